Context: an optimization exercise on an open-source flow, tuned for small area. The choices shown serve that exercise and are no tape-out recipe.
At most, simulation tests tie the RTL to the original design; equivalence was not proved.
The runs stand in the order in which they began. Some may have run side by side, so a run need not build on the results above it, and the first need not be the original design.
Not every run is shown, and edits may drop behaviour that the tests do not exercise.
The RTL of run 1 was laid out without a check of its function.
No driver is modelled on the clock port, so clocking that relies on it looks cheaper here than on a real chip.
Power is estimated from default activity; no workload was simulated.

===== flow/config.mk =====
export PLATFORM = sky130hd
export DESIGN_NAME = msrv32_integer_file
export DESIGN_NICKNAME = msrv32_integer_file
export VERILOG_FILES = /design/flow/design.v
export SDC_FILE = /design/flow/constraint.sdc
export NUM_CORES = 4
export LEC_CHECK = 0
export CAP_MARGIN = 20
export CORE_MARGIN = 2
export CORE_UTILIZATION = 40
export SLEW_MARGIN = 20

===== flow/constraint.sdc =====
create_clock -name core_clock -period 8.0 [get_ports {ms_riscv32_mp_clk_in}]
set_input_delay 1.6000 -clock core_clock [delete_from_list [all_inputs] [get_ports {ms_riscv32_mp_clk_in}]]
set_output_delay 1.6000 -clock core_clock [all_outputs]
set_load 0.01 [all_outputs]

===== flow/design.v =====
module msrv32_integer_file (
    input ms_riscv32_mp_clk_in,
    input ms_riscv32_mp_rst_in,
    input [4:0] rs1_addr_in,
    input [4:0] rs2_addr_in,
    input [4:0] rd_addr_in,
    input wr_en_in,
    input [31:0] rd_in,
    output reg [31:0] rs1_out,
    output reg [31:0] rs2_out
);
    reg [31:0] register_file [31:0];
    always @(posedge ms_riscv32_mp_clk_in or posedge ms_riscv32_mp_rst_in) begin
        if (ms_riscv32_mp_rst_in) begin
            for (integer i = 0; i < 32; i = i + 1) begin
                register_file[i] <= 32'b0;
            end
        end else if (wr_en_in && rd_addr_in != 5'b00000) begin
            register_file[rd_addr_in] <= rd_in;
        end
    end
    always @(*) begin
        if (wr_en_in && rd_addr_in != 5'b00000 && rs1_addr_in == rd_addr_in) 
            rs1_out = rd_in;
        else
            rs1_out = register_file[rs1_addr_in];
        if (wr_en_in && rd_addr_in != 5'b00000 && rs2_addr_in == rd_addr_in) 
            rs2_out = rd_in;
        else
            rs2_out = register_file[rs2_addr_in];
    end
endmodule

===== flow/run.sh =====
#!/bin/bash
# synth_recipe.tcl (not shown) runs the flow's synth.tcl, then flattens the netlist and writes it again
# the make line also repeats each setting of config.mk as NAME=value (left out here)
make -C /OpenROAD-flow-scripts/flow DESIGN_CONFIG=/design/flow/config.mk WORK_HOME=/design/flow/orfs CLKGATE_MAP_FILE= SYNTH_SCRIPT=/design/flow/synth_recipe.tcl finish

==> impl_metrics.toml, run 1 <==
[run_status]
status = "no timing/DRC/antenna violations"

[pwr]
p_leak_nw = 26.7
p_seq_frac = 0.476
power_switching_share = 0.300
clkPwrFrac = 0.376
p_int_mw = 10.7
netSwitchingPower_mw = 4.56
p_comb_frac = 0.147
p_per_area_nw_per_um2 = 252
ir_drop_uv = 168

[logic_synthesis]
synthDistinctLibCells = 77
ys_ff_latch = 1024
syn_area_um2 = 52500
synthFlopType = "dfrtp_1"
async_flop_share = 1.00
syn_nets = 4594
yosys_warnings = 2
avgSynthCellArea_um2 = 11.5
synth-edff-count = 0
ys_seq_area_frac = 0.488
syn_inst = 4544

[global_route]
grt_pass1_wl_mm = 384
grt_max_degree = 159
track_usage = 0.411
grt_pass1_vias = 45700
grt_overflow = 0
antenna_found_initial = 39

[routing]
firstDrtPassIters = 11
vias = 48900
wirelength_mm = 286
drc = 0
final_antenna_net_count = 0
wire_per_inst_um = 44.8
via_per_inst = 7.65
drt_iter0_drc = 10600

[sta]
fin_crit_sh = 0.913
max_freq_ghz = 0.137
slew_headroom = 0.0918
finalWorstSetupSlack_ns = 0.699
final.setup_skew_ns = 0
hold_viol = 0
fin_tns_setup_ns = 0
finalSetupViolCount = 0
slew_viol_final = 0
rsz0062_at_grt = "false"
worst_pin_slew_ns = 1.36
finalCriticalPeriod_ns = 7.30

[floorplan]
fp.dieW_um = 366
rows = 132
ios = 114
core_um2 = 130000
die_area_um2 = 134000
initial_core_util = 0.404
dieHeight_um = 366

[clock_tree]
clk_pin_slew_worst_paths_ns = 0.06
post_cts_resized = 0
htreeDepth = 3
clk_root_buffer_cell = "clkbuf_16"
cts_setup_buffers = 0
clock_latency_ns = 0.76
clkSinkCount = 1024
cts_buffers = 112
ctsHoldBuffers = 0
cts_tree = "done"
cts_buffer_depth = 3

[setup_path]
reg2reg_from = "register_file[9][4]"
path_max_fanout = 32
crit_slowest_cell = "nor2_4"
ff2ff_path_depth = 1
crit_path_start = "rs1_addr_in[0]"
r2r_slack_ns = 7.04
endpoint_kind = "output pin"
arrival_ns = 5.70
slowest_delay_ns = 1.09
worstPathRequired_ns = 6.40
r2r-end = "register_file[9][4]"
crit_chain = "buf_2 -> or3b_1 -> nor2_4 -> buf_4 -> a22oi_1 -> nand3_1 -> nor4_1 -> a21oi_1 -> clkdlybuf4s50_1"
criticalPathCategory = "input pin to output pin"
startpoint_type = "input pin"

[placement]
dpl.hpwl_mm = 172
place_ws_ns = 0.995
gp_congestion = 1.02
numPortBuffers = 113
dp.cells = 6165

[worst_hold_path]
min-delay-start = "register_file[0][26]"
whs_endpoint = "register_file[0][26]"
hp-class = "register to register"
holdPathStages = 0

[layout]
layoutNonFillerInstCount = 6397
drive_gt1_frac = 0.344
regMostFlops = "register_file"
syn2layout_area_growth_pct = 15.2
largestRegisters = "register_file (1024)"
nNetsFinal = 4590
largest_reg_flops = 1024

[job]
cap_violations = 0
## how the worst max path moves through the flow
stage	endpoint	slack, ns	cells past startpoint
after floorplan	register_file[0][0]	-7.71	1
after detailed placement	rs2_out[31]	0.99	10
final	rs1_out[7]	0.70	9
after global placement	rs2_out[31]	1.03	10
after global routing	rs1_out[13]	0.81	8
after CTS	rs2_out[31]	0.98	10
## critical path, delay by kind of cell
kind            cells  cell delay, ns
simple gates        4            1.97
buf+inv             3            1.60
compound gates      2            0.46
## per-layer routing
layer,up-vias,global-route usage,routed length (um)
li1,17500,-,-
met1,24400,0.524,103000
met2,5235,0.545,110000
met3,1740,0.203,47900
met4,35,0.264,24900
met5,-,0.00142,302
## stage by stage
step                      hold slack (ns)  utilization  power [mW]  instance area (um2)
after floorplan                     0.440            -        8.23                52500
after global placement              0.381        0.433        9.34                56200
after detailed placement            0.386        0.434        9.40                56300
after CTS                           0.401        0.465        15.1                60300
after global routing                0.407        0.465        15.5                60400
final                               0.398        0.465        15.2                60400
## layout by cell type (no fill, tap or decap), types with 50 or more instances in the layout
master,synthesis,final
a21oi_1,51,50
and3_1,279,278
a2111oi_0,83,82
nor2_4,8,79
nand3_1,127,123
buf_4,21,229
dfrtp_1,1024,1024
clkbuf_16,0,113
clkdlybuf4s50_1,0,95
nand2_1,171,158
nand4_1,103,103
a22oi_1,676,676
mux2_2,982,982
## power groups by stage
stage          clock network, mW  registers [mW]  logic [mW]
6_report                    5.73            7.25        2.24
3_5_place_dp                   0            7.23        2.17
4_1_cts                     5.73            7.15        2.17
5_1_grt                     5.94            7.27        2.33
3_3_place_gp                   0            7.23        2.11
2_1_floorplan                  0            6.79        1.45
## kinds of logic after synthesis
logic type / Yosys count / synth area share
AOI/OAI and AO/OA: 1038 / 0.148
DFF: 1024 / 0.488
muxes: 994 / 0.213
and+or+nand+nor: 984 / 0.106
buffers and inverters: 494 / 0.0427
xor gates and xnor gates: 10 / 0.00167
## area by class of cell
class | instances | area, um2
fillers | 12100 | 69400
diodes | 22 | 55.1
well taps | 1742 | 2180
flip-flops and latches | 1024 | 25600
clock inverters | 45 | 714
clock buffers | 162 | 3310
repair buffers | 365 | 3250
multi-input cells | 3026 | 25300
inverters | 11 | 45.0
## Yosys cell counts, types with 10 or more instances
cell type | instances | area [um2]
a2111oi_0 | 83 | 727
a21oi_1 | 51 | 255
a221oi_1 | 28 | 245
a22o_1 | 24 | 210
a22oi_1 | 676 | 5070
a31oi_1 | 11 | 68.8
and3_1 | 279 | 1750
and4_1 | 13 | 114
buf_1 | 26 | 97.6
buf_2 | 185 | 926
buf_4 | 21 | 158
buf_6 | 10 | 113
clkbuf_1 | 240 | 901
dfrtp_1 | 1024 | 25600
inv_1 | 11 | 41.3
mux2_2 | 982 | 11100
mux2i_1 | 12 | 120
nand2_1 | 171 | 642
nand3_1 | 127 | 636
nand4_1 | 103 | 644
nor2_1 | 82 | 308
nor2_2 | 24 | 150
nor2b_1 | 11 | 68.8
nor3_1 | 48 | 240
nor4_1 | 47 | 294
o21ai_0 | 45 | 225
o21ai_1 | 10 | 50.1
o22ai_1 | 41 | 257
o31ai_1 | 19 | 143
==> run 2, diff against run 1 <==
==> flow/design.v (replaced) <==
module msrv32_integer_file (
    input ms_riscv32_mp_clk_in,
    input ms_riscv32_mp_rst_in,
    input [4:0] rs1_addr_in,
    input [4:0] rs2_addr_in,
    input [4:0] rd_addr_in,
    input wr_en_in,
    input [31:0] rd_in,
    output [31:0] rs1_out,
    output [31:0] rs2_out
);
    wire clk = ms_riscv32_mp_clk_in;
    wire rst = ms_riscv32_mp_rst_in;
    wire wr_act = wr_en_in & (rd_addr_in != 5'd0);
    wire byp1 = wr_act & (rs1_addr_in == rd_addr_in);
    wire byp2 = wr_act & (rs2_addr_in == rd_addr_in);
    reg  [31:1] valid;
    reg  [31:0] q  [1:31];
    wire [31:0] nx [1:31];
    wire [31:0] s1, s2;
    wire [31:0] t  [0:31];
    assign s1[0] = byp1;
    assign s2[0] = byp2;
    assign t[0]  = rd_in;
    genvar i;
    generate
        for (i = 1; i < 32; i = i + 1) begin : g_reg
            wire hit = wr_en_in & (rd_addr_in == i);
            rf_wr u_wr (.we(hit & ~rst), .hold(~hit), .d(rd_in), .q(q[i]), .nx(nx[i]));
            always @(posedge clk)
                q[i] <= nx[i];
            always @(posedge clk or posedge rst)
                if (rst)
                    valid[i] <= 1'b0;
                else if (hit)
                    valid[i] <= 1'b1;
            assign s1[i] = valid[i] & (rs1_addr_in == i) & ~byp1;
            assign s2[i] = valid[i] & (rs2_addr_in == i) & ~byp2;
            assign t[i]  = q[i];
        end
    endgenerate
    rf_rd u_rd1 (.s(s1), .t0(t[0]), .t1(t[1]), .t2(t[2]), .t3(t[3]), .t4(t[4]), .t5(t[5]), .t6(t[6]), .t7(t[7]),
                 .t8(t[8]), .t9(t[9]), .t10(t[10]), .t11(t[11]), .t12(t[12]), .t13(t[13]), .t14(t[14]), .t15(t[15]),
                 .t16(t[16]), .t17(t[17]), .t18(t[18]), .t19(t[19]), .t20(t[20]), .t21(t[21]), .t22(t[22]), .t23(t[23]),
                 .t24(t[24]), .t25(t[25]), .t26(t[26]), .t27(t[27]), .t28(t[28]), .t29(t[29]), .t30(t[30]), .t31(t[31]),
                 .y(rs1_out));
    rf_rd u_rd2 (.s(s2), .t0(t[0]), .t1(t[1]), .t2(t[2]), .t3(t[3]), .t4(t[4]), .t5(t[5]), .t6(t[6]), .t7(t[7]),
                 .t8(t[8]), .t9(t[9]), .t10(t[10]), .t11(t[11]), .t12(t[12]), .t13(t[13]), .t14(t[14]), .t15(t[15]),
                 .t16(t[16]), .t17(t[17]), .t18(t[18]), .t19(t[19]), .t20(t[20]), .t21(t[21]), .t22(t[22]), .t23(t[23]),
                 .t24(t[24]), .t25(t[25]), .t26(t[26]), .t27(t[27]), .t28(t[28]), .t29(t[29]), .t30(t[30]), .t31(t[31]),
                 .y(rs2_out));
endmodule
module rf_wr (
    input we,
    input hold,
    input [31:0] d,
    input [31:0] q,
    output [31:0] nx
);
    assign nx = ({32{we}} & d) | ({32{hold}} & q);
endmodule
module rf_rd (
    input [31:0] s,
    input [31:0] t0, t1, t2, t3, t4, t5, t6, t7, t8, t9, t10, t11, t12, t13, t14, t15,
    input [31:0] t16, t17, t18, t19, t20, t21, t22, t23, t24, t25, t26, t27, t28, t29, t30, t31,
    output [31:0] y
);
    wire [31:0] n [0:10];
    rf_aoi3 a0 (.s0(s[0]),  .s1(s[1]),  .s2(s[2]),  .a(t0),  .b(t1),  .c(t2),  .y(n[0]));
    rf_aoi3 a1 (.s0(s[3]),  .s1(s[4]),  .s2(s[5]),  .a(t3),  .b(t4),  .c(t5),  .y(n[1]));
    rf_aoi3 a2 (.s0(s[6]),  .s1(s[7]),  .s2(s[8]),  .a(t6),  .b(t7),  .c(t8),  .y(n[2]));
    rf_aoi3 a3 (.s0(s[9]),  .s1(s[10]), .s2(s[11]), .a(t9),  .b(t10), .c(t11), .y(n[3]));
    rf_aoi3 a4 (.s0(s[12]), .s1(s[13]), .s2(s[14]), .a(t12), .b(t13), .c(t14), .y(n[4]));
    rf_aoi3 a5 (.s0(s[15]), .s1(s[16]), .s2(s[17]), .a(t15), .b(t16), .c(t17), .y(n[5]));
    rf_aoi3 a6 (.s0(s[18]), .s1(s[19]), .s2(s[20]), .a(t18), .b(t19), .c(t20), .y(n[6]));
    rf_aoi3 a7 (.s0(s[21]), .s1(s[22]), .s2(s[23]), .a(t21), .b(t22), .c(t23), .y(n[7]));
    rf_aoi3 a8 (.s0(s[24]), .s1(s[25]), .s2(s[26]), .a(t24), .b(t25), .c(t26), .y(n[8]));
    rf_aoi3 a9 (.s0(s[27]), .s1(s[28]), .s2(s[29]), .a(t27), .b(t28), .c(t29), .y(n[9]));
    rf_aoi2 a10 (.s0(s[30]), .s1(s[31]), .a(t30), .b(t31), .y(n[10]));
    rf_nand11 u_or (.n0(n[0]), .n1(n[1]), .n2(n[2]), .n3(n[3]), .n4(n[4]), .n5(n[5]), .n6(n[6]), .n7(n[7]),
                    .n8(n[8]), .n9(n[9]), .n10(n[10]), .y(y));
endmodule
module rf_aoi3 (
    input s0, s1, s2,
    input [31:0] a, b, c,
    output [31:0] y
);
    assign y = ~(({32{s0}} & a) | ({32{s1}} & b) | ({32{s2}} & c));
endmodule
module rf_aoi2 (
    input s0, s1,
    input [31:0] a, b,
    output [31:0] y
);
    assign y = ~(({32{s0}} & a) | ({32{s1}} & b));
endmodule
module rf_nand11 (
    input [31:0] n0, n1, n2, n3, n4, n5, n6, n7, n8, n9, n10,
    output [31:0] y
);
    assign y = ~(n0 & n1 & n2 & n3 & n4 & n5 & n6 & n7 & n8 & n9 & n10);
endmodule
--- a/flow/config.mk
+++ b/flow/config.mk
@@ -11 +11,2 @@
 export SLEW_MARGIN = 20
+export SYNTH_HIERARCHICAL = 1
==> run 2 against run 1 <==
  * Still clean on timing, DRC and antenna
  * Non-clock buffer count down 42
  * Global-route usage down 6.2 points
  * Sequential power is 13% lower
  * Via count decreased by 17%
  * Die area decreased by 17%
  * Sequential cell count fell by 1
  * Setup slack worse by 0.28 ns
  * Design area is 20% lower
  * Clock power down 6.8%
  * Maximum frequency is 3.7% lower
  * Combinational power down 46%
  * Routed wire length down 29%
  * Critical path type unchanged
  * Critical endpoint is now rs1_out[31]
==> impl_metrics.toml, run 2 <==
[global_route]
grt_overflow = 0
grt_max_degree = 35
grt_pass1_vias = 38700
track_usage = 0.348
antenna_found_initial = 6
grt_pass1_wl_mm = 285

[routing]
wire_per_inst_um = 39.4
drt-met1-wl_mm = 74.1
drc = 0
via_per_inst = 7.88
drt_iter0_drc = 11400
firstDrtPassIters = 14
routed.top_layer = "met5"
vias = 40800
final_antenna_net_count = 0
wl_met3_mm = 29.9
detailroute.wirelength.met2_mm = 84.4
wirelength_mm = 204

[sta]
worst_pin_slew_ns = 1.31
rsz0062_at_grt = "false"
finalCriticalPeriod_ns = 7.58
slew_headroom = 0.121
finalSetupViolCount = 0
fin_crit_sh = 0.948
whs_ns = 0.490
slew_viol_final = 0
fin_tns_setup_ns = 0
max_freq_ghz = 0.132
hold_viol = 0
final.setup_skew_ns = 0

[floorplan]
initial_core_util = 0.404
rows = 120
dieHeight_um = 333
fp.dieW_um = 333
core_um2 = 107000
ios = 114
die_area_um2 = 111000

[layout]
mostFrequentLayoutCells = "dfxtp_1, a22o_1, a222oi_1"
drive_gt1_frac = 0.154
final_common_cell = "dfxtp_1"
nNetsFinal = 3730
syn2layout_area_growth_pct = 12.0
final_cell_area_um2 = 48600
largestRegisters = "q (992), valid (31)"
largest_reg_flops = 992
regMostFlops = "q"

[logic_synthesis]
yosysTopAreaCellShare = 0.458
syn_nets = 3706
yosysTopAreaCell = "dfxtp_1"
syn_area_um2 = 43400
synthDistinctLibCells = 33
synthTopCellsByCount = "dfxtp_1, a22o_1, a222oi_1, buf_6, nand4_1"
avgSynthCellArea_um2 = 11.9
synth_area_leaders = "dfxtp_1, a22o_1, a222oi_1"
async_flop_share = 0.0303
yosysMostFrequentCell = "dfxtp_1"
yosys_warnings = 10
synth-edff-count = 0
syn_inst = 3656
ys_seq_area_frac = 0.475
ys_ff_latch = 1023
synthFlopType = "dfxtp_1"

[setup_path]
criticalPathCategory = "input pin to output pin"
endpoint_kind = "output pin"
slowest_delay_ns = 1.08
crit_slowest_cell = "nor4_4"
path_max_fanout = 20
critPathTopFamily = "simple AND/OR/NAND/NOR gates"
critPathBufInv = 3
crit_chain = "clkdlybuf4s50_1 -> or4_4 -> o21ai_4 -> nor4_4 -> nor4_4 -> buf_4 -> a222oi_1 -> nand3_1 -> or3_1 -> clkdlybuf4s50_1"
arrival_ns = 5.98
worstPathRequired_ns = 6.40
startpoint_type = "input pin"

[pwr]
ir_drop_uv = 177
p_int_mw = 9.51
p_per_area_nw_per_um2 = 265
clkPwrFrac = 0.415
p_seq_frac = 0.491
p_comb_frac = 0.094
netSwitchingPower_mw = 3.35
power_switching_share = 0.260
p_leak_nw = 18.4

[clock_tree]
clk_root_buffer_cell = "clkbuf_16"
cts_setup_buffers = 0
clkSinkCount = 1023
post_cts_resized = 0
clk_pin_slew_worst_paths_ns = 0.06
cts_buffers = 108
cts_buffer_depth = 3
clock_latency_ns = 0.69
htreeDepth = 3
cts_tree = "done"
ctsHoldBuffers = 0

[worst_hold_path]
hp-class = "register to register"

[placement]
numPortBuffers = 113
dpl_cell_area_um2 = 44900
dpl.hpwl_mm = 113
gp_congestion = 0.909

[job]
cap_violations = 0

[run_status]
status = "no timing/DRC/antenna violations"
[run 2: changes by cell type in the layout (fill, tap and decap cells not counted), moves of 116 or more]
cell	before	now
a222oi_1	9	640
a22o_1	24	930
a22oi_1	676	64
and3_1	278	1
dfrtp_1	1024	31
dfxtp_1	0	992
mux2_2	982	0
nand2_1	158	42
[run 2: layout make-up]
class	instances	area, um2
sequential	1023	20600
antenna	2	5.00
clock inverter	40	551
fill	9770	58800
multi-input combinational	2223	19600
inverter	1	3.75
tap	1403	1760
timing repair buffer	323	2910
clock buffer	155	3170
[run 2: worst paths after layout]
path,to,cells after the start,startpoint,slack (ns)
worst max-delay path,rs1_out[31],10,rd_addr_in[0],0.42
worst min-delay path,valid[16],1,valid[16],0.49
worst max register to register,valid[3],1,valid[3],7.27
worst min register to register,valid[16],1,valid[16],0.49
max in group asynchronous,valid[9],3,ms_riscv32_mp_rst_in,6.23
min in group asynchronous,valid[21],3,ms_riscv32_mp_rst_in,1.42
[run 2: logic make-up (layout without fill, tap and decap cells)]
family | after synthesis | after routing | share of synthesized area
other | 0 | 2 | 0
flip-flops | 1023 | 1023 | 0.475
XOR/XNOR | 10 | 10 | 0.00202
AO/OA/AOI/OAI | 1697 | 1697 | 0.361
buffers and inverters | 410 | 519 | 0.0920
AND/OR/NAND/NOR | 516 | 516 | 0.0695
[run 2: per-layer routing]
layer / vias to the layer above / GRT usage
met3: 960 / 0.114
met5: - / 0
li1: 16000 / -
met2: 4048 / 0.506
met1: 19700 / 0.438
met4: 8 / 0.233
[run 2: Yosys stat by module (local to each module, per instance), a selection]
module,area [um2],copies in the design
rf_nand11,761,2
msrv32_integer_file,22400,1
rf_aoi2,289,2
rf_aoi3,403,20
rf_wr,350,31
[run 2: power groups by stage]
stage / Combinational [mW] / Clock (mW) / Sequential [mW]
after detailed placement: 1.17 / 0 / 6.37
after CTS: 1.17 / 5.34 / 6.28
after global routing: 1.27 / 5.54 / 6.38
after global placement: 1.14 / 0 / 6.37
after floorplan: 0.733 / 0 / 6.24
final: 1.20 / 5.34 / 6.32
[run 2: per-stage QoR]
step | power [mW] | std cells | worst slack, ns | utilization
after floorplan | 6.97 | 3656 | 2.48 | -
after global placement | 7.51 | 4970 | 0.562 | 0.417
after detailed placement | 7.54 | 4973 | 0.634 | 0.418
after CTS | 12.8 | 5168 | 0.611 | 0.453
after global routing | 13.2 | 5168 | 0.367 | 0.453
final | 12.9 | 5170 | 0.417 | 0.453
==> run 3, diff against run 2 <==
--- a/flow/design.v
+++ b/flow/design.v
@@ -16,2 +16,17 @@
     wire byp2 = wr_act & (rs2_addr_in == rd_addr_in);
+    wire [3:0] wlo, r1lo, r2lo;
+    wire [7:0] whi, r1hi, r2hi;
+    genvar k;
+    generate
+        for (k = 0; k < 4; k = k + 1) begin : g_lo
+            assign wlo[k]  = wr_en_in & (rd_addr_in[1:0] == k);
+            assign r1lo[k] = ~byp1 & (rs1_addr_in[1:0] == k);
+            assign r2lo[k] = ~byp2 & (rs2_addr_in[1:0] == k);
+        end
+        for (k = 0; k < 8; k = k + 1) begin : g_hi
+            assign whi[k]  = (rd_addr_in[4:2] == k);
+            assign r1hi[k] = (rs1_addr_in[4:2] == k);
+            assign r2hi[k] = (rs2_addr_in[4:2] == k);
+        end
+    endgenerate
     reg  [31:1] valid;
@@ -27,3 +42,3 @@
         for (i = 1; i < 32; i = i + 1) begin : g_reg
-            wire hit = wr_en_in & (rd_addr_in == i);
+            wire hit = wlo[i % 4] & whi[i / 4];
             rf_wr u_wr (.we(hit & ~rst), .hold(~hit), .d(rd_in), .q(q[i]), .nx(nx[i]));
@@ -36,4 +51,4 @@
                     valid[i] <= 1'b1;
-            assign s1[i] = valid[i] & (rs1_addr_in == i) & ~byp1;
-            assign s2[i] = valid[i] & (rs2_addr_in == i) & ~byp2;
+            assign s1[i] = valid[i] & r1lo[i % 4] & r1hi[i / 4];
+            assign s2[i] = valid[i] & r2lo[i % 4] & r2hi[i / 4];
             assign t[i]  = q[i];
==> flow/flow/run.sh (new file) <==
#!/bin/bash
# The standard ORFS layout (standard.sh, unchanged synthesis), with changes that only make it
# smaller: plain buf_1 cells as the port buffers, and a clock tree of clkbuf_8 cells without
# dummy loads, whose slowest leaf buffers clkfix.tcl upsizes.
set -euo pipefail
bash standard.sh \
  "BUFFER_PORTS_ARGS=-buffer_cell sky130_fd_sc_hd__buf_1" \
  "CTS_ARGS=-sink_clustering_enable -repair_clock_nets -dont_use_dummy_load -buf_list sky130_fd_sc_hd__clkbuf_8 -sink_clustering_size 16 -sink_clustering_max_diameter 60" \
  "POST_CTS_TCL=$(pwd)/flow/clkfix.tcl" \
  finish > standard_flow.log 2>&1
==> flow/flow/clkfix.tcl (new file) <==
# Upsize clock-tree buffers whose sinks see a slow clock edge.
proc clkfix_pass { thr } {
  estimate_parasitics -placement
  set n 0
  foreach inst [[ord::get_db_block] getInsts] {
    set mname [[$inst getMaster] getName]
    if {![regexp {^sky130_fd_sc_hd__clkbuf_(\d+)$} $mname -> sz]} { continue }
    set onet ""
    foreach it [$inst getITerms] {
      if {[$it isOutputSignal]} { set onet [$it getNet] }
    }
    if {$onet eq "" || [$onet getSigType] ne "CLOCK"} { continue }
    set worst 0
    foreach it [$onet getITerms] {
      if {[$it isInputSignal]} {
        set p [get_pins [[$it getInst] getName]/[[$it getMTerm] getName]]
        set s [get_property $p slew_max]
        if {$s > $worst} { set worst $s }
      }
    }
    if {$worst > $thr} {
      set next [dict get {1 2 2 4 4 8 8 16 16 16} $sz]
      if {$next != $sz} {
        replace_cell [$inst getName] sky130_fd_sc_hd__clkbuf_$next
        incr n
      }
    }
  }
  return $n
}
set thr [expr {[info exists ::env(CLKFIX_SLEW)] ? $::env(CLKFIX_SLEW) : 0.105}]
for {set i 0} {$i < 4} {incr i} {
  set n [clkfix_pass $thr]
  puts "clkfix: pass $i upsized $n clock buffers"
  if {$n == 0} { break }
}
detailed_placement
check_placement -verbose
estimate_parasitics -placement
==> flow/standard.sh (new file) <==
#!/bin/bash
# synth_recipe.tcl (not shown) runs the flow's synth.tcl, then flattens the netlist and writes it again
# the make line also repeats each setting of config.mk as NAME=value (left out here)
make -C /OpenROAD-flow-scripts/flow DESIGN_CONFIG=/design/flow/config.mk WORK_HOME=/design/flow/orfs CLKGATE_MAP_FILE= SYNTH_SCRIPT=/design/flow/synth_recipe.tcl "${@:-finish}"
--- a/flow/config.mk
+++ b/flow/config.mk
@@ -9,3 +9,3 @@
 export CORE_MARGIN = 2
-export CORE_UTILIZATION = 40
+export CORE_UTILIZATION = 60
 export SLEW_MARGIN = 20
removed: flow/run.sh
==> run 3 against run 2 <==
  * Sequential share of layout area up 4.4 points
  * Routed wire length is 10% lower
  * Combinational power is 6% lower
  * Critical path type unchanged
  * Synthesized cell count barely moved
  * Critical endpoint is now rs2_out[6]
  * Die area shrank 33%
==> impl_metrics.toml, run 3 <==
[job]
cap_violations = 0

[setup_path]
endpoint_kind = "output pin"
ff2ff_path_depth = 1
crit_chain = "buf_1 -> xnor2_1 -> nand3_1 -> nor4_4 -> buf_12 -> nor2_4 -> buf_4 -> a222oi_1 -> nand4_1 -> or3_1 -> buf_1"
critPathBufInv = 4
path_max_fanout = 36
cp_num_cells = 11
critPathTopFamily = "simple AND/OR/NAND/NOR gates"
reg2reg_from = "valid[3]"
r2r-end = "valid[3]"
r2r_slack_ns = 7.25
crit_slowest_cell = "or3_1"
startpoint_type = "input pin"
worstPathRequired_ns = 6.40
arrival_ns = 5.39
criticalPathCategory = "input pin to output pin"
cp_common_cell = "buf_1"
slowest_delay_ns = 0.58

[sta]
hold_viol = 0
final.setup_skew_ns = 0
slew_viol_final = 0
fin_crit_sh = 0.874
fin_tns_setup_ns = 0
rsz0062_at_grt = "false"
worst_pin_slew_ns = 1.30
finalSetupViolCount = 0
finalCriticalPeriod_ns = 6.99
max_freq_ghz = 0.143
slew_headroom = 0.133
whs_ns = 0.504

[logic_synthesis]
synthTopCellsByCount = "dfxtp_1, a22o_1, a222oi_1, buf_6, nand4_1"
async_flop_share = 0.0303
yosysMostFrequentCell = "dfxtp_1"
synthFlopType = "dfxtp_1"
yosysTopAreaCell = "dfxtp_1"
synth-edff-count = 0
yosysTopAreaCellShare = 0.460
syn_nets = 3705
syn_area_um2 = 43200
synth_area_leaders = "dfxtp_1, a22o_1, a222oi_1"
synthDistinctLibCells = 33
syn_inst = 3655
ys_seq_area_frac = 0.478
avgSynthCellArea_um2 = 11.8
ys_ff_latch = 1023
yosys_warnings = 10

[routing]
vias = 40000
wire_per_inst_um = 40.1
final_antenna_net_count = 0
firstDrtPassIters = 15
wirelength_mm = 182
drc = 0
via_per_inst = 8.80
drt_iter0_drc = 11400

[floorplan]
rows = 98
dieHeight_um = 272
initial_core_util = 0.605
fp.dieW_um = 272
ios = 114
core_um2 = 71400
die_area_um2 = 74200

[global_route]
grt_overflow = 0
grt_max_degree = 42
grt_pass1_wl_mm = 260
antenna_found_initial = 3
track_usage = 0.469
grt_pass1_vias = 38200

[layout]
largestRegisters = "q (992), valid (31)"
largest_reg_flops = 992
n_fill_cell = 5776
mostFrequentLayoutCells = "dfxtp_1, a22o_1, a222oi_1"
regMostFlops = "q"
final_common_cell = "dfxtp_1"
fin_util = 0.617
nNetsFinal = 3644
syn2layout_area_growth_pct = 1.98
drive_gt1_frac = 0.119

[pwr]
p_leak_nw = 16.6
p_per_area_nw_per_um2 = 231
ir_drop_uv = 160

[worst_hold_path]
hp-class = "register to register"
holdPathStages = 1
whs_endpoint = "q[13][26]"
min-delay-start = "q[13][26]"

[clock_tree]
clkSinkCount = 1023
clk_pin_slew_worst_paths_ns = 0.07
clock_latency_ns = 0.62
cts_tree = "done"

[placement]
gp_congestion = 0.996
numPortBuffers = 113
dpl.hpwl_mm = 106

[run_status]
status = "no timing/DRC/antenna violations"
[run 3: changes by cell type after synthesis, moves of 8 or more]
cell      delta
clkbuf_1     -9
nor4_1       -8
nand2_1     +13
nor3_1      +26
nand3_1     -10
nor4_2      -21
[run 3: how the worst max path moves through the flow]
stage,start,end,slack [ns]
2_1_floorplan,rs2_addr_in[2],rs2_out[10],2.52
6_report,rs2_addr_in[2],rs2_out[6],1.01
3_5_place_dp,rd_addr_in[1],rs2_out[14],0.94
3_3_place_gp,rd_addr_in[1],rs2_out[14],1.11
5_1_grt,rd_addr_in[1],rs1_out[9],1.0
[run 3: per-module statistics from Yosys, one instance, submodules excluded, a selection]
module               flops+latches  cells inside  copies in the design  area (um2)
rf_aoi3                          0            41                    20         403
rf_nand11                        0           128                     2         761
msrv32_integer_file           1023          1325                     1       22200
rf_wr                            0            38                    31         350
rf_aoi2                          0            38                     2         289
[run 3: where the power goes]
group / switching, mW / internal (mW) / leakage, nW / total, mW
registers: 0.555 / 5.76 / 8.51 / 6.32
clock network: 1.70 / 1.02 / 0.627 / 2.72
logic: 0.593 / 0.537 / 7.47 / 1.13
[run 3: area by class of cell]
| cell class | instances | area, um2 | area share |
|---|---|---|---|
| Antenna cell | 3 | 7.51 | 0.000170 |
| Clock buffer | 80 | 1210 | 0.0276 |
| Inverter | 1 | 3.75 | 0.0000852 |
| Multi-Input combinational cell | 2226 | 19300 | 0.438 |
| Sequential cell | 1023 | 20600 | 0.468 |
| Tap cell | 950 | 1190 | 0.0270 |
| Timing Repair Buffer | 262 | 1720 | 0.0391 |
[run 3: per-layer routing]
| metal | part of all wire | track usage | up-vias |
|---|---|---|---|
| li1 | - | - | 15700 |
| met1 | 0.35 | 0.599 | 19300 |
| met2 | 0.41 | 0.658 | 4131 |
| met3 | 0.15 | 0.142 | 831 |
| met4 | 0.090 | 0.365 | 6 |
| met5 | 0.00082 | 0.00770 | - |
[run 3: cells by family after synthesis]
group,count (synthesis),synth area share
compound gates,1697,0.363
xor+xnor,10,0.00203
buf+inv,406,0.0918
flops,1023,0.478
simple gates,519,0.0658
[run 3: through the flow]
stage                     setup WS [ns]  total power, mW  area [um2]  instances
after global routing              0.998             10.4       44000       4542
final                              1.01             10.2       44000       4545
after floorplan                    2.52             6.97       43200       3655
after detailed placement          0.942             7.46       42600       4454
after global placement             1.11             7.38       42600       4453
==> run 4, diff against run 3 <==
==> flow/run.sh (new file) <==
#!/bin/bash
# synth_recipe.tcl (not shown) runs the flow's synth.tcl, then flattens the netlist and writes it again
# the make line also repeats each setting of config.mk as NAME=value (left out here)
make -C /OpenROAD-flow-scripts/flow DESIGN_CONFIG=/design/flow/config.mk WORK_HOME=/design/flow/orfs CLKGATE_MAP_FILE= SYNTH_SCRIPT=/design/flow/synth_recipe.tcl finish
--- a/flow/config.mk
+++ b/flow/config.mk
@@ -10,2 +10,5 @@
 export CORE_UTILIZATION = 60
+export CTS_BUF_LIST = sky130_fd_sc_hd__clkbuf_8
+export CTS_CLUSTER_DIAMETER = 60
+export CTS_CLUSTER_SIZE = 16
 export SLEW_MARGIN = 20
removed: flow/flow/run.sh
removed: flow/flow/clkfix.tcl
removed: flow/standard.sh
==> run 4 against run 3 <==
  * Non-clock buffer count up 64
  * Clock-buffer cell count grew 8
  * Total power up 4.0%
  * Sequential cell count unchanged
  * Register-to-register slack better by 0.02 ns
  * First-iteration DRC count rose by 14%
  * Clock skew stayed put
  * Utilization up 2.3 points
  * Still clean on timing, DRC and antenna
  * Critical endpoint is now rs1_out[4]
  * Critical path depth up 1
  * Final cell count is 2.2% higher
  * Synthesized cell count unchanged
  * Area after synthesis did not move
==> impl_metrics.toml, run 4 <==
[layout]
layoutNonFillerInstCount = 4646
nNetsFinal = 3707
final_cell_area_um2 = 45700
largestRegisters = "q (992), valid (31)"
largest_reg_flops = 992
final_common_cell = "dfxtp_1"
drive_gt1_frac = 0.136
syn2layout_area_growth_pct = 5.81
regMostFlops = "q"
mostFrequentLayoutCells = "dfxtp_1, a22o_1, a222oi_1"

[setup_path]
arrival_ns = 6.28
worstPathRequired_ns = 6.40
startpoint_type = "input pin"
path_max_fanout = 14
criticalPathCategory = "input pin to output pin"
endpoint_kind = "output pin"

[global_route]
grt_pass1_vias = 39400
met3_usage = 0.181
grt.busiest_layer = "met2"
track_usage = 0.512
grt_pass1_wl_mm = 279
grt_use_met2 = 0.718
met1_usage = 0.627
antenna_found_initial = 7
grt_overflow = 0
grt_max_degree = 35

[logic_synthesis]
synth_area_leaders = "dfxtp_1, a22o_1, a222oi_1"
synthDistinctLibCells = 33
synthFlopType = "dfxtp_1"
synthTopCellsByCount = "dfxtp_1, a22o_1, a222oi_1, buf_6, nand4_1"
yosys_warnings = 10
syn_nets = 3705
yosysTopAreaCellShare = 0.460
avgSynthCellArea_um2 = 11.8
ys_ff_latch = 1023
yosysMostFrequentCell = "dfxtp_1"
async_flop_share = 0.0303
synth-edff-count = 0
yosysTopAreaCell = "dfxtp_1"
syn_inst = 3655
syn_area_um2 = 43200
ys_seq_area_frac = 0.478

[clock_tree]
cts_buffers = 79
cts_tree = "done"
clock_latency_ns = 0.80
clkSinkCount = 1023
clk_root_buffer_cell = "clkbuf_8"
htreeDepth = 3
cts_setup_buffers = 0
clk_pin_slew_worst_paths_ns = 0.12
post_cts_resized = 0
ctsHoldBuffers = 0
cts_buffer_depth = 3

[routing]
vias = 41900
wire_per_inst_um = 42.6
drt_iter0_drc = 13000
via_per_inst = 9.02
drc = 0
wirelength_mm = 198
firstDrtPassIters = 20
final_antenna_net_count = 0

[pwr]
netSwitchingPower_mw = 3.03
p_int_mw = 7.54
power_switching_share = 0.286
clkPwrFrac = 0.284
p_seq_frac = 0.600
p_comb_frac = 0.116
p_per_area_nw_per_um2 = 231
ir_drop_uv = 163
p_leak_nw = 17.4

[sta]
whs_ns = 0.507
finalSetupViolCount = 0
finalCriticalPeriod_ns = 7.88
max_freq_ghz = 0.127
fin_tns_setup_ns = 0
slew_viol_final = 0
final.setup_skew_ns = 0
rsz0062_at_grt = "false"
fin_crit_sh = 0.984
worst_pin_slew_ns = 1.35
hold_viol = 0
slew_headroom = 0.0952

[floorplan]
die_area_um2 = 74200
core_um2 = 71400
ios = 114
dieHeight_um = 272
fp.dieW_um = 272
initial_core_util = 0.605
rows = 98

[job]
cap_violations = 0

[placement]
numPortBuffers = 113
dpl_cell_area_um2 = 44000
gp_congestion = 0.985
dp.cells = 4518
dpl.hpwl_mm = 116

[run_status]
status = "no timing/DRC/antenna violations"

[worst_hold_path]
hp-class = "register to register"
-- run 4: cell counts after synthesis --
No cell type changed its count.
-- run 4: per-module statistics from Yosys (local to each module, per instance), a selection --
module               flops+latches  cells inside
msrv32_integer_file           1023          1325
rf_aoi2                          0            38
rf_aoi3                          0            41
rf_nand11                        0           128
rf_wr                            0            38
-- run 4: area by class of cell --
| class | instances | area (um2) |
|---|---|---|
| Antenna cell | 7 | 17.5 |
| Multi-Input combinational cell | 2226 | 19300 |
| Clock inverter | 25 | 285 |
| Sequential cell | 1023 | 20600 |
| Fill cell | 5619 | 25700 |
| Inverter | 1 | 3.75 |
| Tap cell | 950 | 1190 |
| Clock buffer | 88 | 1210 |
| Timing Repair Buffer | 326 | 3060 |
-- run 4: cell families (layout without fill, tap and decap cells) --
family | after synthesis | count (layout) | share of synthesized area
simple gates | 519 | 519 | 0.0658
buf+inv | 406 | 440 | 0.0918
compound gates | 1697 | 1697 | 0.363
other cells | 0 | 7 | 0
xor+xnor | 10 | 10 | 0.00203
flops | 1023 | 1023 | 0.478
-- run 4: worst max-delay path, cell delays in order --
cell and delay, ns:
clkdlybuf4s50_1 0.53, or4_1 0.59, o21ai_2 0.26, nor4_4 0.18, buf_4 0.22, buf_4 0.17
nor4_4 1.09, buf_4 0.42, a222oi_1 0.11, nand4_1 0.22, or3_1 0.26, clkdlybuf4s50_1 0.60
-- run 4: path summary, 6_finish.rpt --
| kind | start | end | slack, ns | cells past startpoint |
|---|---|---|---|---|
| max | rd_addr_in[1] | rs1_out[4] | 0.12 | 12 |
| min | valid[16] | valid[16] | 0.51 | 1 |
| max reg2reg | q[16][25] | q[16][25] | 7.27 | 1 |
| min reg2reg | valid[16] | valid[16] | 0.51 | 1 |
| max in group asynchronous | ms_riscv32_mp_rst_in | valid[29] | 6.10 | 4 |
| min in group asynchronous | ms_riscv32_mp_rst_in | valid[7] | 1.54 | 4 |
-- run 4: power by group through the flow --
stage | logic, mW | registers [mW] | clock network, mW
after floorplan | 0.725 | 6.24 | 0
after global placement | 1.12 | 6.37 | 0
after detailed placement | 1.16 | 6.40 | 0
after CTS | 1.17 | 6.30 | 2.95
after global routing | 1.27 | 6.40 | 3.16
final | 1.22 | 6.35 | 3.01
-- run 4: metal layers --
layer,up-vias,share of wire
li1,15900,-
met1,20100,0.33
met2,4760,0.40
met3,1185,0.16
met4,2,0.10
met5,-,0.000066
-- run 4: through the flow --
stage | setup WS, ns | util | total power [mW]
3_5_place_dp | 0.357 | 0.616 | 7.57
5_1_grt | 0.0905 | 0.640 | 10.8
2_1_floorplan | 2.52 | - | 6.97
6_report | 0.124 | 0.640 | 10.6
4_1_cts | 0.320 | 0.637 | 10.4
3_3_place_gp | 0.383 | 0.615 | 7.49
==> run 5, diff against run 4 <==
==> flow/design.v (replaced) <==
module msrv32_integer_file (
    input ms_riscv32_mp_clk_in,
    input ms_riscv32_mp_rst_in,
    input [4:0] rs1_addr_in,
    input [4:0] rs2_addr_in,
    input [4:0] rd_addr_in,
    input wr_en_in,
    input [31:0] rd_in,
    output [31:0] rs1_out,
    output [31:0] rs2_out
);
    wire clk = ms_riscv32_mp_clk_in;
    wire rst = ms_riscv32_mp_rst_in;
    wire [3:0] wlo, r1lo, r2lo;
    wire [7:0] whi, r1hi, r2hi;
    genvar k;
    generate
        for (k = 0; k < 4; k = k + 1) begin : g_lo
            assign wlo[k]  = wr_en_in & (rd_addr_in[1:0] == k);
            assign r1lo[k] = (rs1_addr_in[1:0] == k);
            assign r2lo[k] = (rs2_addr_in[1:0] == k);
        end
        for (k = 0; k < 8; k = k + 1) begin : g_hi
            assign whi[k]  = (rd_addr_in[4:2] == k);
            assign r1hi[k] = (rs1_addr_in[4:2] == k);
            assign r2hi[k] = (rs2_addr_in[4:2] == k);
        end
    endgenerate
    reg  [31:1] valid;
    reg  [31:0] q  [1:31];
    wire [31:0] nx [1:31];
    wire [31:1] s1, s2;
    genvar i;
    generate
        for (i = 1; i < 32; i = i + 1) begin : g_reg
            wire hit = wlo[i % 4] & whi[i / 4];
            wire live = valid[i] | hit;
            rf_wr u_wr (.we(hit), .hold(~hit), .d(rd_in), .q(q[i]), .nx(nx[i]));
            always @(posedge clk)
                q[i] <= nx[i];
            always @(posedge clk or posedge rst)
                if (rst)
                    valid[i] <= 1'b0;
                else
                    valid[i] <= live;
            assign s1[i] = live & r1lo[i % 4] & r1hi[i / 4];
            assign s2[i] = live & r2lo[i % 4] & r2hi[i / 4];
        end
    endgenerate
    rf_rd u_rd1 (.s(s1), .t1(nx[1]), .t2(nx[2]), .t3(nx[3]), .t4(nx[4]), .t5(nx[5]), .t6(nx[6]), .t7(nx[7]),
                 .t8(nx[8]), .t9(nx[9]), .t10(nx[10]), .t11(nx[11]), .t12(nx[12]), .t13(nx[13]), .t14(nx[14]), .t15(nx[15]),
                 .t16(nx[16]), .t17(nx[17]), .t18(nx[18]), .t19(nx[19]), .t20(nx[20]), .t21(nx[21]), .t22(nx[22]), .t23(nx[23]),
                 .t24(nx[24]), .t25(nx[25]), .t26(nx[26]), .t27(nx[27]), .t28(nx[28]), .t29(nx[29]), .t30(nx[30]), .t31(nx[31]),
                 .y(rs1_out));
    rf_rd u_rd2 (.s(s2), .t1(nx[1]), .t2(nx[2]), .t3(nx[3]), .t4(nx[4]), .t5(nx[5]), .t6(nx[6]), .t7(nx[7]),
                 .t8(nx[8]), .t9(nx[9]), .t10(nx[10]), .t11(nx[11]), .t12(nx[12]), .t13(nx[13]), .t14(nx[14]), .t15(nx[15]),
                 .t16(nx[16]), .t17(nx[17]), .t18(nx[18]), .t19(nx[19]), .t20(nx[20]), .t21(nx[21]), .t22(nx[22]), .t23(nx[23]),
                 .t24(nx[24]), .t25(nx[25]), .t26(nx[26]), .t27(nx[27]), .t28(nx[28]), .t29(nx[29]), .t30(nx[30]), .t31(nx[31]),
                 .y(rs2_out));
endmodule
module rf_wr (
    input we,
    input hold,
    input [31:0] d,
    input [31:0] q,
    output [31:0] nx
);
    assign nx = ({32{we}} & d) | ({32{hold}} & q);
endmodule
module rf_rd (
    input [31:1] s,
    input [31:0] t1, t2, t3, t4, t5, t6, t7, t8, t9, t10, t11, t12, t13, t14, t15,
    input [31:0] t16, t17, t18, t19, t20, t21, t22, t23, t24, t25, t26, t27, t28, t29, t30, t31,
    output [31:0] y
);
    wire [31:0] n [0:10];
    rf_aoi3 a0 (.s0(s[1]),  .s1(s[2]),  .s2(s[3]),  .a(t1),  .b(t2),  .c(t3),  .y(n[0]));
    rf_aoi3 a1 (.s0(s[4]),  .s1(s[5]),  .s2(s[6]),  .a(t4),  .b(t5),  .c(t6),  .y(n[1]));
    rf_aoi3 a2 (.s0(s[7]),  .s1(s[8]),  .s2(s[9]),  .a(t7),  .b(t8),  .c(t9),  .y(n[2]));
    rf_aoi3 a3 (.s0(s[10]), .s1(s[11]), .s2(s[12]), .a(t10), .b(t11), .c(t12), .y(n[3]));
    rf_aoi3 a4 (.s0(s[13]), .s1(s[14]), .s2(s[15]), .a(t13), .b(t14), .c(t15), .y(n[4]));
    rf_aoi3 a5 (.s0(s[16]), .s1(s[17]), .s2(s[18]), .a(t16), .b(t17), .c(t18), .y(n[5]));
    rf_aoi3 a6 (.s0(s[19]), .s1(s[20]), .s2(s[21]), .a(t19), .b(t20), .c(t21), .y(n[6]));
    rf_aoi3 a7 (.s0(s[22]), .s1(s[23]), .s2(s[24]), .a(t22), .b(t23), .c(t24), .y(n[7]));
    rf_aoi3 a8 (.s0(s[25]), .s1(s[26]), .s2(s[27]), .a(t25), .b(t26), .c(t27), .y(n[8]));
    rf_aoi3 a9 (.s0(s[28]), .s1(s[29]), .s2(s[30]), .a(t28), .b(t29), .c(t30), .y(n[9]));
    rf_nand1 a10 (.s0(s[31]), .a(t31), .y(n[10]));
    rf_nand11 u_or (.n0(n[0]), .n1(n[1]), .n2(n[2]), .n3(n[3]), .n4(n[4]), .n5(n[5]), .n6(n[6]), .n7(n[7]),
                    .n8(n[8]), .n9(n[9]), .n10(n[10]), .y(y));
endmodule
module rf_aoi3 (
    input s0, s1, s2,
    input [31:0] a, b, c,
    output [31:0] y
);
    assign y = ~(({32{s0}} & a) | ({32{s1}} & b) | ({32{s2}} & c));
endmodule
module rf_nand1 (
    input s0,
    input [31:0] a,
    output [31:0] y
);
    assign y = ~({32{s0}} & a);
endmodule
module rf_nand11 (
    input [31:0] n0, n1, n2, n3, n4, n5, n6, n7, n8, n9, n10,
    output [31:0] y
);
    assign y = ~(n0 & n1 & n2 & n3 & n4 & n5 & n6 & n7 & n8 & n9 & n10);
endmodule
==> flow/flow/run.sh (new file) <==
#!/bin/bash
# The standard ORFS layout (standard.sh, unchanged synthesis), with changes that only make it
# smaller: plain buf_1 cells as the port buffers, and a clock tree of clkbuf_8 cells without
# dummy loads, whose slowest leaf buffers clkfix.tcl upsizes.
set -euo pipefail
bash standard.sh \
  "BUFFER_PORTS_ARGS=-buffer_cell sky130_fd_sc_hd__buf_1" \
  "CTS_ARGS=-sink_clustering_enable -repair_clock_nets -dont_use_dummy_load -buf_list sky130_fd_sc_hd__clkbuf_8 -sink_clustering_size 16 -sink_clustering_max_diameter 60" \
  "POST_CTS_TCL=$(pwd)/flow/clkfix.tcl" \
  finish > standard_flow.log 2>&1
==> flow/flow/clkfix.tcl (new file) <==
# Upsize clock-tree buffers whose sinks see a slow clock edge.
proc clkfix_pass { thr } {
  estimate_parasitics -placement
  set n 0
  foreach inst [[ord::get_db_block] getInsts] {
    set mname [[$inst getMaster] getName]
    if {![regexp {^sky130_fd_sc_hd__clkbuf_(\d+)$} $mname -> sz]} { continue }
    set onet ""
    foreach it [$inst getITerms] {
      if {[$it isOutputSignal]} { set onet [$it getNet] }
    }
    if {$onet eq "" || [$onet getSigType] ne "CLOCK"} { continue }
    set worst 0
    foreach it [$onet getITerms] {
      if {[$it isInputSignal]} {
        set p [get_pins [[$it getInst] getName]/[[$it getMTerm] getName]]
        set s [get_property $p slew_max]
        if {$s > $worst} { set worst $s }
      }
    }
    if {$worst > $thr} {
      set next [dict get {1 2 2 4 4 8 8 16 16 16} $sz]
      if {$next != $sz} {
        replace_cell [$inst getName] sky130_fd_sc_hd__clkbuf_$next
        incr n
      }
    }
  }
  return $n
}
set thr [expr {[info exists ::env(CLKFIX_SLEW)] ? $::env(CLKFIX_SLEW) : 0.105}]
for {set i 0} {$i < 4} {incr i} {
  set n [clkfix_pass $thr]
  puts "clkfix: pass $i upsized $n clock buffers"
  if {$n == 0} { break }
}
detailed_placement
check_placement -verbose
estimate_parasitics -placement
==> flow/standard.sh (new file) <==
#!/bin/bash
# synth_recipe.tcl (not shown) runs the flow's synth.tcl, then flattens the netlist and writes it again
# the make line also repeats each setting of config.mk as NAME=value (left out here)
make -C /OpenROAD-flow-scripts/flow DESIGN_CONFIG=/design/flow/config.mk WORK_HOME=/design/flow/orfs CLKGATE_MAP_FILE= SYNTH_SCRIPT=/design/flow/synth_recipe.tcl "${@:-finish}"
--- a/flow/config.mk
+++ b/flow/config.mk
@@ -10,5 +10,2 @@
 export CORE_UTILIZATION = 60
-export CTS_BUF_LIST = sky130_fd_sc_hd__clkbuf_8
-export CTS_CLUSTER_DIAMETER = 60
-export CTS_CLUSTER_SIZE = 16
 export SLEW_MARGIN = 20
removed: flow/run.sh
==> run 5 against run 4 <==
  * Routed wire length is 4.1% higher
  * Die area is 1.2% lower
  * Critical path depth is 1 lower
  * Area after synthesis is 1.2% lower
  * Register-to-register slack worse by 0.26 ns
  * Combinational power is 81% higher
  * Largest cell class unchanged
  * Total power is 6.9% higher
  * Clock skew stayed put
  * Final cell count is 3.0% lower
  * Critical path type unchanged
==> impl_metrics.toml, run 5 <==
[routing]
vias = 41800
final_antenna_net_count = 0
drt_iter0_drc = 13200
drc = 0
firstDrtPassIters = 17
via_per_inst = 9.28
wire_per_inst_um = 45.8
wirelength_mm = 206

[logic_synthesis]
syn_area_um2 = 42700
syn_inst = 3597
syn_nets = 3647
async_flop_share = 0.0303
ys_ff_latch = 1023
synthDistinctLibCells = 34
yosysMostFrequentCell = "dfxtp_1"
synth-edff-count = 0
synth_area_leaders = "dfxtp_1, a22o_1, a222oi_1"
ys_seq_area_frac = 0.484
avgSynthCellArea_um2 = 11.9
yosys_warnings = 10
yosysTopAreaCellShare = 0.465
yosysTopAreaCell = "dfxtp_1"
synthTopCellsByCount = "dfxtp_1, a22o_1, a222oi_1, buf_6, nand4_1"
synthFlopType = "dfxtp_1"

[layout]
mostFrequentLayoutCells = "dfxtp_1, a22o_1, a222oi_1"
regMostFlops = "q"
largestRegisters = "q (992), valid (31)"
nNetsFinal = 3609
drive_gt1_frac = 0.118
syn2layout_area_growth_pct = 1.19
final_common_cell = "dfxtp_1"
fin_util = 0.614
largest_reg_flops = 992

[placement]
numPortBuffers = 113
dpl.hpwl_mm = 113
gp_congestion = 0.965

[global_route]
grt_overflow = 0
antenna_found_initial = 16
grt_pass1_vias = 39800
grt_pass1_wl_mm = 287
track_usage = 0.535
grt_max_degree = 34

[worst_hold_path]
min-delay-start = "valid[7]"
whs_endpoint = "valid[7]"
hp-class = "register to register"
holdPathStages = 2

[floorplan]
ios = 114
initial_core_util = 0.607
dieHeight_um = 271
core_um2 = 70300
fp.dieW_um = 271
rows = 97
die_area_um2 = 73300

[sta]
max_freq_ghz = 0.132
finalSetupViolCount = 0
fin_crit_sh = 0.948
rsz0062_at_grt = "false"
slew_headroom = 0.0769
hold_viol = 0
finalCriticalPeriod_ns = 7.59
final.setup_skew_ns = 0
worst_pin_slew_ns = 1.38
fin_tns_setup_ns = 0
slew_viol_final = 0

[setup_path]
startpoint_type = "input pin"
worstPathRequired_ns = 6.40
arrival_ns = 5.99
ff2ff_path_depth = 2
r2r_slack_ns = 7.01
criticalPathCategory = "input pin to output pin"
endpoint_kind = "output pin"
reg2reg_from = "valid[14]"
r2r-end = "valid[14]"
path_max_fanout = 13

[clock_tree]
cts_tree = "done"
clk_pin_slew_worst_paths_ns = 0.06
clock_latency_ns = 0.62
clkSinkCount = 1023

[pwr]
p_per_area_nw_per_um2 = 262
ir_drop_uv = 173
p_leak_nw = 17.5

[job]
cap_violations = 0

[run_status]
status = "no timing/DRC/antenna violations"
## run 5: cell types whose count changed in the layout (fill, tap and decap cells not counted), sizes merged, moves of 13 or more
cell,before,now
inv,10,60
clkbuf,88,101
nand2b,35,6
buf,214,249
a21oi,0,31
nor3,46,62
nand3,79,66
clkdlybuf4s50,112,0
a22oi,64,0
nor2,48,15
## run 5: area by class of cell
class | instances | area (um2)
antenna | 9 | 22.5
clock buffer | 77 | 1170
fill | 5658 | 27100
inverter | 63 | 239
multi-input combinational | 2121 | 18300
sequential | 1023 | 20600
tap | 940 | 1180
timing repair buffer | 273 | 1670
## run 5: per-stage QoR
stage               cells  power (mW)  cell area, um2  hold slack (ns)  setup WS, ns
finish               4506        11.3           43200            0.481         0.413
global route         4497        11.6           43100            0.492         0.490
detailed placement   4418        8.52           41900            0.464         0.949
global placement     4418        8.40           41900            0.452          1.07
floorplan            3597        7.85           42700            0.425          2.74
## run 5: worst max-delay path by stage
stage | start | endpoint | slack, ns | depth (start not counted)
2_1_floorplan | rd_addr_in[1] | rs1_out[10] | 2.74 | 10
3_3_place_gp | rd_addr_in[4] | rs1_out[22] | 1.07 | 11
3_5_place_dp | rd_addr_in[4] | rs1_out[22] | 0.95 | 11
5_1_grt | rd_addr_in[0] | rs1_out[26] | 0.49 | 10
6_report | rd_addr_in[4] | rs1_out[22] | 0.41 | 11
## run 5: logic make-up (layout without fill, tap and decap cells)
| family | Yosys count | in the layout | synth area share |
|---|---|---|---|
| buf+inv | 453 | 413 | 0.0974 |
| simple gates | 458 | 458 | 0.0593 |
| flops | 1023 | 1023 | 0.484 |
| other cells | 0 | 9 | 0 |
| compound gates | 1663 | 1663 | 0.360 |
## run 5: per-layer routing
layer  global-route usage  share of wire
met2                0.716           0.39
met3                0.264           0.19
met4                0.397          0.089
met1                0.657           0.34
met5              0.00197        0.00037
## run 5: critical path, cell delays in order
cell	delay, ns
buf_1	0.34
and4b_2	0.42
nand2_1	0.20
buf_4	0.31
inv_1	0.36
buf_4	0.34
a22o_1	0.27
a222oi_1	0.65
nand4_1	0.66
or3_1	0.62
buf_1	0.19
## run 5: power breakdown
| part | internal [mW] | switching, mW |
|---|---|---|
| combinational | 0.835 | 1.37 |
| clock | 0.985 | 1.72 |
| sequential | 6.09 | 0.288 |
## run 5: Yosys stat by module, one instance, submodules excluded, a selection
| module | cells | copies in the design | flip-flops and latches |
|---|---|---|---|
| rf_aoi3 | 41 | 20 | 0 |
| rf_nand11 | 128 | 2 | 0 |
| msrv32_integer_file | 1273 | 1 | 1023 |
| rf_nand1 | 35 | 2 | 0 |
| rf_wr | 38 | 31 | 0 |
==> run 6, diff against run 5 <==
--- a/flow/design.v
+++ b/flow/design.v
@@ -37,3 +37,6 @@
             wire live = valid[i] | hit;
-            rf_wr u_wr (.we(hit), .hold(~hit), .d(rd_in), .q(q[i]), .nx(nx[i]));
+            wire we, hold;
+            rf_and2 u_we (.a(wlo[i % 4]), .b(whi[i / 4]), .y(we));
+            rf_or2 u_hold (.a(~wlo[i % 4]), .b(~whi[i / 4]), .y(hold));
+            rf_wr u_wr (.we(we), .hold(hold), .d(rd_in), .q(q[i]), .nx(nx[i]));
             always @(posedge clk)
@@ -45,4 +48,4 @@
                     valid[i] <= live;
-            assign s1[i] = live & r1lo[i % 4] & r1hi[i / 4];
-            assign s2[i] = live & r2lo[i % 4] & r2hi[i / 4];
+            rf_and3 u_s1 (.a(live), .b(r1lo[i % 4]), .c(r1hi[i / 4]), .y(s1[i]));
+            rf_and3 u_s2 (.a(live), .b(r2lo[i % 4]), .c(r2hi[i / 4]), .y(s2[i]));
         end
@@ -59,2 +62,11 @@
                  .y(rs2_out));
+endmodule
+module rf_and2 (input a, input b, output y);
+    assign y = a & b;
+endmodule
+module rf_or2 (input a, input b, output y);
+    assign y = a | b;
+endmodule
+module rf_and3 (input a, input b, input c, output y);
+    assign y = a & b & c;
 endmodule
==> flow/flow/run.sh (replaced) <==
#!/bin/bash
# The standard ORFS layout (standard.sh, unchanged synthesis), with changes that only make it
# smaller: plain buf_1 cells as the port buffers; a clock tree of clkbuf_8 cells without dummy
# loads, whose slowest leaf buffers clkfix.tcl upsizes; and, after the clock tree, downsize.tcl
# swaps logic cells for smaller ones of the same function where slew and slack allow.
set -euo pipefail
bash standard.sh \
  "BUFFER_PORTS_ARGS=-buffer_cell sky130_fd_sc_hd__buf_1" \
  "CTS_ARGS=-sink_clustering_enable -repair_clock_nets -dont_use_dummy_load -buf_list sky130_fd_sc_hd__clkbuf_8 -sink_clustering_size 16 -sink_clustering_max_diameter 60" \
  "POST_CTS_TCL=$(pwd)/flow/post_cts.tcl" \
  finish > standard_flow.log 2>&1
==> flow/flow/downsize.tcl (new file) <==
# Greedy area recovery: swap each logic cell for a smaller-area cell of the same family
# (same function, lower drive) when the nets it drives and the nets feeding it keep their
# slew and capacitance well inside the library limits and setup slack stays positive.
set ds_frac [expr {[info exists ::env(DOWNSIZE_FRAC)] ? $::env(DOWNSIZE_FRAC) : 0.7}]
set ds_wns  [expr {[info exists ::env(DOWNSIZE_WNS)] ? $::env(DOWNSIZE_WNS) : 0.3}]
estimate_parasitics -placement

proc ds_area {m} { return [expr {[$m getWidth] * [$m getHeight]}] }

# checks slew and cap on all pins of the given nets against frac * limit
proc ds_check {nets frac} {
  foreach net $nets {
    foreach it [$net getITerms] {
      set pname "[[$it getInst] getName]/[[$it getMTerm] getName]"
      set pin [get_pins -quiet $pname]
      if {$pin eq ""} { continue }
      set s [get_property $pin slew_max]
      if {$s > $frac * 1.5} { return 0 }
    }
  }
  return 1
}

set block [ord::get_db_block]
set db [ord::get_db]
set changed 0
set saved 0.0
set insts [$block getInsts]
foreach inst $insts {
  set m [$inst getMaster]
  set mname [$m getName]
  if {![regexp {^(sky130_fd_sc_hd__[a-z0-9]+)_(\d+)$} $mname -> fam sz]} { continue }
  if {[regexp {__(df|ed|sd|dl|clk|tap|fill|decap|conb|diode)} $mname]} { continue }
  if {$sz <= 1} { continue }
  # nets touched: outputs and inputs
  set nets {}
  set isclk 0
  foreach it [$inst getITerms] {
    set n [$it getNet]
    if {$n eq "NULL"} { continue }
    if {[$n getSigType] eq "CLOCK"} { set isclk 1 }
    if {[$n getSigType] eq "SIGNAL"} { lappend nets $n }
  }
  if {$isclk} { continue }
  # candidates: smaller-area masters of the same family, largest first
  set cands {}
  foreach s {16 12 8 6 4 3 2 1 0} {
    if {$s >= $sz} { continue }
    set cm [$db findMaster "${fam}_$s"]
    if {$cm eq "NULL"} { continue }
    if {[ds_area $cm] >= [ds_area $m]} { continue }
    lappend cands $cm
  }
  if {[llength $cands] == 0} { continue }
  set best ""
  foreach cm [lsort -command {apply {{a b} {expr {[$a getWidth]*[$a getHeight] < [$b getWidth]*[$b getHeight] ? -1 : 1}}}} $cands] {
    replace_cell [$inst getName] [$cm getName]
    set ok [ds_check $nets $ds_frac]
    if {$ok} {
      set wns [expr {[sta::worst_slack_cmd max] * 1e9}]
      if {$wns < $ds_wns} { set ok 0 }
    }
    if {$ok} {
      set best $cm
      break
    }
  }
  if {$best eq ""} {
    replace_cell [$inst getName] $mname
  } else {
    incr changed
    set saved [expr {$saved + ([ds_area $m] - [ds_area $best]) / 1e6}]
  }
}
puts "downsize: $changed cells smaller, [format %.1f $saved] um2 saved"
==> flow/flow/post_cts.tcl (new file) <==
source [file join [file dirname [info script]] clkfix.tcl]
source [file join [file dirname [info script]] downsize.tcl]
detailed_placement
check_placement -verbose
==> run 6 against run 5 <==
  * Area after synthesis up 0.20%
  * Sequential share of layout area increased by 0.19 points
  * Clock power is essentially flat
  * Register-to-register slack gained 0.23 ns
  * Critical endpoint is now rs1_out[24]
==> impl_metrics.toml, run 6 <==
[run_status]
status = "no timing/DRC/antenna violations"

[setup_path]
crit_slowest_cell = "or2_1"
startpoint_type = "input pin"
r2r-end = "valid[25]"
r2r_slack_ns = 7.24
crit_chain = "buf_1 -> nor3b_2 -> inv_1 -> or2_1 -> buf_1 -> a22o_1 -> a222oi_1 -> nand4_1 -> or3_1 -> buf_1"
critPathTopFamily = "simple AND/OR/NAND/NOR gates"
criticalPathCategory = "input pin to output pin"
cp_common_cell = "buf_1"
reg2reg_from = "valid[25]"
slowest_delay_ns = 0.67
path_max_fanout = 13
endpoint_kind = "output pin"
endpoint = "rs1_out[24]"
ff2ff_path_depth = 1
crit_path_start = "wr_en_in"
cp_num_cells = 10
worstPathRequired_ns = 6.40
arrival_ns = 5.89
critPathBufInv = 4

[pwr]
netSwitchingPower_mw = 3.32
p_int_mw = 7.90
power_mw = 11.2
p_leak_nw = 17.6
power_switching_share = 0.296
p_per_area_nw_per_um2 = 261
clkPwrFrac = 0.239
p_comb_frac = 0.192
p_seq_frac = 0.569
ir_drop_uv = 174

[logic_synthesis]
yosysTopAreaCell = "dfxtp_1"
syn_nets = 3606
syn_area_um2 = 42700
async_flop_share = 0.0303
yosysTopAreaCellShare = 0.465
synthFlopType = "dfxtp_1"
synth-edff-count = 0
synthTopCellsByCount = "dfxtp_1, a22o_1, a222oi_1, buf_6, nand4_1"
yosys_warnings = 10
synthDistinctLibCells = 27
avgSynthCellArea_um2 = 12.0
ys_ff_latch = 1023
yosysMostFrequentCell = "dfxtp_1"
ys_seq_area_frac = 0.483
syn_inst = 3556
synth_area_leaders = "dfxtp_1, a22o_1, a222oi_1"

[routing]
final_antenna_net_count = 0
drt_iter0_drc = 12200
wire_per_inst_um = 41.7
drc = 0
wirelength_mm = 188
vias = 40200
firstDrtPassIters = 14
via_per_inst = 8.91

[layout]
layoutNonFillerInstCount = 4506
nNetsFinal = 3612
mostFrequentLayoutCells = "a22o_1, dfxtp_1, a222oi_1"
final_cell_area_um2 = 43000
largest_reg_flops = 992
syn2layout_area_growth_pct = 0.585
regMostFlops = "q"
fin_util = 0.612
drive_gt1_frac = 0.0716
largestRegisters = "q (992), valid (31)"
n_fill_cell = 5806

[job]
cap_violations = 0

[global_route]
track_usage = 0.485
grt_overflow = 0
antenna_found_initial = 17
grt_pass1_vias = 38000
grt_pass1_wl_mm = 265
grt_max_degree = 33

[placement]
gp_congestion = 0.978
dpl_cell_area_um2 = 41800
dpl.hpwl_mm = 113
numPortBuffers = 113
dp.cells = 4394

[sta]
hold_viol = 0
max_freq_ghz = 0.133
slew_viol_final = 0
rsz0062_at_grt = "false"
final.setup_skew_ns = 0
worst_pin_slew_ns = 1.30
finalSetupViolCount = 0
slew_headroom = 0.131
finalCriticalPeriod_ns = 7.49
fin_crit_sh = 0.936
fin_tns_setup_ns = 0

[clock_tree]
clkSinkCount = 1023
cts_tree = "done"
clock_latency_ns = 0.63
clk_pin_slew_worst_paths_ns = 0.07

[floorplan]
ios = 114
initial_core_util = 0.608
die_area_um2 = 73400
fp.dieW_um = 271
dieHeight_um = 271
core_um2 = 70300
rows = 97

[worst_hold_path]
hp-class = "register to register"
run 6: cells by family after synthesis:
family	after synthesis	share of synthesized area
AOI/OAI and AO/OA	1663	0.360
buffers and inverters	388	0.0907
DFF	1023	0.483
and+or+nand+nor	482	0.0662
run 6: metrics by stage:
step | worst slack [ns] | hold WS [ns]
5_1_grt | 0.464 | 0.499
3_3_place_gp | 1.19 | 0.456
6_report | 0.509 | 0.480
2_1_floorplan | 2.75 | 0.429
3_5_place_dp | 1.03 | 0.456
run 6: cell type report:
type / count / area, um2 / area share
tap: 940 / 1180 / 0.0274
inverter: 13 / 48.8 / 0.00113
timing repair buffer: 301 / 1790 / 0.0417
multi-input combinational: 2145 / 18200 / 0.422
clock buffer: 78 / 1170 / 0.0273
antenna: 6 / 15.0 / 0.000349
sequential: 1023 / 20600 / 0.480
run 6: power by group through the flow:
| stage | clock, mW | combinational, mW | sequential, mW |
|---|---|---|---|
| final | 2.68 | 2.16 | 6.38 |
| after floorplan | 0 | 1.44 | 6.39 |
| after global placement | 0 | 1.94 | 6.45 |
| after global routing | 2.84 | 2.24 | 6.45 |
| after detailed placement | 0 | 2.04 | 6.47 |
run 6: worst min path at each step:
stage	from	end	slack (ns)	cells past startpoint
after floorplan	valid[10]	valid[10]	0.43	1
after global routing	valid[11]	valid[11]	0.50	1
after detailed placement	valid[11]	valid[11]	0.46	1
final	valid[19]	valid[19]	0.48	1
after global placement	valid[11]	valid[11]	0.46	1
run 6: per-layer routing:
layer,wire length (um),GRT usage,vias to the layer above
met5,192,0.0217,-
met4,13100,0.290,18
met3,32100,0.206,943
met2,75700,0.681,4325
met1,66800,0.615,19400
li1,-,-,15400
run 6: Yosys stat by module, one instance, submodules excluded, a selection:
module / copies in the design / flip-flops and latches / cell area (um2) / cells
rf_aoi3: 20 / 0 / 403 / 41
rf_wr: 31 / 0 / 350 / 38
rf_nand1: 2 / 0 / 154 / 35
msrv32_integer_file: 1 / 1023 / 21200 / 1108
rf_nand11: 2 / 0 / 761 / 128
rf_and3: 62 / 0 / 6.26 / 1
rf_or2: 31 / 0 / 6.26 / 1
rf_and2: 31 / 0 / 6.26 / 1
==> run 7, diff against run 6 <==
==> flow/flow/downsize.tcl (replaced) <==
# Greedy area recovery: swap each logic cell for a smaller-area cell of the same family
# (same function, lower drive) when the slew on every net it drives stays well inside the
# library limit (or no worse than before), no capacitance limit is broken, and setup slack
# stays above a margin.
set ds_frac [expr {[info exists ::env(DOWNSIZE_FRAC)] ? $::env(DOWNSIZE_FRAC) : 0.6}]
set ds_wns  [expr {[info exists ::env(DOWNSIZE_WNS)] ? $::env(DOWNSIZE_WNS) : 0.3}]
if {[info exists ::env(DOWNSIZE_GRT)]} { estimate_parasitics -global_routing } else { estimate_parasitics -placement }

proc ds_area {m} { return [expr {[$m getWidth] * [$m getHeight]}] }

proc ds_net_slew {net} {
  set w 0
  foreach it [$net getITerms] {
    set pin [get_pins -quiet "[[$it getInst] getName]/[[$it getMTerm] getName]"]
    if {$pin eq ""} { continue }
    set s [get_property $pin slew_max]
    if {$s > $w} { set w $s }
  }
  return $w
}

set block [ord::get_db_block]
set db [ord::get_db]
set changed 0
set saved 0.0
set base_cap [sta::max_capacitance_violation_count]
set base_slew [sta::max_slew_violation_count]
foreach inst [$block getInsts] {
  set m [$inst getMaster]
  set mname [$m getName]
  if {![regexp {^(sky130_fd_sc_hd__[a-z0-9]+)_(\d+)$} $mname -> fam sz]} { continue }
  if {[regexp {__(df|ed|sd|dl|tap|fill|decap|conb|diode)} $mname]} { continue }
  if {$sz <= 1} { continue }
  set outs {}
  set isclk 0
  foreach it [$inst getITerms] {
    set n [$it getNet]
    if {$n eq "NULL"} { continue }
    if {[$n getSigType] eq "CLOCK"} { set isclk 1 }
    if {[$n getSigType] eq "SIGNAL" && [$it isOutputSignal]} { lappend outs $n }
  }
  if {$isclk || [llength $outs] == 0} { continue }
  set old {}
  foreach n $outs { lappend old [ds_net_slew $n] }
  set cands {}
  foreach s {16 12 8 6 4 3 2 1 0} {
    if {$s >= $sz} { continue }
    set cm [$db findMaster "${fam}_$s"]
    if {$cm eq "NULL"} { continue }
    if {[ds_area $cm] >= [ds_area $m]} { continue }
    lappend cands $cm
  }
  if {[llength $cands] == 0} { continue }
  set best ""
  foreach cm [lsort -command {apply {{a b} {expr {[$a getWidth]*[$a getHeight] < [$b getWidth]*[$b getHeight] ? -1 : 1}}}} $cands] {
    replace_cell [$inst getName] [$cm getName]
    set ok 1
    foreach n $outs o $old {
      set s [ds_net_slew $n]
      if {$s > $ds_frac * 1.5 && $s > $o + 0.005} { set ok 0; break }
    }
    if {$ok && [sta::max_capacitance_violation_count] > $base_cap} { set ok 0 }
    if {$ok && [sta::max_slew_violation_count] > $base_slew} { set ok 0 }
    if {$ok && [expr {[sta::worst_slack_cmd max] * 1e9}] < $ds_wns} { set ok 0 }
    if {$ok} { set best $cm; break }
  }
  if {$best eq ""} {
    replace_cell [$inst getName] $mname
  } else {
    incr changed
    set saved [expr {$saved + ([ds_area $m] - [ds_area $best]) / 1e6}]
  }
}
puts "downsize: $changed cells smaller, [format %.1f $saved] um2 saved"
report_check_types -max_slew -max_capacitance -violators
==> run 7 against run 6 <==
  * Critical path type unchanged
  * Die area stayed put
  * Clock-buffer cell count stayed put
  * Routed wire length is 0.13% lower
  * Register-to-register slack about the same
  * Maximum frequency is 0.50% higher
==> impl_metrics.toml, run 7 <==
[run_status]
status = "no timing/DRC/antenna violations"

[pwr]
power_switching_share = 0.295
clkPwrFrac = 0.239
p_seq_frac = 0.569
p_int_mw = 7.90
ir_drop_uv = 175
p_per_area_nw_per_um2 = 263
p_leak_nw = 17.4
p_comb_frac = 0.192
netSwitchingPower_mw = 3.31

[placement]
numPortBuffers = 113
dpl.hpwl_mm = 113
gp_congestion = 0.978
dpl_cell_area_um2 = 41800

[sta]
slew_viol_final = 0
worst_pin_slew_ns = 1.28
max_freq_ghz = 0.134
finalCriticalPeriod_ns = 7.45
whs_ns = 0.484
finalSetupViolCount = 0
final.setup_skew_ns = 0
slew_headroom = 0.148
rsz0062_at_grt = "false"
fin_tns_setup_ns = 0
hold_viol = 0
fin_crit_sh = 0.932

[logic_synthesis]
ys_seq_area_frac = 0.483
yosysTopAreaCellShare = 0.465
async_flop_share = 0.0303
yosysTopAreaCell = "dfxtp_1"
yosysMostFrequentCell = "dfxtp_1"
syn_inst = 3556
synthFlopType = "dfxtp_1"
ys_ff_latch = 1023
synth_area_leaders = "dfxtp_1, a22o_1, a222oi_1"
avgSynthCellArea_um2 = 12.0
yosys_warnings = 10
syn_area_um2 = 42700
synth-edff-count = 0
synthTopCellsByCount = "dfxtp_1, a22o_1, a222oi_1, buf_6, nand4_1"
synthDistinctLibCells = 27
syn_nets = 3606

[layout]
mostFrequentLayoutCells = "a22o_1, dfxtp_1, a222oi_1"
largestRegisters = "q (992), valid (31)"
final_cell_area_um2 = 42600
n_fill_cell = 5840
syn2layout_area_growth_pct = -0.313
largest_reg_flops = 992
drive_gt1_frac = 0.0695
nNetsFinal = 3592
regMostFlops = "q"

[global_route]
grt_pass1_vias = 37900
grt_pass1_wl_mm = 265
grt_max_degree = 33
grt_overflow = 0
antenna_found_initial = 16
track_usage = 0.485

[routing]
firstDrtPassIters = 15
via_per_inst = 8.92
drt_iter0_drc = 11900
wire_per_inst_um = 41.8
final_antenna_net_count = 0
wirelength_mm = 188
drc = 0
vias = 40000

[job]
cap_violations = 0

[setup_path]
endpoint_kind = "output pin"
criticalPathCategory = "input pin to output pin"
worstPathRequired_ns = 6.40
arrival_ns = 5.85
path_max_fanout = 13
startpoint_type = "input pin"

[clock_tree]
clock_latency_ns = 0.63
cts_tree = "done"
clk_pin_slew_worst_paths_ns = 0.07
clkSinkCount = 1023

[floorplan]
die_area_um2 = 73400
initial_core_util = 0.608
ios = 114
fp.dieW_um = 271
core_um2 = 70300
dieHeight_um = 271
rows = 97

[worst_hold_path]
hp-class = "register to register"
-- run 7: power groups by stage --
stage | sequential (mW) | clock [mW] | combinational [mW]
2_1_floorplan | 6.39 | 0 | 1.44
3_3_place_gp | 6.45 | 0 | 1.94
3_5_place_dp | 6.47 | 0 | 2.04
5_1_grt | 6.45 | 2.84 | 2.23
6_report | 6.38 | 2.68 | 2.15
-- run 7: kinds of logic (layout without fill, tap and decap cells) --
group           count (synthesis)  after routing  share of synthesized area
buf+inv                       388            372                     0.0907
simple gates                  482            482                     0.0662
other cells                     0              6                          0
compound gates               1663           1663                      0.360
flops                        1023           1023                      0.483
-- run 7: stage by stage --
step | total power, mW | instances | util | setup slack [ns]
5_1_grt | 11.5 | 4480 | 0.606 | 0.465
2_1_floorplan | 7.84 | 3556 | - | 2.75
3_5_place_dp | 8.51 | 4394 | 0.595 | 1.03
3_3_place_gp | 8.38 | 4394 | 0.595 | 1.19
6_report | 11.2 | 4486 | 0.606 | 0.546
-- run 7: worst paths after layout --
check	cells after the start	end	slack, ns	start
worst min-delay path	1	valid[11]	0.48	valid[11]
worst max-delay path	10	rs1_out[24]	0.55	wr_en_in
min in group asynchronous	3	valid[27]	1.24	ms_riscv32_mp_rst_in
worst max register to register	1	valid[25]	7.23	valid[25]
max in group asynchronous	3	valid[13]	6.18	ms_riscv32_mp_rst_in
worst min register to register	1	valid[11]	0.48	valid[11]
-- run 7: worst max-delay path, cell delays in order --
cell and delay, ns:
buf_1 0.12, nor3b_2 0.55, inv_1 0.42, or2_1 0.67
buf_1 0.51, a22o_1 0.37, a222oi_1 0.39, nand4_1 0.50
or3_1 0.55, buf_1 0.14
-- run 7: Yosys stat by module (local to each module, per instance), excerpt --
module / copies in the design / cells
rf_nand11: 2 / 128
rf_wr: 31 / 38
rf_and3: 62 / 1
rf_or2: 31 / 1
rf_nand1: 2 / 35
rf_and2: 31 / 1
rf_aoi3: 20 / 41
-- run 7: layout make-up --
cell class                 instances  area [um2]  area share
timing repair buffer             281        1410      0.0330
inverter                          13        48.8     0.00115
antenna                            6        15.0    0.000352
multi-input combinational       2145       18200       0.426
tap                              940        1180      0.0276
clock buffer                      78        1170      0.0276
sequential                      1023       20600       0.484
-- run 7: routing by layer --
layer	global-route usage	vias up	share of wire
met2	0.679	4287	0.40
met3	0.208	971	0.18
met1	0.615	19400	0.35
met5	0.0197	-	0.0011
li1	-	15400	-
met4	0.290	20	0.071
==> run 8, diff against run 7 <==
--- a/flow/flow/run.sh
+++ b/flow/flow/run.sh
@@ -4,3 +4,4 @@
 # loads, whose slowest leaf buffers clkfix.tcl upsizes; and, after the clock tree, downsize.tcl
-# swaps logic cells for smaller ones of the same function where slew and slack allow.
+# swaps logic cells for smaller ones of the same function where slew and slack allow,
+# and post_grt.tcl repeats that after global route.
 set -euo pipefail
@@ -10,2 +11,3 @@
   "POST_CTS_TCL=$(pwd)/flow/post_cts.tcl" \
+  "POST_GLOBAL_ROUTE_TCL=$(pwd)/flow/post_grt.tcl" \
   finish > standard_flow.log 2>&1
==> flow/flow/post_grt.tcl (new file) <==
# After global route and its repairs: a second downsizing pass with global-route parasitics.
set ::env(DOWNSIZE_GRT) 1
source [file join [file dirname [info script]] downsize.tcl]
==> run 8 against run 7 <==
  * Now fails the layout checks on max-capacitance violations, max-slew violations
  * Critical path depth is 1 higher
  * Non-clock buffer count stayed put
  * Synthesized cell count stayed put
  * Area after synthesis stayed put
  * Clock power hardly changed
  * Utilization is 0.20 points lower
  * Routed wire length is 0.13% higher
  * Total power hardly changed
  * Maximum frequency is 2.2% lower
  * Critical path type unchanged
==> impl_metrics.toml, run 8 <==
[global_route]
antenna_found_initial = 16
grt_max_degree = 33
grt_pass1_vias = 37900
grt_pass1_wl_mm = 265
grt_overflow = 0
track_usage = 0.485

[clock_tree]
cts_tree = "done"
clk_pin_slew_worst_paths_ns = 0.07
clkSinkCount = 1023
clock_latency_ns = 0.64

[logic_synthesis]
synthAdderAreaFrac = 0
syn_nets = 3606
async_flop_share = 0.0303
synth-xor-area-share = 0
yosys_warnings = 10
yosysTopAreaCell = "dfxtp_1"
yosysTopAreaCellShare = 0.465
yosysMostFrequentCell = "dfxtp_1"
avgSynthCellArea_um2 = 12.0
synthTopCellsByCount = "dfxtp_1, a22o_1, a222oi_1, buf_6, nand4_1"
syn_inst = 3556
synth-simple-area-share = 0.0662
syn_area_um2 = 42700
ys_ff_latch = 1023
synth_compound_area_frac = 0.360
synthMuxAreaShare = 0
synth-edff-count = 0
synthFlopType = "dfxtp_1"
synthDistinctLibCells = 27
synth_area_leaders = "dfxtp_1, a22o_1, a222oi_1"
synth_top_family_by_area = "compound AO/OA/AOI/OAI gates"
ys_seq_area_frac = 0.483

[pwr]
p_comb_frac = 0.192
p_per_area_nw_per_um2 = 264
netSwitchingPower_mw = 3.31
power_mw = 11.2
p_leak_nw = 17.4
clkPwrFrac = 0.239
power_switching_share = 0.295
p_int_mw = 7.90
ir_drop_uv = 174
p_seq_frac = 0.569

[sta]
final.setup_skew_ns = 0
hold_viol = 0
worst_pin_slew_ns = 1.76
finalCriticalPeriod_ns = 7.62
fin_tns_setup_ns = 0
fin_crit_sh = 0.953
finalSetupViolCount = 0
finalWorstSetupSlack_ns = 0.378
slew_viol_final = 21
slew_headroom = -0.173
max_freq_ghz = 0.131
whs_ns = 0.482

[layout]
regMostFlops = "q"
largestRegisters = "q (992), valid (31)"
drive_gt1_frac = 0.0669
fin_util = 0.604
syn2layout_area_growth_pct = -0.638
nNetsFinal = 3592
final_cell_area_um2 = 42500
mostFrequentLayoutCells = "a22o_1, dfxtp_1, a222oi_1"
layoutNonFillerInstCount = 4486
largest_reg_flops = 992

[placement]
dpl_cell_area_um2 = 41800
gp_congestion = 0.978
dp.cells = 4394
numPortBuffers = 113
dpl.hpwl_mm = 113
place_ws_ns = 1.03

[routing]
drc = 0
vias = 40100
wirelength_mm = 188
drt_iter0_drc = 11700
final_antenna_net_count = 0
firstDrtPassIters = 12
via_per_inst = 8.94
wire_per_inst_um = 41.9

[setup_path]
path_max_fanout = 14
r2r-end = "valid[25]"
worstPathRequired_ns = 6.40
startpoint_type = "input pin"
reg2reg_from = "valid[25]"
ff2ff_path_depth = 1
r2r_slack_ns = 7.23
criticalPathCategory = "input pin to output pin"
endpoint_kind = "output pin"
arrival_ns = 6.02

[floorplan]
core_um2 = 70300
ios = 114
die_area_um2 = 73400
initial_core_util = 0.608
dieHeight_um = 271
fp.dieW_um = 271
rows = 97

[worst_hold_path]
holdPathStages = 1
hp-class = "register to register"
whs_endpoint = "valid[11]"
min-delay-start = "valid[11]"

[run_status]
violatedChecks = "max-capacitance violations, max-slew violations"
status = "complete, but fails checks"

[job]
cap_violations = 1
[run 8: cell counts after synthesis]
No cell type changed its count.
[run 8: power groups by stage]
stage,Sequential [mW],Combinational [mW],Clock (mW)
finish,6.38,2.15,2.68
detailed placement,6.47,2.04,0
global placement,6.45,1.94,0
floorplan,6.39,1.44,0
[run 8: per-layer routing]
metal | share of wire | track usage | vias to the layer above
li1 | - | - | 15400
met4 | 0.069 | 0.290 | 18
met2 | 0.40 | 0.679 | 4138
met3 | 0.17 | 0.208 | 976
met5 | 0.0010 | 0.0197 | -
met1 | 0.35 | 0.615 | 19600
[run 8: cell type report]
cell class | instances | area (um2)
Timing Repair Buffer | 281 | 1270
Inverter | 13 | 48.8
Clock buffer | 78 | 1170
Antenna cell | 6 | 15.0
Sequential cell | 1023 | 20600
Tap cell | 940 | 1180
Fill cell | 5862 | 27800
Multi-Input combinational cell | 2145 | 18200
[run 8: how the worst max path moves through the flow]
stage / end / start / slack, ns
after floorplan: rs1_out[21] / rd_addr_in[1] / 2.75
after global placement: rs1_out[24] / rd_addr_in[1] / 1.19
after detailed placement: rs1_out[24] / wr_en_in / 1.03
final: rs1_out[27] / rd_addr_in[0] / 0.38
[run 8: per-module statistics from Yosys (local to each module, per instance), excerpt]
module	cell area, um2	cells inside	copies in the design	flops+latches
rf_nand11	761	128	2	0
rf_and3	6.26	1	62	0
rf_nand1	154	35	2	0
rf_and2	6.26	1	31	0
rf_or2	6.26	1	31	0
rf_wr	350	38	31	0
rf_aoi3	403	41	20	0
[run 8: cell families (layout without fill, tap and decap cells)]
logic type	count (synthesis)	in the layout
buf+inv	388	372
other cells	0	6
flops	1023	1023
compound gates	1663	1663
simple gates	482	482
[run 8: critical path: stages]
cell and delay (ns):
buf_1 0.11, and3b_1 0.53, inv_1 0.39, or2_1 0.48, clkbuf_1 0.45, buf_2 0.45, a22o_1 0.31, a222oi_1 0.38
nand4_1 0.57, or3_1 0.58, buf_1 0.16
==> run 9, diff against run 8 <==
--- a/flow/flow/run.sh
+++ b/flow/flow/run.sh
@@ -4,4 +4,4 @@
 # loads, whose slowest leaf buffers clkfix.tcl upsizes; and, after the clock tree, downsize.tcl
-# swaps logic cells for smaller ones of the same function where slew and slack allow,
-# and post_grt.tcl repeats that after global route.
+# swaps logic cells for smaller ones of the same function where slew (below half the limit)
+# and slack allow.
 set -euo pipefail
@@ -11,3 +11,2 @@
   "POST_CTS_TCL=$(pwd)/flow/post_cts.tcl" \
-  "POST_GLOBAL_ROUTE_TCL=$(pwd)/flow/post_grt.tcl" \
   finish > standard_flow.log 2>&1
--- a/flow/flow/post_cts.tcl
+++ b/flow/flow/post_cts.tcl
@@ -1 +1,2 @@
+set ::env(DOWNSIZE_FRAC) 0.5
 source [file join [file dirname [info script]] clkfix.tcl]
removed: flow/flow/post_grt.tcl
==> run 9 against run 8 <==
  * The run now finishes clean
  * Setup slack better by 0.15 ns
  * Maximum frequency is 2.0% higher
  * Critical path depth is 1 lower
  * Area after synthesis stayed put
  * Clock skew stayed put
  * Utilization is 0.23 points higher
  * Register-to-register slack hardly changed
  * Design area is 0.38% higher
==> impl_metrics.toml, run 9 <==
[pwr]
p_per_area_nw_per_um2 = 263
p_leak_nw = 17.4
ir_drop_uv = 175

[floorplan]
rows = 97
core_um2 = 70300
initial_core_util = 0.608
fp.dieW_um = 271
die_area_um2 = 73400
dieHeight_um = 271
ios = 114

[logic_synthesis]
synthFlopType = "dfxtp_1"
avgSynthCellArea_um2 = 12.0
synthDistinctLibCells = 27
synth_area_leaders = "dfxtp_1, a22o_1, a222oi_1"
ys_seq_area_frac = 0.483
yosysMostFrequentCell = "dfxtp_1"
syn_nets = 3606
synthTopCellsByCount = "dfxtp_1, a22o_1, a222oi_1, buf_6, nand4_1"
yosys_warnings = 10
yosysTopAreaCell = "dfxtp_1"
syn_inst = 3556
syn_area_um2 = 42700
synth-edff-count = 0
yosysTopAreaCellShare = 0.465
ys_ff_latch = 1023
async_flop_share = 0.0303

[layout]
layoutNonFillerInstCount = 4487
largest_reg_flops = 992
syn2layout_area_growth_pct = -0.258
nNetsFinal = 3590
mostFrequentLayoutCells = "a22o_1, dfxtp_1, a222oi_1"
regMostFlops = "q"
drive_gt1_frac = 0.0709
largestRegisters = "q (992), valid (31)"
n_fill_cell = 5826

[sta]
slew_viol_final = 0
hold_viol = 0
finalCriticalPeriod_ns = 7.47
rsz0062_at_grt = "false"
fin_tns_setup_ns = 0
worst_pin_slew_ns = 1.28
slew_headroom = 0.146
max_freq_ghz = 0.134
fin_crit_sh = 0.934
finalSetupViolCount = 0
final.setup_skew_ns = 0

[setup_path]
crit_slowest_cell = "or2_1"
crit_chain = "buf_1 -> nor3b_2 -> inv_1 -> or2_1 -> buf_1 -> a22o_1 -> a222oi_1 -> nand4_1 -> or3_1 -> buf_1"
cp_common_cell = "buf_1"
worstPathRequired_ns = 6.40
endpoint_kind = "output pin"
arrival_ns = 5.87
slowest_delay_ns = 0.65
criticalPathCategory = "input pin to output pin"
critPathBufInv = 4
startpoint_type = "input pin"
critPathTopFamily = "simple AND/OR/NAND/NOR gates"
path_max_fanout = 13

[placement]
dpl.hpwl_mm = 113
numPortBuffers = 113
dp.cells = 4394
gp_congestion = 0.978

[routing]
firstDrtPassIters = 15
vias = 40100
detailroute.wirelength.met2_mm = 76.0
routed.top_layer = "met5"
final_antenna_net_count = 0
drt-met1-wl_mm = 66.5
drc = 0
via_per_inst = 8.93
wirelength_mm = 188
drt_iter0_drc = 12100
wl_met3_mm = 32.2
wire_per_inst_um = 41.9

[clock_tree]
clkSinkCount = 1023
clock_latency_ns = 0.63
cts_tree = "done"
clk_pin_slew_worst_paths_ns = 0.07

[global_route]
track_usage = 0.485
antenna_found_initial = 16
grt_max_degree = 33
grt_pass1_vias = 37900
grt_pass1_wl_mm = 265
grt_overflow = 0

[run_status]
status = "no timing/DRC/antenna violations"

[job]
cap_violations = 0

[worst_hold_path]
hp-class = "register to register"
## run 9: cell counts after synthesis
Identical to the previous run, type by type.
## run 9: logic make-up after synthesis
family                 share of synthesized area
AO/OA/AOI/OAI                              0.360
buffers and inverters                     0.0907
flip-flops                                 0.483
AND/OR/NAND/NOR                           0.0662
## run 9: worst paths after layout
kind,slack (ns),to,from,cells past startpoint
worst min register to register,0.48,valid[11],valid[11],1
max in group asynchronous,6.50,valid[13],ms_riscv32_mp_rst_in,3
worst max-delay path,0.53,rs1_out[24],wr_en_in,10
worst min-delay path,0.48,valid[11],valid[11],1
min in group asynchronous,1.11,valid[27],ms_riscv32_mp_rst_in,3
worst max register to register,7.24,valid[25],valid[25],1
## run 9: metal layers
| metal | global-route usage | up-vias |
|---|---|---|
| met5 | 0.0217 | - |
| met3 | 0.208 | 964 |
| met4 | 0.289 | 18 |
| met2 | 0.680 | 4216 |
| li1 | - | 15400 |
| met1 | 0.614 | 19500 |
## run 9: cell type report
| cell class | count | area [um2] | share of cell area |
|---|---|---|---|
| diodes | 9 | 22.5 | 0.000528 |
| clock buffers | 78 | 1170 | 0.0276 |
| inverters | 13 | 48.8 | 0.00114 |
| multi-input cells | 2145 | 18200 | 0.426 |
| flip-flops and latches | 1023 | 20600 | 0.484 |
| well taps | 940 | 1180 | 0.0276 |
| repair buffers | 279 | 1410 | 0.0331 |
## run 9: per-module statistics from Yosys (local to each module, per instance), excerpt
module / area, um2 / copies in the design / cells inside
msrv32_integer_file: 21200 / 1 / 1108
rf_or2: 6.26 / 31 / 1
rf_and2: 6.26 / 31 / 1
rf_wr: 350 / 31 / 38
rf_nand1: 154 / 2 / 35
rf_and3: 6.26 / 62 / 1
rf_aoi3: 403 / 20 / 41
rf_nand11: 761 / 2 / 128
## run 9: stage by stage
stage / utilization / total power, mW / area [um2] / setup slack [ns] / hold WS (ns)
after detailed placement: 0.595 / 8.51 / 41800 / 1.03 / 0.456
final: 0.607 / 11.2 / 42600 / 0.530 / 0.482
after floorplan: - / 7.84 / 42700 / 2.75 / 0.429
after global routing: 0.606 / 11.5 / 42600 / 0.465 / 0.499
after global placement: 0.595 / 8.38 / 41800 / 1.19 / 0.456
## run 9: power by group
part	switching (mW)	internal, mW
registers	0.287	6.09
clock network	1.70	0.984
logic	1.33	0.823
total	3.32	7.90

## port drivers added, routing unchanged
How much do the figures lean on ideal ports? The routed layouts below were timed once more, with nothing changed but the port constraints. Step 1 assumes that a clkbuf_16 drives the clock port and a buf_2 every other input. Step 2 also shifts input and output timing later by t, the mid clock arrival at the registers, as if the neighbouring blocks saw the same clock. a / b / c = ideal / step 1 / step 2; a / b = the first two.
| run | t (ns) | setup slack, ns | slew at the worst register clock pin (ns) |
|---|---|---|---|
| run 1 | 0.853 | 0.699 / 0.617 / 0.617 | 0.07 / 0.07 |
| run 2 | 0.772 | 0.417 / 0.395 / 0.395 | 0.07 / 0.07 |
| run 3 | 0.691 | 1.006 / 0.978 / 0.978 | 0.11 / 0.11 |
| run 4 | 0.865 | 0.124 / 0.103 / 0.103 | 0.12 / 0.12 |
| run 5 | 0.699 | 0.413 / 0.383 / 0.383 | 0.11 / 0.11 |
| run 6 | 0.682 | 0.509 / 0.483 / 0.483 | 0.11 / 0.11 |
| run 7 | 0.681 | 0.546 / 0.519 / 0.519 | 0.11 / 0.11 |
| run 8 | 0.683 | 0.378 / 0.347 / 0.347 | 0.11 / 0.11 |
| run 9 | 0.683 | 0.530 / 0.503 / 0.503 | 0.12 / 0.12 |
The setup slack of run 1, which loses most, moves by -0.082 ns with the drivers and by -0.082 ns with both steps.
